What follows belongs to an exercise in optimizing a design on an open flow for small area; a production flow would make more cautious choices.
Where RTL was checked, it was by simulation tests only, not by an equivalence proof against the original.
Order is by start time. A run may have started before the one above it ended, and the first run may already hold edits.
Some runs may be left out. An edit can pass the tests and still lose a function that they never use.
Function not checked in runs 2 to 6: the RTL went through the layout flow alone.
In runs 7 and 8 the design's own scripts or RTL, not TritonCTS, make the clock network.
The flow treats the clock pin as an ideal source. Dropping or thinning the clock tree relies on that and would not hold on a real chip.
Power and IR drop assume default switching activity.

File: design/flow/run.sh
#!/bin/bash
# synth_recipe.tcl (not shown) runs the flow's synth.tcl, then flattens the netlist and writes it again
# the make line also repeats each setting of config.mk as NAME=value (left out here)
make -C /OpenROAD-flow-scripts/flow DESIGN_CONFIG=/design/flow/config.mk WORK_HOME=/design/flow/orfs CLKGATE_MAP_FILE= SYNTH_SCRIPT=/design/flow/synth_recipe.tcl finish
File: design/flow/config.mk
export PLATFORM = sky130hd
export DESIGN_NAME = volt
export DESIGN_NICKNAME = volt
export VERILOG_FILES = /design/flow/design.v
export SDC_FILE = /design/flow/constraint.sdc
export NUM_CORES = 4
export LEC_CHECK = 0
export CAP_MARGIN = 20
export CORE_MARGIN = 2
export CORE_UTILIZATION = 40
export SLEW_MARGIN = 20
File: design/flow/constraint.sdc
create_clock -name core_clock -period 16.0 [get_ports {clk}]
set_input_delay 3.2000 -clock core_clock [delete_from_list [all_inputs] [get_ports {clk}]]
set_output_delay 3.2000 -clock core_clock [all_outputs]
set_load 0.01 [all_outputs]
File: design/flow/design.v
`timescale 1ns / 1ps
module volt(
		clk,
		rst,
		power,
		ANODE,
		CATODE,
		UP,
		DOWN,
		GLITCH
    );
	input clk;
	input rst;
	input UP;
	input DOWN;
	input GLITCH;
	output power;
	output reg [3:0] ANODE;
	output reg [6:0] CATODE;
	reg [26:0] time_counter;
	reg power;
	reg [1:0] do_glitch;
	reg [15:0] displayed_number;
	localparam [26:0] button_delay = 19; 
	localparam [26:0] delay_voltage_drop = 1; 
	reg [26:0] current_max_count;
	always @(posedge clk )
    begin
		if(rst) begin
			time_counter <= 0;
			displayed_number <= 0;
			do_glitch = 0;
			current_max_count = button_delay;
			power = 1'b1;
		end
		else begin
			if(time_counter >= current_max_count) begin
				time_counter <= 0;
				if(UP) begin
					if(displayed_number < 9999) begin
						displayed_number <= displayed_number + 1;
					end
				end
				if(DOWN) begin
					if(displayed_number > 0) begin
						displayed_number <= displayed_number - 1;
					end				
				end
				if(do_glitch[0] == 1) begin
					if(displayed_number > 0) begin
						displayed_number <= displayed_number - 1;
					end
					else begin
						do_glitch[0] = 0;
						current_max_count = button_delay;
						power=1'b1;
					end
				end
			end
			else begin
				time_counter <= time_counter + 1;
			end
		if(GLITCH) begin
			current_max_count = delay_voltage_drop;
			do_glitch[0] = 1;
			power=1'b0;
		end
		end
    end    
	reg [5:0] refresh_counter;
	wire [1:0] LED_activating_counter; 
	always @(posedge clk)
    begin 
        if(rst)
            refresh_counter <= 0;
        else
            refresh_counter <= refresh_counter + 1;
    end 
	assign LED_activating_counter = refresh_counter[5:4];
	reg [3:0] LED_BCD;
	always @(*)
    begin
        case(LED_activating_counter)
        2'b00: begin
            ANODE = 4'b0111; 
            LED_BCD = displayed_number/1000;
              end
        2'b01: begin
            ANODE = 4'b1011; 
            LED_BCD = (displayed_number % 1000)/100;
              end
        2'b10: begin
            ANODE = 4'b1101; 
            LED_BCD = ((displayed_number % 1000)%100)/10;
                end
        2'b11: begin
            ANODE = 4'b1110; 
            LED_BCD = ((displayed_number % 1000)%100)%10;
               end
        endcase
    end
	always @(*)
    begin
        case(LED_BCD)
        4'b0000: CATODE = 7'b0000001;  
        4'b0001: CATODE = 7'b1001111;  
        4'b0010: CATODE = 7'b0010010;  
        4'b0011: CATODE = 7'b0000110;  
        4'b0100: CATODE = 7'b1001100;  
        4'b0101: CATODE = 7'b0100100;  
        4'b0110: CATODE = 7'b0100000;  
        4'b0111: CATODE = 7'b0001111;  
        4'b1000: CATODE = 7'b0000000;  
        4'b1001: CATODE = 7'b0000100;  
        default: CATODE = 7'b0000001;  
        endcase
    end
endmodule
==> run summary, run 1 <==
status finished clean; #FFs+latches synth 51; # hold bufs at CTS 0; CP endpoint kind primary output; Post-synth EDFFs 0; Mapped Area 0.00705 mm^2; total wire length 18,400 um; Hold WC Path Type reg -> reg; RSZ-0062 raised after global routing false; Rows 48; Antenna Cells 0; Final ANT Viol Nets 0; die area 0.0187 mm^2; crit share post-route 0.946; DR pass1 iterations 6; Distinct cells, synth 121; relative slew slack 0.392; Synth top area share 0.145; Required @ worst endpoint around 13 ns; CTS tree built; Tmin final 15.14 ns; Filler cells 1,763; clk sinks 51; Avg WL per Cell 15.8 um; GR Overflow Total 0; final net count 956; vias 7,051; Die H between 100 and 150 um; Synth async-reset ratio 0; Arrival @ worst endpoint around 12 ns; startpoint class of the critical path flip-flop; CP max FO 12; Multi-input gate area 0.00571 mm^2; first-pass GRT wire length 31,100 um; CP max-delay cell dfxtp_1; clock buffer depth 2; drt via density 6.06; largest net degree at the start of global routing 30; Placer Congestion between 0.8 and 0.9; CP top delay family compound AO/OA/AOI/OAI gates; Worst-path clk slew 0.07 ns; GRT Overall Usage 0.196; initial antenna violation count 0; MaxCap Viol Count 0; CP Class reg -> out; Final Max Slew Viols 0; root buffer cell clkbuf_16; clk_skew 0.00838 ns; largest cells by area after synthesis dfxtp_1 (14%), nor2_1 (5.2%), xnor2_1 (4.5%); starting density of the core 0.409; prevailing post-synth register cell dfxtp_1; cell taking the most area after synthesis dfxtp_1; Syn Inst Count 943; register area share after synthesis 0.145; DRC 0; Die Width 137 um; clock latency (worst-skew pair) roughly 0.29 ns; Hold Violations, Final 0; sequential cell area a little over 0.001 mm^2; vias in the first global route 6,263; CTS H-Tree Depth 2; Buf+Inv Stages, Crit Path 2; Avg Cell Area, Syn 7.47 um^2; num ports 17; Yosys warnings 1; Initial DRC Count 618; share of cells above drive strength 1 0.124; Synth-to-Final Area Change 6.29%; CP most frequent cell a21o_1; slowest stage delay, CP 0.55 ns; fmax 66.1 MHz; Final setup viols 0; core area 0.0172 mm^2; TritonCTS buffer count 5; Setup TNS Final 0 ns; port bufs 16; Least-Margin Pin Slew 0.909 ns; Post-DP HPWL 13,900 um
timing repair:
| item | in CTS | in global routing |
|---|---|---|
| endpoints found under the hold margin | 0 | 0 |
| setup endpoints to repair | 0 | 7 |
| buffers inserted | 0 | 1 |
| resized for setup | 0 | 12 |
cell usage in the layout (no fill, tap or decap), types with 13 or more instances in the layout:
master           synthesis  final
nand2b_1                14     13
and2_1                  14     13
and3_1                  13     13
dfxtp_1                 51     47
a31oi_1                 16     16
nor3_1                  42     42
inv_1                   19     19
o21ai_0                 39     39
clkdlybuf4s50_1          0     16
conb_1                   1     21
or3_1                   14     14
ha_1                    13     13
nand3_1                 37     37
nand2_1                 80     80
a211oi_1                20     20
nor2_1                  97     97
o211ai_1                16     16
xnor2_1                 36     36
a21oi_1                 59     59
state kept, by name, summed over array words and instances, names as in the netlist:
signal / count
time_counter: 27
displayed_number: 16
refresh_counter: 6
current_max_count: 1
do_glitch: 1
cell usage after synthesis, types with 12 or more instances:
library cell  count
a211oi_1         20
a21o_1           12
a21oi_1          59
a31oi_1          16
and2_1           14
and3_1           13
buf_2            14
buf_4            12
clkbuf_1         24
dfxtp_1          51
ha_1             13
inv_1            19
nand2_1          80
nand2b_1         14
nand3_1          37
nor2_1           97
nor3_1           42
nor4_1           12
o211ai_1         16
o21ai_0          39
o31ai_1          12
or3_1            14
xnor2_1          36
cells by family after synthesis:
logic type / Yosys count / share of synthesized area
simple gates: 395 / 0.295
compound gates: 331 / 0.375
buf+inv: 80 / 0.0591
flops: 51 / 0.145
xor+xnor: 48 / 0.0653
mux: 20 / 0.0316
fa+ha+maj: 17 / 0.0288
other cells: 1 / 0.000532
worst paths after layout:
check / start / endpoint / slack, ns / depth (start not counted)
setup / recovery: displayed_number[14] / CATODE[2] / 0.86 / 41
hold / removal: refresh_counter[0] / refresh_counter[0] / 0.47 / 1
setup reg to reg: displayed_number[5] / displayed_number[13] / 12.51 / 11
hold reg to reg: refresh_counter[0] / refresh_counter[0] / 0.47 / 1
per-stage QoR:
step                utilization  area [um^2]  cells  hold slack [ns]  worst slack, ns
floorplan                     -         7120    963            0.426             2.62
global placement          0.424         7300   1155            0.447            0.823
detailed placement        0.424         7300   1155            0.451            0.867
CTS                       0.432         7450   1163            0.474            0.500
global route              0.435         7490   1164            0.505          0.00564
finish                    0.435         7490   1164            0.469            0.861
metal layers:
metal  wire length [um]  track usage  up-vias
met5                  0            0        -
met3                671       0.0111        8
met4                 85       0.0307        0
met1               9240        0.292     3291
li1                   -            -     3587
met2               8360        0.316      165
final cells by class:
type,instances,area share
Timing Repair Buffer,28,0.0334
Inverter,20,0.0100
Tap cell,225,0.0376
Sequential cell,51,0.137
Multi-Input combinational cell,832,0.762
Clock buffer,5,0.0167
Clock inverter,3,0.00301
Power of run 1 is not shown: default switching activity piles up to over one toggle a cycle in this logic, so the estimate is an artifact.
==> inputs of run 2 (changes only) <==
==> design/flow/design.v (replaced) <==
`timescale 1ns / 1ps
module volt(
		clk,
		rst,
		power,
		ANODE,
		CATODE,
		UP,
		DOWN,
		GLITCH
    );
	input clk;
	input rst;
	input UP;
	input DOWN;
	input GLITCH;
	output reg power;
	output reg [3:0] ANODE;
	output reg [6:0] CATODE;
	reg [4:0] t;               
	reg [3:0] d0, d1, d2, d3;  
	reg [5:0] s;               
	wire glitching = ~power;
	wire step = glitching ? (|t) : (t[4] & t[1] & t[0]);
	wire z0 = ~|d0, z1 = ~|d1, z2 = ~|d2, z3 = ~|d3;
	wire n0 = d0[3] & d0[0], n1 = d1[3] & d1[0], n2 = d2[3] & d2[0], n3 = d3[3] & d3[0];
	wire is0 = z0 & z1 & z2 & z3;
	wire is9999 = n0 & n1 & n2 & n3;
	wire want_dec = glitching | DOWN;
	wire dec = step & want_dec & ~is0;
	wire inc = step & ~(want_dec & ~is0) & UP & ~is9999;
	function [3:0] tog;
		input [3:0] d;
		input u, e;
		begin
			tog[0] = u | e;
			tog[1] = (u & d[0] & ~d[3]) | (e & ~d[0] & (d[1] | d[2] | d[3]));
			tog[2] = (u & d[0] & d[1]) | (e & ~d[0] & ~d[1] & (d[2] | d[3]));
			tog[3] = (u & d[0] & (d[3] | (d[1] & d[2]))) | (e & ~d[0] & ~d[1] & ~d[2]);
		end
	endfunction
	wire u1 = inc & n0, u2 = u1 & n1, u3 = u2 & n2;
	wire e1 = dec & z0, e2 = e1 & z1, e3 = e2 & z2;
	always @(posedge clk) begin
		if (rst) begin
			t <= 0;
			d0 <= 0; d1 <= 0; d2 <= 0; d3 <= 0;
			power <= 1'b1;
			s <= 0;
		end else begin
			t <= step ? 5'd0 : t + 5'd1;
			d0 <= d0 ^ tog(d0, inc, dec);
			d1 <= d1 ^ tog(d1, u1, e1);
			d2 <= d2 ^ tog(d2, u2, e2);
			d3 <= d3 ^ tog(d3, u3, e3);
			if (GLITCH)
				power <= 1'b0;
			else if (step & glitching & is0)
				power <= 1'b1;
			s <= s + 6'd1;
		end
	end
	reg [3:0] bcd;
	always @(*) begin
		case (s[5:4])
		2'b00: begin ANODE = 4'b0111; bcd = d3; end
		2'b01: begin ANODE = 4'b1011; bcd = d2; end
		2'b10: begin ANODE = 4'b1101; bcd = d1; end
		2'b11: begin ANODE = 4'b1110; bcd = d0; end
		endcase
	end
	always @(*) begin
		case (bcd)
		4'd0: CATODE = 7'b0000001;
		4'd1: CATODE = 7'b1001111;
		4'd2: CATODE = 7'b0010010;
		4'd3: CATODE = 7'b0000110;
		4'd4: CATODE = 7'b1001100;
		4'd5: CATODE = 7'b0100100;
		4'd6: CATODE = 7'b0100000;
		4'd7: CATODE = 7'b0001111;
		4'd8: CATODE = 7'b0000000;
		4'd9: CATODE = 7'b0000100;
		default: CATODE = 7'b0000001;
		endcase
	end
endmodule
--- a/design/flow/config.mk
+++ b/design/flow/config.mk
@@ -5,7 +5,11 @@
 export SDC_FILE = /design/flow/constraint.sdc
 export NUM_CORES = 4
 export LEC_CHECK = 0
+export ABC_AREA = 0
 export CAP_MARGIN = 20
 export CORE_MARGIN = 2
-export CORE_UTILIZATION = 40
+export CORE_UTILIZATION = 70
+export CTS_BUF_LIST = sky130_fd_sc_hd__clkbuf_8
+export CTS_CLUSTER_DIAMETER = 100
+export CTS_CLUSTER_SIZE = 30
 export SLEW_MARGIN = 20
==> run 2 against run 1 <==
Cell area down 73%. Routed wire length shrank 77%. First-iteration DRC count shrank 88%. Hold slack worse by 0.0018 ns. Sequential cell count down 23. Critical path type unchanged.
==> run summary, run 2 <==
Mapped Area 0.00181 mm^2 (was 0.00705 mm^2); worst setup path start s[5] (was displayed_number[14]); share of cells above drive strength 1 0.0925 (was 0.124); GR Overflow Total 0 (unchanged); CTS H-Tree Depth 1 (was 2); most frequent cells in the layout nor2_1 (32), dfxtp_1 (28), clkdlybuf4s50_1 (16) (was nor2_1 (97), nand2_1 (80), a21oi_1 (59)); first-pass GRT wire length 6580 um (was 31,100 um); starting density of the core 0.738 (was 0.409); final net count 240 (was 956); Least-Margin Pin Slew 0.960 ns (was 0.909 ns); port bufs 16 (unchanged); vias 1,707 (was 7,051); Hold Violations, Final 0 (unchanged); met3 WL 276 um (was 671 um); post-CTS setup buffer count 0 (unchanged); cell taking the most area after synthesis dfxtp_1 (unchanged); total wire length 4180 um (was 18,400 um); register area share after synthesis 0.309 (was 0.145); CP endpoint kind primary output (unchanged); Die Width 54.9 um (was 137 um); fmax 174 MHz (was 66.1 MHz); vias in the first global route 1,481 (was 6,263); startpoint class of the critical path flip-flop (unchanged); num ports 17 (unchanged); Resize count post-CTS 0 (unchanged); maximum vdd drop around 90 uV; largest cells by area after synthesis dfxtp_1 (31%), nor2_1 (6.6%), mux4_2 (5.0%) (was dfxtp_1 (14%), nor2_1 (5.2%), xnor2_1 (4.5%)); Synth-to-Final Area Change 11.7% (was 6.29%); # hold bufs at CTS 0 (unchanged); Buf+Inv Stages, Crit Path 1 (was 2); FF-to-FF setup slack 13.22 ns (was 12.51 ns); initial antenna violation count 0 (unchanged); clk sinks 28 (was 51); Arrival @ worst endpoint 2.54 ns (was 11.94 ns); Worst Hold Launch s[0] (was refresh_counter[0]); Avg Cell Area, Syn 8.24 um^2 (was 7.47 um^2); max reg flops 6 (was 27); Worst-path clk slew 0.09 ns (was 0.07 ns); largest registers s: 6 flops, t: 5 flops (was time_counter: 27 flops, displayed_number: 16 flops, refresh_counter: 6 flops); MaxCap Viol Count 0 (unchanged); status finished clean (unchanged); cell leakage power 0.707 nW; RR Endpoint d2[1] (was displayed_number[13]); worst r2r src d0[0] (was displayed_number[5]); CP top delay family multiplexers (was compound AO/OA/AOI/OAI gates); Cell Count, Final, Fillers Out 257 (was 1,164); Post-synth EDFFs 0 (unchanged); Final Max Slew Viols 0 (unchanged); Rows 18 (was 48); CP Class reg -> out (unchanged); GRT Overall Usage 0.308 (was 0.196); Post-DP HPWL 3000 um (was 13,900 um); core area 0.00245 mm^2 (was 0.0172 mm^2); Die H 54.9 um (was 137 um); Tmin final 5.74 ns (was 15.14 ns); DR pass1 iterations 4 (was 6); top cells by count, synth nor2_1 (32), dfxtp_1 (28), nand3_1 (13), clkbuf_1 (11), nor3_1 (11) (was nor2_1 (97), nand2_1 (80), a21oi_1 (59), dfxtp_1 (51), nor3_1 (42)); Placed Instances 253 (was 1,155); prevailing post-synth register cell dfxtp_1 (unchanged); Hold WC Path Type reg -> reg (unchanged); Syn Inst Count 220 (was 943); r2r worst-path depth 6 (was 11); DRC 0 (unchanged); Yosys warnings 1 (unchanged); Distinct cells, synth 53 (was 121); Initial DRC Count 73 (was 618); most common cell after layout, fill and taps aside nor2_1 (unchanged); hold path depth 1 (unchanged); die area 0.00301 mm^2 (was 0.0187 mm^2); Filler cells 154 (was 1,763); Metal-1 WL 1680 um (was 9240 um); TritonCTS buffer count 3 (was 5); Setup TNS Final 0 ns (unchanged); Placer Congestion 1.03 (was 0.867); Highest Signal Layer met4 (unchanged); CTS tree built (unchanged); slowest stage delay, CP 0.62 ns (was 0.55 ns); #FFs+latches synth 28 (was 51); clk_skew 0.00712 ns (was 0.00838 ns); drt via density 6.64 (was 6.06); Final ANT Viol Nets 0 (unchanged); CP max-delay cell mux4_2 (was dfxtp_1); Required @ worst endpoint 12.80 ns (about the same); largest net degree at the start of global routing 28 (was 30); Antenna Cells 0 (unchanged); clock latency (worst-skew pair) 0.29 ns (about the same); Synth async-reset ratio 0 (unchanged); Synth top area share 0.309 (was 0.145); root buffer cell clkbuf_8 (was clkbuf_16); CP max FO 9 (was 12); top-count cell post-synth nor2_1 (unchanged); relative slew slack 0.358 (was 0.392); worst-path cell chain mux4_2 > ha_1 > nand2_1 > a21oi_1 > clkdlybuf4s50_1; RSZ-0062 raised after global routing false (unchanged); wire length on met2 2100 um (was 8360 um); Avg WL per Cell 16.2 um (was 15.8 um); Worst Hold Path EP s[0] (was refresh_counter[0]); largest reg by FF count s (was time_counter); clock buffer depth 2 (unchanged); Final setup viols 0 (unchanged); power density over the cells 77.5 mW/mm^2; crit share post-route 0.359 (was 0.946)
==> run 2: kinds of logic after synthesis <==
family,after synthesis,synth area share
flip-flops,28,0.309
AO/OA/AOI/OAI,40,0.158
adder cells (fa/ha/maj),7,0.0483
AND/OR/NAND/NOR,102,0.298
XOR/XNOR,14,0.0677
buffers and inverters,22,0.0504
multiplexers,7,0.0677
==> run 2: stage by stage <==
step / power [mW] / hold slack, ns / setup WS, ns / utilization / cell area (um^2)
floorplan: 0.0954 / 0.418 / 11.03 / - / 1810
global placement: 0.0989 / 0.427 / 10.66 / 0.795 / 1950
detailed placement: 0.101 / 0.454 / 10.47 / 0.795 / 1950
CTS: 0.158 / 0.476 / 10.25 / 0.824 / 2020
global route: 0.163 / 0.495 / 10.11 / 0.824 / 2020
finish: 0.157 / 0.467 / 10.26 / 0.824 / 2020
==> run 2: worst max path at each step <==
stage	to	slack (ns)	depth (start not counted)
4_1_cts	CATODE[3]	10.25	6
6_report	CATODE[3]	10.26	5
2_1_floorplan	CATODE[3]	11.03	5
3_5_place_dp	d1[0]	10.47	7
3_3_place_gp	CATODE[3]	10.66	5
5_1_grt	CATODE[3]	10.11	6
==> run 2: cell type report <==
type                    count  area (um^2)  share of cell area
clock inverters             1         30.0              0.0148
flip-flops and latches     28          561               0.277
multi-input cells         170         1160               0.573
well taps                  30         37.5              0.0186
inverters                   9         33.8              0.0167
repair buffers             16          160              0.0792
clock buffers               3         41.3              0.0204
==> run 2: worst reg2reg max path, stage by stage, from the launching register on <==
cell	delay (ns)
dfxtp_1	0.45
or4_4	0.61
or3_4	0.42
o22a_1	0.37
or4_1	0.59
a2bb2oi_1	0.16
a21oi_2	0.11
==> run 2: per-layer routing <==
layer | vias up | GRT usage
li1 | 815 | -
met5 | - | 0
met1 | 805 | 0.338
met4 | 0 | 0.129
met2 | 71 | 0.554
met3 | 16 | 0.0792
==> run 2: power by group <==
part           switching, mW  internal (mW)
combinational         0.0133        0.00979
sequential           0.00435         0.0723
clock                 0.0234         0.0336
total                 0.0410          0.116
==> inputs of run 3 (changes only) <==
--- a/design/flow/config.mk
+++ b/design/flow/config.mk
@@ -9,7 +9,5 @@
 export CAP_MARGIN = 20
 export CORE_MARGIN = 2
 export CORE_UTILIZATION = 70
-export CTS_BUF_LIST = sky130_fd_sc_hd__clkbuf_8
-export CTS_CLUSTER_DIAMETER = 100
-export CTS_CLUSTER_SIZE = 30
+export CTS_BUF_LIST = sky130_fd_sc_hd__clkbuf_16
 export SLEW_MARGIN = 20
==> run 3 against run 2 <==
Still clean on timing, DRC and antenna. Routed wire length up 2.3%. Sequential share of layout area down 0.45 points. Setup slack worse by 0.031 ns. Sequential cell count unchanged. Critical endpoint unchanged. Area after synthesis unchanged.
==> run summary, run 3 <==
maximum vdd drop 79.5 uV (was 92.1 uV); cell leakage power 0.722 nW (was 0.707 nW); Hold WC Path Type reg -> reg (unchanged); Synth-to-Final Area Change 13.5% (was 11.7%); largest registers s: 6 flops, t: 5 flops (unchanged); final net count 240 (unchanged); final instance area 0.00206 mm^2 (was 0.00202 mm^2); core area 0.00245 mm^2 (unchanged); Distinct cells, synth 53 (unchanged); num ports 17 (unchanged); status finished clean (unchanged); top cells by count, synth nor2_1 (32), dfxtp_1 (28), nand3_1 (13), clkbuf_1 (11), nor3_1 (11) (unchanged); Die Width 54.9 um (unchanged); Post-synth EDFFs 0 (unchanged); cell taking the most area after synthesis dfxtp_1 (unchanged); # hold bufs at CTS 0 (unchanged); area post-placement 0.00195 mm^2 (unchanged); Reg power frac 0.439 (was 0.489); Avg WL per Cell 16.6 um (was 16.2 um); crit share post-route 0.361 (was 0.359); Initial DRC Count 56 (was 73); Rows 18 (unchanged); CP max-delay cell mux4_2 (unchanged); Tmin final 5.77 ns (was 5.74 ns); GR Overflow Total 0 (unchanged); Net Sw Frac 0.244 (was 0.262); vias in the first global route 1,500 (was 1,481); DRC 0 (unchanged); hold slack final 0.462 ns (was 0.467 ns); hold path depth 1 (unchanged); Antenna Cells 0 (unchanged); share of cells above drive strength 1 0.0925 (unchanged); slowest stage delay, CP 0.62 ns (about the same); Post-DP HPWL 3000 um (unchanged); clock share of power 0.428 (was 0.363); Die H 54.9 um (unchanged); die area 0.00301 mm^2 (unchanged); dpl ws 10.47 ns (unchanged); setup slack after layout 10.23 ns (was 10.26 ns); largest net degree at the start of global routing 28 (unchanged); DR pass1 iterations 5 (was 4); power density over the cells 84.9 mW/mm^2 (was 77.5 mW/mm^2); Combinational Power Share 0.133 (was 0.147); first-pass GRT wire length 6660 um (was 6580 um); clk_skew 0.00390 ns (was 0.00712 ns); Worst-path clk slew 0.07 ns (was 0.09 ns); Avg Cell Area, Syn 8.24 um^2 (unchanged); clock buffer depth 2 (unchanged); cell internal pwr 132 uW (was 116 uW); Required @ worst endpoint 12.80 ns (about the same); sw power 42.6 uW (was 41.0 uW); port bufs 16 (unchanged); Final Max Slew Viols 0 (unchanged); register area share after synthesis 0.309 (unchanged); max reg flops 6 (unchanged); r2r worst-path depth 6 (unchanged); fmax 173 MHz (was 174 MHz); clock latency (worst-skew pair) 0.27 ns (was 0.29 ns); MaxCap Viol Count 0 (unchanged); #FFs+latches synth 28 (unchanged); Yosys warnings 1 (unchanged); RSZ-0062 raised after global routing false (unchanged); total wire length 4270 um (was 4180 um); clk sinks 28 (unchanged); Hold Violations, Final 0 (unchanged); Synth top area share 0.309 (unchanged); post-CTS setup buffer count 0 (unchanged); Least-Margin Pin Slew 0.954 ns (was 0.960 ns); GRT Overall Usage 0.311 (was 0.308); most frequent cells in the layout nor2_1 (32), dfxtp_1 (28), clkdlybuf4s50_1 (16) (unchanged); CP Class reg -> out (unchanged); TritonCTS buffer count 3 (unchanged); Arrival @ worst endpoint 2.57 ns (was 2.54 ns); Resize count post-CTS 0 (unchanged); Syn Inst Count 220 (unchanged); starting density of the core 0.738 (unchanged); largest cells by area after synthesis dfxtp_1 (31%), nor2_1 (6.6%), mux4_2 (5.0%) (unchanged); top-count cell post-synth nor2_1 (unchanged); CTS tree built (unchanged); Final ANT Viol Nets 0 (unchanged); startpoint class of the critical path flip-flop (unchanged); CP endpoint kind primary output (unchanged); drt via density 6.66 (was 6.64); Placer Congestion 1.03 (unchanged); Final setup viols 0 (unchanged); CTS H-Tree Depth 1 (unchanged); Mapped Area 0.00181 mm^2 (unchanged); relative slew slack 0.362 (was 0.358); worst-path cell chain mux4_2 > inv_1 > ha_1 > nand2b_1 > a21oi_1 > clkdlybuf4s50_1 (was mux4_2 > ha_1 > nand2_1 > a21oi_1 > clkdlybuf4s50_1); initial antenna violation count 0 (unchanged); vias 1,712 (was 1,707); CP max FO 9 (unchanged); largest reg by FF count s (unchanged); Setup TNS Final 0 ns (unchanged); prevailing post-synth register cell dfxtp_1 (unchanged); root buffer cell clkbuf_16 (was clkbuf_8); most common cell after layout, fill and taps aside nor2_1 (unchanged); Synth async-reset ratio 0 (unchanged)
-- run 3: metal layers --
metal / part of all wire / global-route usage
met5: 0 / 0
met4: 0.029 / 0.142
met3: 0.056 / 0.0546
met2: 0.51 / 0.565
met1: 0.40 / 0.347
-- run 3: stage by stage --
| step | util | power [mW] | cells |
|---|---|---|---|
| 2_1_floorplan | - | 0.0954 | 220 |
| 3_3_place_gp | 0.795 | 0.0989 | 253 |
| 3_5_place_dp | 0.795 | 0.101 | 253 |
| 4_1_cts | 0.838 | 0.175 | 257 |
| 5_1_grt | 0.838 | 0.180 | 257 |
| 6_report | 0.838 | 0.175 | 257 |
-- run 3: power by group through the flow --
stage	Sequential [mW]	Clock, mW	Combinational, mW
6_report	0.0767	0.0747	0.0232
5_1_grt	0.0773	0.0773	0.0256
4_1_cts	0.0765	0.0749	0.0232
3_5_place_dp	0.0782	0	0.0227
3_3_place_gp	0.0778	0	0.0211
2_1_floorplan	0.0758	0	0.0196
-- run 3: worst paths after layout --
kind | from | slack, ns | end
worst min-delay path | s[0] | 0.46 | s[0]
worst max register to register | d0[0] | 13.19 | d2[1]
worst max-delay path | s[5] | 10.23 | CATODE[3]
worst min register to register | s[0] | 0.46 | s[0]
-- run 3: layout make-up --
| cell class | instances | area [um^2] |
|---|---|---|
| sequential | 28 | 561 |
| inverter | 9 | 33.8 |
| clock buffer | 3 | 75.1 |
| multi-input combinational | 170 | 1160 |
| tap | 30 | 37.5 |
| fill | 153 | 398 |
| timing repair buffer | 16 | 160 |
| clock inverter | 1 | 30.0 |
-- run 3: kinds of logic (layout without fill, tap and decap cells) --
kind of cell / Yosys count / count (layout) / share of synthesized area
AOI/OAI and AO/OA: 40 / 40 / 0.158
xor gates and xnor gates: 14 / 14 / 0.0677
adders and majority gates: 7 / 7 / 0.0483
buffers and inverters: 22 / 29 / 0.0504
DFF: 28 / 28 / 0.309
muxes: 7 / 7 / 0.0677
and+or+nand+nor: 102 / 102 / 0.298
-- run 3: worst max-delay path: cells and delay by family, from the launching register on --
family | cells | cell delay, ns
buffers and inverters | 2 | 0.71
flip-flops | 1 | 0.54
adder cells (fa/ha/maj) | 1 | 0.21
AND/OR/NAND/NOR | 1 | 0.09
multiplexers | 1 | 0.62
AO/OA/AOI/OAI | 1 | 0.14
==> inputs of run 4 (changes only) <==
--- a/design/flow/design.v
+++ b/design/flow/design.v
@@ -69,19 +69,14 @@
 		2'b11: begin ANODE = 4'b1110; bcd = d0; end
 		endcase
 	end
+	wire [3:0] b = bcd;
 	always @(*) begin
-		case (bcd)
-		4'd0: CATODE = 7'b0000001;
-		4'd1: CATODE = 7'b1001111;
-		4'd2: CATODE = 7'b0010010;
-		4'd3: CATODE = 7'b0000110;
-		4'd4: CATODE = 7'b1001100;
-		4'd5: CATODE = 7'b0100100;
-		4'd6: CATODE = 7'b0100000;
-		4'd7: CATODE = 7'b0001111;
-		4'd8: CATODE = 7'b0000000;
-		4'd9: CATODE = 7'b0000100;
-		default: CATODE = 7'b0000001;
-		endcase
+		CATODE[6] = (~b[3] & ~b[2] & ~b[1] & b[0]) | (b[2] & ~b[1] & ~b[0]);
+		CATODE[5] = b[2] & (b[1] ^ b[0]);
+		CATODE[4] = ~b[2] & b[1] & ~b[0];
+		CATODE[3] = (b[2] & ~(b[1] ^ b[0])) | (~b[3] & ~b[2] & ~b[1] & b[0]);
+		CATODE[2] = b[0] | (b[2] & ~b[1]);
+		CATODE[1] = (~b[3] & ~b[2] & (b[1] | b[0])) | (b[2] & b[1] & b[0]);
+		CATODE[0] = (~b[3] & ~b[2] & ~b[1]) | (b[2] & b[1] & b[0]);
 	end
 endmodule
==> design/flow/flow/run.sh (new file) <==
#!/bin/bash
# Own layout flow: the standard synthesis, then the combinational logic
# between the (unchanged) registers is re-mapped by ABC with an area-oriented
# script; the rest is the standard layout with port buffers and a clock
# tree chosen for area. Every tool writes its full output to a log here.
set -euo pipefail
W=$(pwd)
R=$W/orfs/results/$FLOW_PLATFORM/volt/base
LIB=$FLOW_HOME/platforms/$FLOW_PLATFORM/lib/sky130_fd_sc_hd__tt_025C_1v80.lib
YOSYS=$FLOW_HOME/../tools/install/yosys/bin/yosys
[[ -x $YOSYS ]] || YOSYS=yosys

# 1. standard synthesis (register names and cell types come from here)
bash standard.sh synth > "$W/flow_1_synth.log" 2>&1
cp "$R/1_2_yosys.v" "$W/1_2_yosys.standard.v"

# 2. re-map the logic between the registers
sed -e "s#@IN@#$W/1_2_yosys.standard.v#g" -e "s#@OUT@#$W/1_2_yosys.remap.v#g" \
    -e "s#@LIB@#$LIB#g" -e "s#@ABC@#$W/flow/remap.abc#g" "$W/flow/remap.ys" > "$W/remap.ys"
"$YOSYS" -l "$W/flow_2_remap.log" -q "$W/remap.ys" > /dev/null 2>&1
cp "$W/1_2_yosys.remap.v" "$R/1_2_yosys.v"
rm -f "$R/1_synth.odb" "$R/1_synth.sdc"

# 3. the rest of the standard layout
bash standard.sh \
  "BUFFER_PORTS_ARGS=-buffer_cell sky130_fd_sc_hd__buf_1" \
  "CTS_ARGS=-repair_clock_nets -dont_use_dummy_load -buf_list sky130_fd_sc_hd__clkbuf_8 -root_buf sky130_fd_sc_hd__clkbuf_8" \
  finish > "$W/flow_3_layout.log" 2>&1
==> design/flow/flow/remap.abc (new file) <==
strash
&get -n
&deepsyn -T 30
&put
dch -f
amap
==> design/flow/flow/remap.ys (new file) <==
read_liberty -ignore_miss_func @LIB@
read_verilog @IN@
hierarchy -top volt
setattr -mod -set keep_hierarchy 1 sky130_fd_sc_hd__df* sky130_fd_sc_hd__edf* sky130_fd_sc_hd__sdf*
flatten
opt -purge
abc -script @ABC@ -liberty @LIB@ -dont_use *lpflow* -dont_use *probe*
read_liberty -lib -overwrite -ignore_miss_func @LIB@
opt_clean -purge
splitnets
opt_clean -purge
hilomap -singleton -hicell sky130_fd_sc_hd__conb_1 HI -locell sky130_fd_sc_hd__conb_1 LO
insbuf -buf sky130_fd_sc_hd__buf_4 A X
stat -liberty @LIB@
check -assert
select volt
write_verilog -noattr -nohex -nodec -selected @OUT@
==> design/flow/standard.sh (new file) <==
#!/bin/bash
# synth_recipe.tcl (not shown) runs the flow's synth.tcl, then flattens the netlist and writes it again
# the make line also repeats each setting of config.mk as NAME=value (left out here)
make -C /OpenROAD-flow-scripts/flow DESIGN_CONFIG=/design/flow/config.mk WORK_HOME=/design/flow/orfs CLKGATE_MAP_FILE= SYNTH_SCRIPT=/design/flow/synth_recipe.tcl "${@:-finish}"
==> design/flow/config.mk (replaced) <==
export PLATFORM = sky130hd
export DESIGN_NAME = volt
export DESIGN_NICKNAME = volt
export VERILOG_FILES = /design/flow/design.v
export SDC_FILE = /design/flow/constraint.sdc
export NUM_CORES = 4
export LEC_CHECK = 0
export CAP_MARGIN = 20
export CORE_MARGIN = 2
export CORE_UTILIZATION = 70
export SLEW_MARGIN = 20
removed: design/flow/run.sh
==> run 4 against run 3 <==
Still clean on timing, DRC and antenna. Clock-buffer cell count did not move. Highest routed layer unchanged. Critical endpoint is now CATODE[1]. Final cell count fell by 4.7%. Core utilization fell by 6.4 points. Sequential power rose by 4.4%. Via count fell by 15%. Cell area fell by 26%. Hold slack got worse by 0.027 ns. Routed wire length fell by 23%.
==> run summary, run 4 <==
status finished clean (unchanged); clock buffer depth 2 (unchanged); Tmin final 5.22 ns (was 5.77 ns); Rows 16 (was 18); port bufs 16 (unchanged); CTS tree built (unchanged); num ports 17 (unchanged); Die Width 49.8 um (was 54.9 um); Worst-path clk slew 0.10 ns (was 0.07 ns); clk sinks 28 (unchanged); Arrival @ worst endpoint 2.02 ns (was 2.57 ns); clock latency (worst-skew pair) 0.28 ns (was 0.27 ns); largest registers s: 6 flops, t: 5 flops (unchanged); share of cells above drive strength 1 0.0138 (was 0.0925); Initial DRC Count 60 (was 56); maximum vdd drop 88.7 uV (was 79.5 uV); post-CTS setup buffer count 0 (unchanged); Hold Violations, Final 0 (unchanged); Cell Count, Final, Fillers Out 245 (was 257); GR Overflow Total 0 (unchanged); fmax 192 MHz (was 173 MHz); Required @ worst endpoint 12.80 ns (about the same); MaxCap Viol Count 0 (unchanged); most common cell after layout, fill and taps aside nor2_1 (unchanged); Die H 49.8 um (was 54.9 um); max reg flops 6 (unchanged); Final setup viols 0 (unchanged); CTS H-Tree Depth 1 (unchanged); DR pass1 iterations 4 (was 5); TritonCTS buffer count 3 (unchanged); largest net degree at the start of global routing 18 (was 28); Placed Instances 242 (was 253); startpoint class of the critical path flip-flop (unchanged); Placer Congestion 0.858 (was 1.03); vias in the first global route 1,377 (was 1,500); first-pass GRT wire length 5550 um (was 6660 um); Mapped Area 0.00147 mm^2 (was 0.00181 mm^2); largest reg by FF count s (unchanged); RSZ-0062 raised after global routing false (unchanged); die area 0.00248 mm^2 (was 0.00301 mm^2); Yosys warnings 1 (unchanged); most frequent cells in the layout nor2_1 (49), dfxtp_1 (28), nand2_1 (24) (was nor2_1 (32), dfxtp_1 (28), clkdlybuf4s50_1 (16)); crit share post-route 0.326 (was 0.361); relative slew slack 0.474 (was 0.362); cell leakage power 0.551 nW (was 0.722 nW); Final Max Slew Viols 0 (unchanged); GRT Overall Usage 0.286 (was 0.311); final net count 225 (was 240); Resize count post-CTS 0 (unchanged); clk_skew 0.0130 ns (was 0.00390 ns); starting density of the core 0.747 (was 0.738); core area 0.00196 mm^2 (was 0.00245 mm^2); Avg Cell Area, Syn 6.98 um^2 (was 8.24 um^2); CP Class reg -> out (unchanged); Avg WL per Cell 13.3 um (was 16.6 um); Hold WC Path Type reg -> reg (unchanged); CP endpoint kind primary output (unchanged); Antenna Cells 0 (unchanged); Least-Margin Pin Slew 0.789 ns (was 0.954 ns); Synth-to-Final Area Change 3.58% (was 13.5%); Post-DP HPWL 2460 um (was 3000 um); Final ANT Viol Nets 0 (unchanged); vias 1,463 (was 1,712); Setup TNS Final 0 ns (unchanged); CP max FO 5 (was 9); power density over the cells 103 mW/mm^2 (was 84.9 mW/mm^2); # hold bufs at CTS 0 (unchanged); DRC 0 (unchanged); Syn Inst Count 210 (was 220); root buffer cell clkbuf_8 (was clkbuf_16); drt via density 5.97 (was 6.66); initial antenna violation count 0 (unchanged); total wire length 3270 um (was 4270 um)
[run 4: stage by stage]
step	setup slack [ns]	power (mW)	util	hold WS, ns	area [um^2]
2_1_floorplan	11.21	0.112	-	0.402	1470
3_3_place_gp	10.93	0.116	0.753	0.419	1480
3_5_place_dp	10.79	0.118	0.753	0.426	1480
6_report	10.78	0.157	0.774	0.436	1520
4_1_cts	10.84	0.155	0.774	0.438	1520
5_1_grt	10.68	0.163	0.774	0.455	1520
[run 4: cell type report]
class,instances,area (um^2)
Inverter,19,71.3
Sequential cell,28,561
Tap cell,27,33.8
Clock buffer,3,41.3
Multi-Input combinational cell,152,752
Fill cell,169,443
Timing Repair Buffer,16,60.1
[run 4: final timing paths]
path | startpoint | end | slack, ns | depth (start not counted)
max | s[5] | CATODE[1] | 10.78 | 9
min reg2reg | t[0] | t[0] | 0.44 | 1
max reg2reg | t[0] | d3[2] | 13.16 | 14
min | t[0] | t[0] | 0.44 | 1
[run 4: power breakdown]
part / leakage [nW] / switching (mW) / internal [mW]
sequential: 0.227 / 0.00549 / 0.0746
clock: 0.0216 / 0.0218 / 0.0170
combinational: 0.302 / 0.0244 / 0.0133
[run 4: worst max-delay path, cell delays in order, from the launching register on]
cell and delay, ns:
dfxtp_1 0.41, clkinv_1 0.11, nand2_1 0.18, o22ai_1 0.10, nor2_1 0.20, clkinv_1 0.13, nor2_1 0.21, nand2_1 0.13
o21ai_0 0.10, buf_1 0.17
[run 4: metal layers]
| layer | routed length [um] | GRT usage | up-vias |
|---|---|---|---|
| li1 | - | - | 728 |
| met1 | 1480 | 0.337 | 666 |
| met2 | 1540 | 0.507 | 58 |
| met3 | 177 | 0.0576 | 11 |
| met4 | 70 | 0.111 | 0 |
| met5 | 0 | 0 | - |
==> inputs of run 5 (changes only) <==
--- a/design/flow/design.v
+++ b/design/flow/design.v
@@ -21,7 +21,9 @@
 	reg [3:0] d0, d1, d2, d3;  
 	reg [5:0] s;               
 	wire glitching = ~power;
-	wire step = glitching ? (|t) : (t[4] & t[1] & t[0]);
+	wire t_last = t[4] & ~t[2] & ~t[0];
+	wire t_zero = ~t[3] & ~t[1] & ~t[0];
+	wire step = glitching ? ~t_zero : t_last;
 	wire z0 = ~|d0, z1 = ~|d1, z2 = ~|d2, z3 = ~|d3;
 	wire n0 = d0[3] & d0[0], n1 = d1[3] & d1[0], n2 = d2[3] & d2[0], n3 = d3[3] & d3[0];
 	wire is0 = z0 & z1 & z2 & z3;
@@ -48,7 +50,7 @@
 			power <= 1'b1;
 			s <= 0;
 		end else begin
-			t <= step ? 5'd0 : t + 5'd1;
+			t <= step ? 5'd0 : {t[3:0], ~(t[4] ^ t[0])};
 			d0 <= d0 ^ tog(d0, inc, dec);
 			d1 <= d1 ^ tog(d1, u1, e1);
 			d2 <= d2 ^ tog(d2, u2, e2);
@@ -57,7 +59,9 @@
 				power <= 1'b0;
 			else if (step & glitching & is0)
 				power <= 1'b1;
-			s <= s + 6'd1;
+			s[3:0] <= {s[2:0], ~(s[3] ^ s[0]) ^ (s[2] & s[1] & s[0])};
+			if (s[3:0] == 4'b1000)
+				s[5:4] <= s[5:4] + 2'd1;
 		end
 	end
 	reg [3:0] bcd;
==> design/flow/flow/run.sh (replaced) <==
#!/bin/bash
# Own layout flow. Synthesis is the standard synthesis script, except that
# its one ABC call (the mapping of the logic between the registers, which are
# already mapped by then) is run with several area-oriented ABC scripts and
# the smallest result kept. The rest is the standard layout, with buf_1
# port buffers and a clkbuf_8 clock tree without dummy loads. Every tool
# writes its full output to a log of its own here.
set -euo pipefail
W=$(pwd)
export FLOW_ABC_DIR=$W/flow
{ echo "source $W/flow/abc_override.tcl"; cat "$W/synth_recipe.tcl"; } > "$W/own_synth.tcl"

bash standard.sh "SYNTH_SCRIPT=$W/own_synth.tcl" synth > "$W/flow_1_synth.log" 2>&1

bash standard.sh "SYNTH_SCRIPT=$W/own_synth.tcl" \
  "BUFFER_PORTS_ARGS=-buffer_cell sky130_fd_sc_hd__buf_1" \
  "CTS_ARGS=-repair_clock_nets -dont_use_dummy_load -buf_list sky130_fd_sc_hd__clkbuf_8 -root_buf sky130_fd_sc_hd__clkbuf_8" \
  finish > "$W/flow_2_layout.log" 2>&1
==> design/flow/flow/abc_1.abc (new file) <==
strash
&get -n
&deepsyn -T 8 -S 1
&put
dch -f
amap
==> design/flow/flow/abc_2.abc (new file) <==
strash
&get -n
&deepsyn -T 12 -S 2
&put
dch -f
amap
==> design/flow/flow/abc_3.abc (new file) <==
strash
&get -n
&deepsyn -T 16 -S 3
&put
dch -f
amap
==> design/flow/flow/abc_4.abc (new file) <==
strash
&get -n
&deepsyn -T 20 -S 4
&put
dch -f
amap
==> design/flow/flow/abc_5.abc (new file) <==
strash
&get -n
&deepsyn -T 25 -S 5
&put
dch -f
amap
==> design/flow/flow/abc_6.abc (new file) <==
strash
&get -n
&deepsyn -T 30 -S 6
&put
dch -f
amap
==> design/flow/flow/abc_override.tcl (new file) <==
# Replaces the ABC call of the standard synthesis: the same ABC command is run
# with each of a few area-oriented scripts (flow/abc_*.abc) on the same
# design, and the smallest result is kept. Registers are mapped before this
# call, so their names and cells are those of the standard synthesis.
proc abc {args} {
  set i [lsearch -exact $args -script]
  set l [lsearch -exact $args -liberty]
  set lib [lindex $args [expr {$l + 1}]]
  yosys design -save my_pre_abc
  set best -1
  foreach script [lsort [glob $::env(FLOW_ABC_DIR)/abc_*.abc]] {
    yosys design -load my_pre_abc
    lset args [expr {$i + 1}] $script
    yosys abc {*}$args
    set st [yosys tee -q -s result.string stat -liberty $lib]
    if {![regexp {Chip area for module[^:]*: ([0-9.]+)} $st -> area]} { continue }
    puts "abc script $script: area $area"
    if {$best < 0 || $area < $best} {
      set best $area
      yosys design -save my_best_abc
    }
  }
  yosys design -load my_best_abc
  puts "abc: kept area $best"
}
removed: design/flow/flow/remap.abc
removed: design/flow/flow/remap.ys
==> run 5 against run 4 <==
Power fell by 12%. Routed wire length is 5.4% higher. Largest power group unchanged. Setup slack worse by 0.31 ns. Cell area rose by 1.8%. Global-route usage rose by 2.8 points. Sequential power shrank 4.7%. First-iteration DRC count is 65% higher.
==> run summary, run 5 <==
status finished clean (unchanged); first-pass GRT wire length 5890 um (was 5550 um); fin util 0.805 (was 0.774); GR peak layer met2 (unchanged); Avg Cell Area, Syn 7.51 um^2 (was 6.98 um^2); initial antenna violation count 0 (unchanged); Hold WC Path Type reg -> reg (unchanged); largest reg by FF count s (unchanged); Rows 16 (unchanged); Final Max Slew Viols 0 (unchanged); share of cells above drive strength 1 0.0145 (was 0.0138); Tmin final 5.54 ns (was 5.22 ns); clk sinks 28 (unchanged); r2r worst-path depth 17 (was 14); drt via density 6.20 (was 5.97); DR pass1 iterations 4 (unchanged); num ports 17 (unchanged); maximum vdd drop 76.4 uV (was 88.7 uV); dpl ws 10.53 ns (was 10.79 ns); Post-synth EDFFs 0; largest cells by area after synthesis dfxtp_1 (40%), nor2_1 (9.8%), clkinv_1 (8.0%); cell leakage power 0.510 nW (was 0.551 nW); root buffer cell clkbuf_8 (unchanged); clk_skew 0.00981 ns (was 0.0130 ns); met2 Track Usage GR 0.578 (was 0.507); Synth top area share 0.397; CP endpoint kind flip-flop (was primary output); core area 0.00192 mm^2 (was 0.00196 mm^2); DRC 0 (unchanged); Initial DRC Count 99 (was 60); vias 1,451 (was 1,463); fmax 181 MHz (was 192 MHz); prevailing post-synth register cell dfxtp_1; Antenna Cells 0 (unchanged); CTS H-Tree Depth 1 (unchanged); power density over the cells 88.9 mW/mm^2 (was 103 mW/mm^2); most common cell after layout, fill and taps aside nor2_1 (unchanged); RSZ-0062 raised after global routing false (unchanged); GR Overflow Total 0 (unchanged); MaxCap Viol Count 0 (unchanged); top-count cell post-synth nor2_1; total wire length 3440 um (was 3270 um); max reg flops 6 (unchanged); met3 Use GR 0.0552 (was 0.0576); Die Width 48.9 um (was 49.8 um); Final ANT Viol Nets 0 (unchanged); Die H 48.9 um (was 49.8 um); CP Class in -> reg (was reg -> out); starting density of the core 0.734 (was 0.747); GRT Overall Usage 0.314 (was 0.286); crit share post-route 0.346 (was 0.326); CTS tree built (unchanged); clock latency (worst-skew pair) 0.27 ns (was 0.28 ns); Synth async-reset ratio 0; Hold Violations, Final 0 (unchanged); top cells by count, synth nor2_1 (37), clkinv_1 (30), dfxtp_1 (28), o21ai_0 (15), nand2_1 (11); Avg WL per Cell 14.7 um (was 13.3 um); largest registers s: 6 flops, t: 5 flops (unchanged); register area share after synthesis 0.397; die area 0.00239 mm^2 (was 0.00248 mm^2); Distinct cells, synth 32; post-CTS setup buffer count 0 (unchanged); vias in the first global route 1,405 (was 1,377); final net count 219 (was 225); hold path depth 2 (was 1); TritonCTS buffer count 3 (unchanged); Syn Inst Count 188 (was 210); Placer Congestion 0.897 (was 0.858); Least-Margin Pin Slew 0.882 ns (was 0.789 ns); most frequent cells in the layout nor2_1 (37), clkinv_1 (30), dfxtp_1 (28) (was nor2_1 (49), dfxtp_1 (28), nand2_1 (24)); Arrival @ worst endpoint 5.69 ns (was 2.02 ns); clock buffer depth 2 (unchanged); Setup TNS Final 0 ns (unchanged); relative slew slack 0.412 (was 0.474); Post-DP HPWL 2490 um (was 2460 um); met1 global-route usage 0.354 (was 0.337); #FFs+latches synth 28; startpoint class of the critical path input pin (was flip-flop); # hold bufs at CTS 0 (unchanged); largest net degree at the start of global routing 21 (was 18); Final setup viols 0 (unchanged); Required @ worst endpoint 16.16 ns (was 12.80 ns); Synth-to-Final Area Change 9.57% (was 3.58%); Mapped Area 0.00141 mm^2 (was 0.00147 mm^2); port bufs 16 (unchanged); Yosys warnings 1 (unchanged); CP max FO 5 (unchanged); setup slack after layout 10.46 ns (was 10.78 ns); Resize count post-CTS 0 (unchanged); cell taking the most area after synthesis dfxtp_1; Worst-path clk slew 0.09 ns (was 0.10 ns)
[run 5: area by class of cell]
cell class                 count  area [um^2]
tap                           27         33.8
timing repair buffer          16         60.1
clock buffer                   3         41.3
inverter                      30          113
multi-input combinational    130          738
sequential                    28          561
fill                         151          375
[run 5: final timing paths]
| kind | start | to | slack [ns] |
|---|---|---|---|
| max | DOWN | d2[2] | 10.46 |
| min | s[2] | s[3] | 0.44 |
| max reg2reg | d1[1] | d2[2] | 12.44 |
| min reg2reg | s[2] | s[3] | 0.44 |
[run 5: cell families (layout without fill, tap and decap cells)]
family	after synthesis	in the layout	synth area share
flip-flops	28	28	0.397
buffers and inverters	30	49	0.0798
AND/OR/NAND/NOR	79	79	0.258
adder cells (fa/ha/maj)	5	5	0.0443
AO/OA/AOI/OAI	46	46	0.221
[run 5: worst max-delay path, stage by stage]
cell and delay (ns):
buf_1 0.08, nor2_1 0.05, and3b_1 0.25, a31oi_1 0.07, nor2_1 0.16, nand2_1 0.11, nor2_1 0.24, nand2_1 0.16
clkinv_1 0.09, nand2_1 0.07, o21ai_0 0.24, clkinv_1 0.12, o21ai_0 0.32, o21ai_0 0.19, a211oi_1 0.34
[run 5: per-layer routing]
metal | part of all wire | vias up
met5 | 0 | -
met4 | 0.021 | 0
met3 | 0.060 | 16
met2 | 0.52 | 62
met1 | 0.40 | 664
li1 | - | 709
[run 5: through the flow]
stage          instance area, um^2  hold slack [ns]  power, mW  instances
4_1_cts                       1550            0.441      0.137        234
3_3_place_gp                  1510            0.422     0.0991        231
5_1_grt                       1550            0.472      0.143        234
3_5_place_dp                  1510            0.428      0.100        231
6_report                      1550            0.441      0.137        234
2_1_floorplan                 1410            0.411     0.0935        188
[run 5: power breakdown]
part           internal (mW)  switching, mW  total, mW
combinational        0.00847         0.0151     0.0235
clock                 0.0169         0.0207     0.0376
sequential            0.0730        0.00330     0.0763
total                 0.0984         0.0391      0.137
==> inputs of run 6 (changes only) <==
==> design/flow/flow/run.sh (replaced) <==
#!/bin/bash
# Own layout flow. Synthesis is the standard synthesis script with two
# changes to the logic between the registers (the registers themselves are
# mapped as in the standard synthesis): adders are not mapped to adder cells
# but left to ABC, and the one ABC call is run with several area-oriented
# ABC scripts, keeping the smallest result. The layout is the standard
# layout, with buf_1 port buffers and a clock tree of one clkbuf_8 that drives
# every register. Every tool writes its full output to a log of its own here.
set -euo pipefail
W=$(pwd)
export FLOW_ABC_DIR=$W/flow
export FLOW_CLOCK_BUFFER=sky130_fd_sc_hd__clkbuf_8
{ echo "source $W/flow/abc_override.tcl"; cat "$W/synth_recipe.tcl"; } > "$W/own_synth.tcl"
KNOBS=("SYNTH_SCRIPT=$W/own_synth.tcl" "ADDER_MAP_FILE="
       "BUFFER_PORTS_ARGS=-buffer_cell sky130_fd_sc_hd__buf_1"
       "PRE_CTS_TCL=$W/flow/cts_single.tcl")

bash standard.sh "${KNOBS[@]}" synth > "$W/flow_1_synth.log" 2>&1
bash standard.sh "${KNOBS[@]}" finish > "$W/flow_2_layout.log" 2>&1
==> design/flow/flow/cts_single.tcl (new file) <==
# PRE_CTS hook: the clock tree is a single buffer. The clock port drives one
# clock buffer placed at the centre of the registers, and that buffer drives
# every register's clock pin (every register gets the same clock).
proc clock_tree_synthesis {args} {
  set block [ord::get_db_block]
  set port [lindex [get_ports -quiet [get_property [lindex [all_clocks] 0] sources]] 0]
  set pname [get_full_name $port]
  set net [$block findNet $pname]
  set n 0; set sx 0.0; set sy 0.0
  foreach it [$net getITerms] {
    set bb [[$it getInst] getBBox]
    set sx [expr {$sx + ([$bb xMin] + [$bb xMax]) / 2.0}]
    set sy [expr {$sy + ([$bb yMin] + [$bb yMax]) / 2.0}]
    incr n
  }
  set dbu [$block getDbUnitsPerMicron]
  set x [expr {$sx / $n / $dbu}]
  set y [expr {$sy / $n / $dbu}]
  puts "single clock buffer for $n sinks of $pname at ($x, $y)"
  insert_buffer -buffer_cell $::env(FLOW_CLOCK_BUFFER) -net $pname \
    -location [list $x $y] -buffer_name clkbuf_0_$pname -net_name clknet_0_$pname
  foreach nm [list $pname clknet_0_$pname] {
    [$block findNet $nm] setSigType CLOCK
  }
  set_propagated_clock [all_clocks]
}
==> run 6 against run 5 <==
The run now fails in clock tree synthesis (4_1_cts). Area after synthesis down 5.5%. Synthesized cell count is 0.53% higher.
==> run summary, run 6 <==
Die H 47.7 um (was 48.9 um); Synth top area share 0.420 (was 0.397); register area share after synthesis 0.420 (was 0.397); Post-DP HPWL 2440 um (was 2490 um); prevailing post-synth register cell dfxtp_1 (unchanged); Mapped Area 0.00133 mm^2 (was 0.00141 mm^2); Yosys warnings 1 (unchanged); starting density of the core 0.756 (was 0.734); Placer Congestion 0.868 (was 0.897); num ports 17 (unchanged); largest cells by area after synthesis dfxtp_1 (42%), nor2_1 (11%), clkinv_1 (8.7%) (was dfxtp_1 (40%), nor2_1 (9.8%), clkinv_1 (8.0%)); #FFs+latches synth 28 (unchanged); Synth async-reset ratio 0 (unchanged); top cells by count, synth nor2_1 (38), clkinv_1 (31), dfxtp_1 (28), o21ai_0 (22), nand2_1 (13) (was nor2_1 (37), clkinv_1 (30), dfxtp_1 (28), o21ai_0 (15), nand2_1 (11)); cell taking the most area after synthesis dfxtp_1 (unchanged); Avg Cell Area, Syn 7.06 um^2 (was 7.51 um^2); Distinct cells, synth 24 (was 32); Halt Stage clock tree synthesis (4_1_cts); top-count cell post-synth nor2_1 (unchanged); Syn Inst Count 189 (was 188); Die Width 47.7 um (was 48.9 um); port bufs 16 (unchanged); Rows 15 (was 16); status aborted with a tool error (was finished clean); Post-synth EDFFs 0 (unchanged); stop err [ERROR STA-0333] object '_a22492c4bb7f0000_p_Pin' is not a port.
## run 6: cell types whose count changed after synthesis, sizes merged, moves of 3 or more
| cell | delta |
|---|---|
| nor3 | +3 |
| nand4 | +3 |
| ha | -5 |
| a21oi | +4 |
| or2 | -4 |
| nor2b | -4 |
| o21ai | +7 |
## run 6: worst min-delay path by stage
stage,start,end,slack (ns)
2_1_floorplan,t[1],t[2],0.40
3_3_place_gp,t[1],t[2],0.41
3_5_place_dp,t[1],t[2],0.42
## run 6: stage by stage
step	instance area, um^2	instances	setup slack [ns]
2_1_floorplan	1330	189	10.85
3_3_place_gp	1430	230	10.59
3_5_place_dp	1430	230	10.40
## run 6: logic make-up after synthesis
logic type | synth area share
buffers and inverters | 0.0872
DFF | 0.420
AOI/OAI and AO/OA | 0.240
and+or+nand+nor | 0.252
==> inputs of run 7 (changes only) <==
==> design/flow/design.v (replaced) <==
`timescale 1ns / 1ps
module volt(
		clk,
		rst,
		power,
		ANODE,
		CATODE,
		UP,
		DOWN,
		GLITCH
    );
	input clk;
	input rst;
	input UP;
	input DOWN;
	input GLITCH;
	output reg power;
	output reg [3:0] ANODE;
	output reg [6:0] CATODE;
	reg [4:0] t;               
	reg [3:0] d0, d1, d2, d3;  
	reg [5:0] s;               
	function [3:0] tup;
		input [3:0] d;
		begin
			tup[0] = 1'b1;
			tup[1] = (d[2] & d[3]) | (d[0]);
			tup[2] = (d[0] & d[1]) | (d[2] & d[3]);
			tup[3] = (d[0] & d[1] & d[2]) | (d[2] & d[3]);
		end
	endfunction
	function [3:0] tdn;
		input [3:0] d;
		begin
			tdn[0] = 1'b1;
			tdn[1] = (~d[0]) | (~d[2] & ~d[3]);
			tdn[2] = (~d[2] & ~d[3]) | (~d[0] & ~d[1]);
			tdn[3] = (~d[2] & ~d[3]) | (~d[0] & ~d[1] & ~d[2]);
		end
	endfunction
	function is9;
		input [3:0] d;
		begin
			is9 = (d[2] & d[3]);
		end
	endfunction
	function is0;
		input [3:0] d;
		begin
			is0 = (~d[2] & ~d[3]);
		end
	endfunction
	wire glitching = ~power;
	wire t_last = t[4] & ~t[2] & ~t[0];
	wire t_zero = ~t[3] & ~t[1] & ~t[0];
	wire step = glitching ? ~t_zero : t_last;
	wire z0 = is0(d0), z1 = is0(d1), z2 = is0(d2), z3 = is0(d3);
	wire n0 = is9(d0), n1 = is9(d1), n2 = is9(d2), n3 = is9(d3);
	wire all0 = z0 & z1 & z2 & z3;
	wire all9 = n0 & n1 & n2 & n3;
	wire want_dec = glitching | DOWN;
	wire dec = step & want_dec & ~all0;
	wire inc = step & ~(want_dec & ~all0) & UP & ~all9;
	wire u1 = inc & n0, u2 = u1 & n1, u3 = u2 & n2;
	wire e1 = dec & z0, e2 = e1 & z1, e3 = e2 & z2;
	always @(posedge clk) begin
		if (rst) begin
			t <= 0;
			d0 <= 4'b0011; d1 <= 4'b0011; d2 <= 4'b0011; d3 <= 4'b0011;
			power <= 1'b1;
			s <= 0;
		end else begin
			t <= step ? 5'd0 : {t[3:0], ~(t[4] ^ t[0])};
			d0 <= d0 ^ ({4{inc}} & tup(d0)) ^ ({4{dec}} & tdn(d0));
			d1 <= d1 ^ ({4{u1}} & tup(d1)) ^ ({4{e1}} & tdn(d1));
			d2 <= d2 ^ ({4{u2}} & tup(d2)) ^ ({4{e2}} & tdn(d2));
			d3 <= d3 ^ ({4{u3}} & tup(d3)) ^ ({4{e3}} & tdn(d3));
			if (GLITCH)
				power <= 1'b0;
			else if (step & glitching & all0)
				power <= 1'b1;
			s[3:0] <= {s[2:0], ~(s[3] ^ s[0]) ^ (s[2] & s[1] & s[0])};
			if (s[3:0] == 4'b1000)
				s[5:4] <= s[5:4] + 2'd1;
		end
	end
	reg [3:0] b;
	always @(*) begin
		case (s[5:4])
		2'b00: begin ANODE = 4'b0111; b = d3; end
		2'b01: begin ANODE = 4'b1011; b = d2; end
		2'b10: begin ANODE = 4'b1101; b = d1; end
		2'b11: begin ANODE = 4'b1110; b = d0; end
		endcase
	end
	always @(*) begin
		CATODE[6] = (b[0] & b[1] & b[2]) | (~b[0] & ~b[1] & ~b[3]);
		CATODE[5] = (~b[1] & ~b[2]);
		CATODE[4] = (b[0] & ~b[1] & ~b[3]);
		CATODE[3] = (~b[0] & b[1] & b[3]) | (b[0] & b[1] & b[2]) | (~b[0] & ~b[1] & ~b[3]);
		CATODE[2] = (~b[0]) | (b[1] & b[2]);
		CATODE[1] = (~b[1] & ~b[3]) | (~b[0] & b[1]);
		CATODE[0] = (~b[2] & ~b[3]) | (~b[0] & b[1] & b[3]) | (~b[0] & ~b[1] & ~b[3]);
	end
endmodule
--- a/design/flow/flow/run.sh
+++ b/design/flow/flow/run.sh
@@ -4,12 +4,12 @@
 # mapped as in the standard synthesis): adders are not mapped to adder cells
 # but left to ABC, and the one ABC call is run with several area-oriented
 # ABC scripts, keeping the smallest result. The layout is the standard
-# layout, with buf_1 port buffers and a clock tree of one clkbuf_8 that drives
+# layout, with buf_1 port buffers and a clock tree of one buf_12 that drives
 # every register. Every tool writes its full output to a log of its own here.
 set -euo pipefail
 W=$(pwd)
 export FLOW_ABC_DIR=$W/flow
-export FLOW_CLOCK_BUFFER=sky130_fd_sc_hd__clkbuf_8
+export FLOW_CLOCK_BUFFER=sky130_fd_sc_hd__buf_12
 { echo "source $W/flow/abc_override.tcl"; cat "$W/synth_recipe.tcl"; } > "$W/own_synth.tcl"
 KNOBS=("SYNTH_SCRIPT=$W/own_synth.tcl" "ADDER_MAP_FILE="
        "BUFFER_PORTS_ARGS=-buffer_cell sky130_fd_sc_hd__buf_1"
==> design/flow/flow/abc_01.abc (new file) <==
strash
&get -n
&deepsyn -T 8 -S 1
&put
dch -f
amap
==> design/flow/flow/abc_02.abc (new file) <==
strash
&get -n
&deepsyn -T 12 -S 2
&put
dch -f
amap
==> design/flow/flow/abc_03.abc (new file) <==
strash
&get -n
&deepsyn -T 16 -S 3
&put
dch -f
amap
==> design/flow/flow/abc_04.abc (new file) <==
strash
&get -n
&deepsyn -T 20 -S 4
&put
dch -f
amap
==> design/flow/flow/abc_05.abc (new file) <==
strash
&get -n
&deepsyn -T 25 -S 5
&put
dch -f
amap
==> design/flow/flow/abc_06.abc (new file) <==
strash
&get -n
&deepsyn -T 30 -S 6
&put
dch -f
amap
==> design/flow/flow/abc_07.abc (new file) <==
strash
&get -n
&deepsyn -T 10 -S 7
&put
dch -f
amap
==> design/flow/flow/abc_08.abc (new file) <==
strash
&get -n
&deepsyn -T 14 -S 8
&put
dch -f
amap
==> design/flow/flow/abc_09.abc (new file) <==
strash
&get -n
&deepsyn -T 18 -S 9
&put
dch -f
amap
==> design/flow/flow/abc_10.abc (new file) <==
strash
&get -n
&deepsyn -T 22 -S 10
&put
dch -f
amap
==> design/flow/flow/abc_11.abc (new file) <==
strash
&get -n
&deepsyn -T 27 -S 11
&put
dch -f
amap
==> design/flow/flow/abc_12.abc (new file) <==
strash
&get -n
&deepsyn -T 35 -S 12
&put
dch -f
amap
==> design/flow/flow/cts_single.tcl (replaced) <==
# PRE_CTS hook: the clock tree is a single buffer. The clock port drives one
# clock buffer placed at the centre of the registers, and that buffer drives
# every register's clock pin (every register gets the same clock).
proc clock_tree_synthesis {args} {
  set block [ord::get_db_block]
  set pname [get_full_name [lindex [get_property [lindex [all_clocks] 0] sources] 0]]
  set net [$block findNet $pname]
  set n 0; set sx 0.0; set sy 0.0
  foreach it [$net getITerms] {
    set bb [[$it getInst] getBBox]
    set sx [expr {$sx + ([$bb xMin] + [$bb xMax]) / 2.0}]
    set sy [expr {$sy + ([$bb yMin] + [$bb yMax]) / 2.0}]
    incr n
  }
  set dbu [$block getDbUnitsPerMicron]
  set x [expr {$sx / $n / $dbu}]
  set y [expr {$sy / $n / $dbu}]
  puts "single clock buffer for $n sinks of $pname at ($x, $y)"
  set r [insert_buffer -buffer_cell $::env(FLOW_CLOCK_BUFFER) -net $pname \
    -location [list $x $y] -buffer_name clkbuf_0_$pname -net_name clknet_0_$pname]
  set buf [$block findInst [get_full_name $r]]
  puts "clock buffer [$buf getName]"
  foreach it [$buf getITerms] {
    set nt [$it getNet]
    if {$nt ne "NULL"} { $nt setSigType CLOCK; puts "clock net [$nt getName]" }
  }
  set_propagated_clock [all_clocks]
}
--- a/design/flow/config.mk
+++ b/design/flow/config.mk
@@ -7,5 +7,5 @@
 export LEC_CHECK = 0
 export CAP_MARGIN = 20
 export CORE_MARGIN = 2
-export CORE_UTILIZATION = 70
+export CORE_UTILIZATION = 40
 export SLEW_MARGIN = 20
removed: design/flow/flow/abc_1.abc
removed: design/flow/flow/abc_2.abc
removed: design/flow/flow/abc_3.abc
removed: design/flow/flow/abc_4.abc
removed: design/flow/flow/abc_5.abc
removed: design/flow/flow/abc_6.abc
==> run 7 against run 6 <==
Now clean on timing, DRC and antenna. Synthesized cell count down 7.4%. Area after synthesis down 1.7%.
==> run summary, run 7 <==
largest family of logic cells by synthesized area simple AND/OR/NAND/NOR gates (unchanged); register area share after synthesis 0.427 (was 0.420); Placer Congestion 0.823 (was 0.868); Initial DRC Count 44; Final setup viols 0; Avg WL per Cell 12.6 um; fmax 194 MHz; post-CTS setup buffer count 0; Final ANT Viol Nets 0; Worst-path clk slew 0.11 ns; most frequent cells in the layout nor2_1 (28), dfxtp_1 (28), clkinv_1 (22); initial antenna violation count 0; largest registers s: 6 flops, t: 5 flops; Post-DP HPWL 2340 um (was 2440 um); port bufs 16 (unchanged); sequential cell area 561 um^2; total wire length 2980 um; Mapped Area 0.00131 mm^2 (was 0.00133 mm^2); final net count 199; status finished clean (was aborted with a tool error); CP Class reg -> out; maximum vdd drop 45.8 uV; Placed Instances 235 (was 230); Synth top area share 0.427 (was 0.420); Yosys warnings 1 (unchanged); Synth-to-Final Area Change 10.3%; Post-synth EDFFs 0 (unchanged); Setup TNS Final 0 ns; Hold Violations, Final 0; Die Width 61.3 um (was 47.7 um); vias in the first global route approximately 1,100; multiplexer share of the synthesized area 0 (unchanged); first-pass GRT wire length 5040 um; die area 0.00375 mm^2; GR Overflow Total 0; Distinct cells, synth 29 (was 24); prevailing post-synth register cell dfxtp_1 (unchanged); CP max FO 5; Arrival @ worst endpoint 1.97 ns; post-synthesis compound-gate area fraction 0.241 (was 0.240); Filler cells 339; Required @ worst endpoint between 10 and 15 ns; largest reg by FF count s; GRT Overall Usage 0.171; RSZ-0062 raised after global routing false; CP endpoint kind primary output; Die H 61.3 um (was 47.7 um); clk_skew 0.00834 ns; relative slew slack 0.542; vias 1,268; power density over the cells 97.7 mW/mm^2; share of cells above drive strength 1 0.00521; largest net degree at the start of global routing 29; Rows 20 (was 15); Syn Inst Count 175 (was 189); num ports 17 (unchanged); crit share post-route 0.323; #FFs+latches synth 28 (unchanged); max reg flops 6; simple-gate share of the synthesized area 0.268 (was 0.252); MaxCap Viol Count 0; Synth async-reset ratio 0 (unchanged); starting density of the core 0.426 (was 0.756); top cells by count, synth dfxtp_1 (28), nor2_1 (28), clkinv_1 (22), nand2_1 (15), o21ai_0 (12) (was nor2_1 (38), clkinv_1 (31), dfxtp_1 (28), o21ai_0 (22), nand2_1 (13)); DRC 0; cell taking the most area after synthesis dfxtp_1 (unchanged); Hold WC Path Type reg -> reg; Final Max Slew Viols 0; Multi-input gate area 668 um^2; # hold bufs at CTS 0; clock latency (worst-skew pair) 0.14 ns; core area 0.00308 mm^2; Resize count post-CTS 0; largest cells by area after synthesis dfxtp_1 (43%), nor2_1 (8.0%), clkinv_1 (6.3%) (was dfxtp_1 (42%), nor2_1 (11%), clkinv_1 (8.7%)); Cell Count, Final, Fillers Out ~240; cell leakage power 0.507 nW; Least-Margin Pin Slew 0.687 ns; DR pass1 iterations 4; Synth Area in Adders 0 (unchanged); Antenna Cells 0; xor and xnor area share after synthesis 0 (unchanged); startpoint class of the critical path flip-flop; drt via density about 5.4; Avg Cell Area, Syn 7.49 um^2 (was 7.06 um^2); Tmin final 5.16 ns
-- run 7: cell families after synthesis --
kind of cell           Yosys count
AO/OA/AOI/OAI                   50
AND/OR/NAND/NOR                 75
flip-flops                      28
buffers and inverters           22
-- run 7: layout make-up, clock buffers not listed --
cell class                      count  area share
Multi-Input combinational cell    125       0.462
Inverter                           22      0.0571
Sequential cell                    28       0.388
Tap cell                           44      0.0381
Timing Repair Buffer               16      0.0415
-- run 7: final timing paths --
path,startpoint,to,slack (ns),depth (start not counted)
worst max register to register,d0[2],d2[3],13.35,12
worst min register to register,s[2],s[3],0.45,2
worst min-delay path,s[2],s[3],0.45,2
worst max-delay path,s[4],CATODE[6],10.84,9
-- run 7: metrics by stage --
| stage | worst slack, ns | instance area [um^2] | hold slack (ns) | total power [mW] | utilization |
|---|---|---|---|---|---|
| finish | 10.84 | 1450 | 0.447 | 0.141 | 0.470 |
| global route | 10.56 | 1450 | 0.473 | 0.151 | 0.470 |
| CTS | 10.85 | 1450 | 0.453 | 0.143 | 0.470 |
| detailed placement | 10.96 | 1430 | 0.432 | 0.115 | 0.463 |
| global placement | 11.06 | 1430 | 0.421 | 0.115 | 0.463 |
| floorplan | 11.13 | 1310 | 0.409 | 0.107 | - |
-- run 7: report_power, final --
part,switching [mW],internal (mW)
clock network,0.0176,0.0102
logic,0.0177,0.0115
registers,0.00783,0.0765
total,0.0432,0.0982
-- run 7: critical path, cell delays in order, from the launching register on --
cell and delay, ns:
dfxtp_1 0.37, clkinv_1 0.13, nand2_1 0.20, o22ai_1 0.13, nor2_1 0.28, a21oi_1 0.10
or2_0 0.22, o21ai_0 0.10, nor2b_1 0.15, buf_1 0.15
-- run 7: per-layer routing --
| layer | vias to the layer above | global-route usage | wire (um) |
|---|---|---|---|
| li1 | 668 | - | - |
| met1 | 575 | 0.258 | 1440 |
| met2 | 23 | 0.284 | 1420 |
| met3 | 2 | 0.00840 | 94 |
| met4 | 0 | 0.0124 | 23 |
| met5 | - | 0 | 0 |
==> inputs of run 8 (changes only) <==
--- a/design/flow/design.v
+++ b/design/flow/design.v
@@ -51,8 +51,8 @@
 		end
 	endfunction
 	wire glitching = ~power;
-	wire t_last = t[4] & ~t[2] & ~t[0];
-	wire t_zero = ~t[3] & ~t[1] & ~t[0];
+	wire t_last = t[4] & ~t[1] & ~t[0];
+	wire t_zero = ~t[2] & ~t[1] & ~t[0];
 	wire step = glitching ? ~t_zero : t_last;
 	wire z0 = is0(d0), z1 = is0(d1), z2 = is0(d2), z3 = is0(d3);
 	wire n0 = is9(d0), n1 = is9(d1), n2 = is9(d2), n3 = is9(d3);
@@ -70,7 +70,7 @@
 			power <= 1'b1;
 			s <= 0;
 		end else begin
-			t <= step ? 5'd0 : {t[3:0], ~(t[4] ^ t[0])};
+			t <= step ? 5'd0 : {t[3:0], ~(t[4] ^ t[1])};
 			d0 <= d0 ^ ({4{inc}} & tup(d0)) ^ ({4{dec}} & tdn(d0));
 			d1 <= d1 ^ ({4{u1}} & tup(d1)) ^ ({4{e1}} & tdn(d1));
 			d2 <= d2 ^ ({4{u2}} & tup(d2)) ^ ({4{e2}} & tdn(d2));
==> design/flow/flow/abc_01.abc (replaced) <==
strash
&get -n
&deepsyn -T 15 -S 1
&put
dch -f
amap
==> design/flow/flow/abc_02.abc (replaced) <==
strash
&get -n
&deepsyn -T 22 -S 2
&put
dch -f
amap
==> design/flow/flow/abc_03.abc (replaced) <==
strash
&get -n
&deepsyn -T 29 -S 3
&put
dch -f
amap
==> design/flow/flow/abc_04.abc (replaced) <==
strash
&get -n
&deepsyn -T 11 -S 4
&put
dch -f
amap
==> design/flow/flow/abc_05.abc (replaced) <==
strash
&get -n
&deepsyn -T 18 -S 5
&put
dch -f
amap
==> design/flow/flow/abc_06.abc (replaced) <==
strash
&get -n
&deepsyn -T 25 -S 6
&put
dch -f
amap
==> design/flow/flow/abc_07.abc (replaced) <==
strash
&get -n
&deepsyn -T 32 -S 7
&put
dch -f
amap
==> design/flow/flow/abc_09.abc (replaced) <==
strash
&get -n
&deepsyn -T 21 -S 9
&put
dch -f
amap
==> design/flow/flow/abc_10.abc (replaced) <==
strash
&get -n
&deepsyn -T 28 -S 10
&put
dch -f
amap
==> design/flow/flow/abc_11.abc (replaced) <==
strash
&get -n
&deepsyn -T 10 -S 11
&put
dch -f
amap
==> design/flow/flow/abc_12.abc (replaced) <==
strash
&get -n
&deepsyn -T 17 -S 12
&put
dch -f
amap
==> design/flow/flow/abc_13.abc (new file) <==
strash
&get -n
&deepsyn -T 24 -S 13
&put
dch -f
amap
==> design/flow/flow/abc_14.abc (new file) <==
strash
&get -n
&deepsyn -T 31 -S 14
&put
dch -f
amap
==> design/flow/flow/abc_15.abc (new file) <==
strash
&get -n
&deepsyn -T 13 -S 15
&put
dch -f
amap
==> design/flow/flow/abc_16.abc (new file) <==
strash
&get -n
&deepsyn -T 20 -S 16
&put
dch -f
amap
==> design/flow/flow/abc_17.abc (new file) <==
strash
&get -n
&deepsyn -T 27 -S 17
&put
dch -f
amap
==> design/flow/flow/abc_18.abc (new file) <==
strash
&get -n
&deepsyn -T 9 -S 18
&put
dch -f
amap
==> design/flow/flow/abc_19.abc (new file) <==
strash
&get -n
&deepsyn -T 16 -S 19
&put
dch -f
amap
==> design/flow/flow/abc_20.abc (new file) <==
strash
&get -n
&deepsyn -T 23 -S 20
&put
dch -f
amap
==> design/flow/flow/abc_21.abc (new file) <==
strash
&get -n
&deepsyn -T 30 -S 21
&put
dch -f
amap
==> design/flow/flow/abc_22.abc (new file) <==
strash
&get -n
&deepsyn -T 12 -S 22
&put
dch -f
amap
==> design/flow/flow/abc_23.abc (new file) <==
strash
&get -n
&deepsyn -T 19 -S 23
&put
dch -f
amap
==> design/flow/flow/abc_24.abc (new file) <==
strash
&get -n
&deepsyn -T 26 -S 24
&put
dch -f
amap
==> run 8 against run 7 <==
Clock power is 3% higher. Sequential power is 8.5% lower. Synthesized cell count is 4.0% higher. Cell area is 0.78% higher. Global-route usage is 0.090 points higher. Critical path type unchanged. Core utilization is 0.37 points higher. Register-to-register slack better by 0.07 ns. Setup slack worse by 0.023 ns. Sequential cell count stayed put. Clock skew is 0.0047 ns lower.
==> run summary, run 8 <==
status finished clean (unchanged); DRC 0 (unchanged); Synth top area share 0.426 (was 0.427); fmax 193 MHz (was 194 MHz); Initial DRC Count 34 (was 44); hold path depth 2 (unchanged); Tmin final 5.19 ns (was 5.16 ns); Post-synth EDFFs 0 (unchanged); Synth-to-Final Area Change 10.8% (was 10.3%); core area 0.00308 mm^2 (unchanged); CP max FO 6 (was 5); Die H 61.3 um (about the same); GRT Overall Usage 0.172 (was 0.171); clock share of power 0.233 (was 0.197); Required @ worst endpoint 12.80 ns (about the same); sw power 32.3 uW (was 43.2 uW); largest registers s: 6 flops, t: 5 flops (unchanged); Placer Congestion 0.799 (was 0.823); Distinct cells, synth 25 (was 29); final instance area 0.00146 mm^2 (was 0.00145 mm^2); Reg power frac 0.632 (was 0.597); Resize count post-CTS 0 (unchanged); register area share after synthesis 0.426 (was 0.427); share of cells above drive strength 1 0.0100 (was 0.00521); largest cells by area after synthesis dfxtp_1 (43%), nor2_1 (9.7%), o21ai_0 (6.9%) (was dfxtp_1 (43%), nor2_1 (8.0%), clkinv_1 (6.3%)); final net count 207 (was 199); Post-DP HPWL 2290 um (was 2340 um); cell internal pwr 89.8 uW (was 98.2 uW); clk_skew 0.00359 ns (was 0.00834 ns); top cells by count, synth nor2_1 (34), dfxtp_1 (28), clkinv_1 (24), o21ai_0 (18), nand2_1 (17) (was dfxtp_1 (28), nor2_1 (28), clkinv_1 (22), nand2_1 (15), o21ai_0 (12)); startpoint class of the critical path flip-flop (unchanged); power density over the cells 83.8 mW/mm^2 (was 97.7 mW/mm^2); Filler cells 311 (was 339); DR pass1 iterations 4 (unchanged); Hold Violations, Final 0 (unchanged); Worst-path clk slew 0.11 ns (about the same); total wire length 2880 um (was 2980 um); sequential cell area 561 um^2 (unchanged); GR Overflow Total 0 (unchanged); cell taking the most area after synthesis dfxtp_1 (unchanged); vias in the first global route 1,201 (was 1,098); most frequent cells in the layout nor2_1 (34), dfxtp_1 (28), clkinv_1 (24) (was nor2_1 (28), dfxtp_1 (28), clkinv_1 (22)); r2r worst-path depth 13 (was 12); starting density of the core 0.427 (was 0.426); post-CTS setup buffer count 0 (unchanged); Net Sw Frac 0.264 (was 0.305); drt via density 5.23 (was 5.37); Avg Cell Area, Syn 7.23 um^2 (was 7.49 um^2); Combinational Power Share 0.135 (was 0.206); # hold bufs at CTS 0 (unchanged); largest net degree at the start of global routing 29 (unchanged); largest reg by FF count s (unchanged); MaxCap Viol Count 0 (unchanged); Antenna Cells 0 (unchanged); crit share post-route 0.324 (was 0.323); num ports 17 (unchanged); setup slack after layout 10.81 ns (was 10.84 ns); max reg flops 6 (unchanged); Mapped Area 0.00132 mm^2 (was 0.00131 mm^2); Synth async-reset ratio 0 (unchanged); most common cell after layout, fill and taps aside nor2_1; first-pass GRT wire length 5170 um (was 5040 um); top-count cell post-synth nor2_1; Setup TNS Final 0 ns (unchanged); fin util 0.474 (was 0.470); relative slew slack 0.721 (was 0.542); RSZ-0062 raised after global routing false (unchanged); Rows 20 (unchanged); Avg WL per Cell 11.8 um (was 12.6 um); initial antenna violation count 0 (unchanged); Syn Inst Count 182 (was 175); vias 1,277 (was 1,268); area post-placement 0.00144 mm^2 (was 0.00143 mm^2); Arrival @ worst endpoint 1.99 ns (was 1.97 ns); Final setup viols 0 (unchanged); prevailing post-synth register cell dfxtp_1 (unchanged); Multi-input gate area 664 um^2 (was 668 um^2); CP Class reg -> out (unchanged); Die Width 61.3 um (about the same); #FFs+latches synth 28 (unchanged); clock latency (worst-skew pair) 0.14 ns (about the same); Final Max Slew Viols 0 (unchanged); CP endpoint kind primary output (unchanged); die area 0.00376 mm^2 (was 0.00375 mm^2); Hold WC Path Type reg -> reg (unchanged); port bufs 16 (unchanged); Final ANT Viol Nets 0 (unchanged); cell leakage power 0.484 nW (was 0.507 nW); maximum vdd drop 37.7 uV (was 45.8 uV); dpl ws 11.00 ns (was 10.96 ns); Least-Margin Pin Slew 0.414 ns (was 0.687 ns); Yosys warnings 1 (unchanged)
==> run 8: cell types whose count changed after synthesis, moves of 3 or more <==
cell	previous run	this run
nor2_1	28	34
o21ai_0	12	18
nand3_1	1	6
nor4_1	4	1
o21a_1	1	4
==> run 8: routing by layer <==
| layer | GRT usage | vias up | share of wire |
|---|---|---|---|
| li1 | - | 683 | - |
| met3 | 0.0168 | 2 | 0.025 |
| met1 | 0.231 | 581 | 0.48 |
| met5 | 0 | - | 0 |
| met2 | 0.312 | 11 | 0.48 |
| met4 | 0.0152 | 0 | 0.0083 |
==> run 8: worst paths after layout <==
check             start         to  slack [ns]
setup / recovery   s[4]  CATODE[3]       10.81
setup reg to reg  d0[3]      d3[3]       13.42
hold reg to reg    s[1]       s[2]        0.44
hold / removal     s[1]       s[2]        0.44
==> run 8: cell families (layout without fill, tap and decap cells) <==
group           Yosys count  in the layout  synth area share
compound gates           56             56             0.261
buf+inv                  24             42            0.0685
flops                    28             28             0.426
simple gates             74             74             0.245
==> run 8: cell type report, clock buffers not listed <==
class,instances,area share
flip-flops and latches,28,0.385
well taps,44,0.0378
repair buffers,17,0.0464
multi-input cells,130,0.456
inverters,24,0.0618
==> run 8: power groups by stage <==
stage / Clock [mW] / Combinational, mW / Sequential (mW)
5_1_grt: 0.0317 / 0.0192 / 0.0778
4_1_cts: 0.0295 / 0.0166 / 0.0771
2_1_floorplan: 0 / 0.0121 / 0.0777
3_3_place_gp: 0 / 0.0163 / 0.0787
3_5_place_dp: 0 / 0.0165 / 0.0786
6_report: 0.0285 / 0.0165 / 0.0772
==> run 8: through the flow <==
step | hold WS [ns] | instances | power (mW)
finish | 0.436 | 244 | 0.122
global route | 0.464 | 244 | 0.129
CTS | 0.439 | 244 | 0.123
detailed placement | 0.422 | 243 | 0.0951
global placement | 0.411 | 243 | 0.0950
floorplan | 0.409 | 182 | 0.0898
==> run 8: worst max-delay path, cell delays in order (launching register included) <==
cell	delay (ns)
dfxtp_1	0.43
clkinv_1	0.10
nand2_1	0.16
o22ai_1	0.10
nor2_1	0.22
clkinv_1	0.14
o21ai_0	0.25
o21a_1	0.17
o21bai_1	0.10
buf_1	0.17

re-timing with driven ports:
The results above use ideal ports. As a check the final layouts listed here were re-extracted and re-timed, cells and wires unchanged.
Step 1: set_driving_cell puts a clkbuf_16 on clk and a buf_2 on each other input, an assumption about the parent block.
Step 2 adds t to the input delays and takes it off the output delays; t is the mean of the earliest and latest rising clock arrival at the registers after step 1. Input paths then give back, and output paths get back, about the clock's delay inside the block.
Three values: ideal, step 1, step 2; two values: the first two.
run	t, ns	slack for setup (ns)	clock arrival spread, ns	slew at the worst register clock pin (ns)	pins driven straight from the clock port
run 1	0.315	0.861 / 0.831 / 1.145	0.008 / 0.009	0.07 / 0.07	1
run 2	0.309	10.262 / 10.234 / 10.351	0.007 / 0.007	0.10 / 0.10	1
run 3	0.297	10.230 / 10.198 / 10.405	0.004 / 0.005	0.07 / 0.07	1
run 4	0.299	10.779 / 10.756 / 10.737	0.013 / 0.013	0.10 / 0.10	1
run 5	0.291	10.464 / 10.466 / 10.175	0.010 / 0.010	0.09 / 0.09	1
run 7	0.173	10.835 / 10.801 / 10.914	0.008 / 0.008	0.11 / 0.11	1
run 8	0.171	10.812 / 10.781 / 10.952	0.004 / 0.004	0.11 / 0.11	1
After both steps every run listed still meets setup and hold. The setup slack of run 5, which loses most, moves by +0.002 ns with the drivers and by -0.289 ns with both steps.
